Context: an optimization exercise on an open-source flow, tuned for small area and few clock cycles. The choices shown serve that exercise and are no tape-out recipe.
Only simulation tests tie the RTL to the original design; equivalence was not proved.
The runs stand in the order in which they began. Some may have run side by side, so a run need not build on the results above it, and the first need not be the original design.
Not every run is shown, and edits may drop behaviour that the tests do not exercise.
No activity file was given, so power comes from the tool's default toggle rates.

[design/flow/design.v]
module FIFO2(CLK,
             RST_N,
             D_IN,
             ENQ,
             FULL_N,
             D_OUT,
             DEQ,
             EMPTY_N,
             CLR);
   parameter width = 1;
   parameter guarded = 1;
   input     CLK ;
   input     RST_N ;
   input [width - 1 : 0] D_IN;
   input                 ENQ;
   input                 DEQ;
   input                 CLR ;
   output                FULL_N;
   output                EMPTY_N;
   output [width - 1 : 0] D_OUT;
   reg                    full_reg;
   reg                    empty_reg;
   reg [width - 1 : 0]    data0_reg;
   reg [width - 1 : 0]    data1_reg;
   assign                 FULL_N = full_reg ;
   assign                 EMPTY_N = empty_reg ;
   assign                 D_OUT = data0_reg ;
   wire                   d0di = (ENQ && ! empty_reg ) || ( ENQ && DEQ && full_reg ) ;
   wire                   d0d1 = DEQ && ! full_reg ;
   wire                   d0h = ((! DEQ) && (! ENQ )) || (!DEQ && empty_reg ) || ( ! ENQ &&full_reg) ;
   wire                   d1di = ENQ & empty_reg ;
   always@(posedge CLK  )
     begin
        if (!RST_N)
          begin
             empty_reg <=  1'b0;
             full_reg  <=  1'b1;
          end  
        else
          begin
             if (CLR)
               begin
                  empty_reg <=  1'b0;
                  full_reg  <=  1'b1;
               end  
             else if ( ENQ && ! DEQ )  
               begin
                  empty_reg <=  1'b1;
                  full_reg <=  ! empty_reg ;
               end
             else if ( DEQ && ! ENQ )
               begin
                  full_reg  <=  1'b1;
                  empty_reg <=  ! full_reg;
               end  
          end  
     end  
   always@(posedge CLK   )
     begin
          begin
             data0_reg  <= 
                           {width{d0di}} & D_IN | {width{d0d1}} & data1_reg | {width{d0h}} & data0_reg ;
             data1_reg <= 
                          d1di ? D_IN : data1_reg ;
          end  
     end  
   always@(posedge CLK)
     begin: error_checks
        reg deqerror, enqerror ;
        deqerror =  0;
        enqerror = 0;
        if ( RST_N )
          begin
             if ( ! empty_reg && DEQ )
               begin
                  deqerror =  1;
                  $display( "Warning: FIFO2: %m -- Dequeuing from empty fifo" ) ;
               end
             if ( ! full_reg && ENQ && (!DEQ || guarded) )
               begin
                  enqerror = 1;
                  $display( "Warning: FIFO2: %m -- Enqueuing to a full fifo" ) ;
               end
          end
     end  
endmodule
module mkBluetreeMux2(CLK,
		      RST_N,
		      EN_client_request_get,
		      client_request_get,
		      RDY_client_request_get,
		      client_response_put,
		      EN_client_response_put,
		      RDY_client_response_put,
		      server0_request_put,
		      EN_server0_request_put,
		      RDY_server0_request_put,
		      EN_server0_response_get,
		      server0_response_get,
		      RDY_server0_response_get,
		      server1_request_put,
		      EN_server1_request_put,
		      RDY_server1_request_put,
		      EN_server1_response_get,
		      server1_response_get,
		      RDY_server1_response_get);
  input  CLK;
  input  RST_N;
  input  EN_client_request_get;
  output [197 : 0] client_request_get;
  output RDY_client_request_get;
  input  [174 : 0] client_response_put;
  input  EN_client_response_put;
  output RDY_client_response_put;
  input  [197 : 0] server0_request_put;
  input  EN_server0_request_put;
  output RDY_server0_request_put;
  input  EN_server0_response_get;
  output [174 : 0] server0_response_get;
  output RDY_server0_response_get;
  input  [197 : 0] server1_request_put;
  input  EN_server1_request_put;
  output RDY_server1_request_put;
  input  EN_server1_response_get;
  output [174 : 0] server1_response_get;
  output RDY_server1_response_get;
  wire [197 : 0] client_request_get;
  wire [174 : 0] server0_response_get, server1_response_get;
  wire RDY_client_request_get,
       RDY_client_response_put,
       RDY_server0_request_put,
       RDY_server0_response_get,
       RDY_server1_request_put,
       RDY_server1_response_get;
  wire down_valid_0_1__whas, down_valid_1_1__whas;
  reg [174 : 0] down;
  wire [174 : 0] down__D_IN;
  wire down__EN;
  reg down_valid_0;
  wire down_valid_0__D_IN, down_valid_0__EN;
  reg down_valid_1;
  wire down_valid_1__D_IN, down_valid_1__EN;
  reg [31 : 0] ticks;
  wire [31 : 0] ticks__D_IN;
  wire ticks__EN;
  wire [197 : 0] in0__D_IN, in0__D_OUT;
  wire in0__CLR, in0__DEQ, in0__EMPTY_N, in0__ENQ, in0__FULL_N;
  wire [197 : 0] in1__D_IN, in1__D_OUT;
  wire in1__CLR, in1__DEQ, in1__EMPTY_N, in1__ENQ, in1__FULL_N;
  wire [197 : 0] up__D_IN, up__D_OUT;
  wire up__CLR, up__DEQ, up__EMPTY_N, up__ENQ, up__FULL_N;
  wire CAN_FIRE_RL_relay_up_1, WILL_FIRE_RL_relay_up_0;
  wire [197 : 0] MUX_up__enq_1__VAL_1, MUX_up__enq_1__VAL_2;
  wire MUX_up__enq_1__SEL_2;
  wire [7 : 0] x__h1007, x__h1149, x__h1627, y_avValue_cpu_id__h1526;
  assign client_request_get = up__D_OUT ;
  assign RDY_client_request_get = up__EMPTY_N ;
  assign RDY_client_response_put = 1'd1 ;
  assign RDY_server0_request_put = in0__FULL_N ;
  assign server0_response_get = down ;
  assign RDY_server0_response_get = down_valid_0 ;
  assign RDY_server1_request_put = in1__FULL_N ;
  assign server1_response_get = down ;
  assign RDY_server1_response_get = down_valid_1 ;
  FIFO2 #(.width(32'd198), .guarded(32'd1)) in0(.RST_N(RST_N),
						.CLK(CLK),
						.D_IN(in0__D_IN),
						.ENQ(in0__ENQ),
						.DEQ(in0__DEQ),
						.CLR(in0__CLR),
						.D_OUT(in0__D_OUT),
						.FULL_N(in0__FULL_N),
						.EMPTY_N(in0__EMPTY_N));
  FIFO2 #(.width(32'd198), .guarded(32'd1)) in1(.RST_N(RST_N),
						.CLK(CLK),
						.D_IN(in1__D_IN),
						.ENQ(in1__ENQ),
						.DEQ(in1__DEQ),
						.CLR(in1__CLR),
						.D_OUT(in1__D_OUT),
						.FULL_N(in1__FULL_N),
						.EMPTY_N(in1__EMPTY_N));
  FIFO2 #(.width(32'd198), .guarded(32'd1)) up(.RST_N(RST_N),
					       .CLK(CLK),
					       .D_IN(up__D_IN),
					       .ENQ(up__ENQ),
					       .DEQ(up__DEQ),
					       .CLR(up__CLR),
					       .D_OUT(up__D_OUT),
					       .FULL_N(up__FULL_N),
					       .EMPTY_N(up__EMPTY_N));
  assign WILL_FIRE_RL_relay_up_0 = in0__EMPTY_N && up__FULL_N ;
  assign CAN_FIRE_RL_relay_up_1 = up__FULL_N && in1__EMPTY_N ;
  assign MUX_up__enq_1__SEL_2 =
	     CAN_FIRE_RL_relay_up_1 && !WILL_FIRE_RL_relay_up_0 ;
  assign MUX_up__enq_1__VAL_1 =
	     { in0__D_OUT[197:16], x__h1007, in0__D_OUT[7:0] } ;
  assign MUX_up__enq_1__VAL_2 =
	     { in1__D_OUT[197:16], x__h1149, in1__D_OUT[7:0] } ;
  assign down_valid_0_1__whas =
	     EN_client_response_put &&
	     (client_response_put[7:0] == 8'd255 || !client_response_put[0]) ;
  assign down_valid_1_1__whas =
	     EN_client_response_put && client_response_put[0] ;
  assign down__D_IN = { client_response_put[174:8], x__h1627 } ;
  assign down__EN = EN_client_response_put ;
  assign down_valid_0__D_IN = down_valid_0_1__whas ;
  assign down_valid_0__EN = 1'd1 ;
  assign down_valid_1__D_IN = down_valid_1_1__whas ;
  assign down_valid_1__EN = 1'd1 ;
  assign ticks__D_IN = ticks + 32'd1 ;
  assign ticks__EN = 1'd1 ;
  assign in0__D_IN = server0_request_put ;
  assign in0__ENQ = EN_server0_request_put ;
  assign in0__DEQ = WILL_FIRE_RL_relay_up_0 ;
  assign in0__CLR = 1'b0 ;
  assign in1__D_IN = server1_request_put ;
  assign in1__ENQ = EN_server1_request_put ;
  assign in1__DEQ = MUX_up__enq_1__SEL_2 ;
  assign in1__CLR = 1'b0 ;
  assign up__D_IN =
	     WILL_FIRE_RL_relay_up_0 ?
	       MUX_up__enq_1__VAL_1 :
	       MUX_up__enq_1__VAL_2 ;
  assign up__ENQ =
	     WILL_FIRE_RL_relay_up_0 ||
	     CAN_FIRE_RL_relay_up_1 && !WILL_FIRE_RL_relay_up_0 ;
  assign up__DEQ = EN_client_request_get ;
  assign up__CLR = 1'b0 ;
  assign x__h1007 =
	     (in0__D_OUT[15:8] == 8'd255) ?
	       in0__D_OUT[15:8] :
	       { in0__D_OUT[14:8], 1'd0 } ;
  assign x__h1149 =
	     (in1__D_OUT[15:8] == 8'd255) ?
	       in1__D_OUT[15:8] :
	       { in1__D_OUT[14:8], 1'd1 } ;
  assign x__h1627 =
	     (client_response_put[7:0] == 8'd255) ?
	       client_response_put[7:0] :
	       y_avValue_cpu_id__h1526 ;
  assign y_avValue_cpu_id__h1526 = { 1'd0, client_response_put[7:1] } ;
  always@(posedge CLK)
  begin
    if (!RST_N)
      begin
        down <=  175'd0;
	down_valid_0 <=  1'd0;
	down_valid_1 <=  1'd0;
	ticks <=  32'd0;
      end
    else
      begin
        if (down__EN) down <=  down__D_IN;
	if (down_valid_0__EN)
	  down_valid_0 <=  down_valid_0__D_IN;
	if (down_valid_1__EN)
	  down_valid_1 <=  down_valid_1__D_IN;
	if (ticks__EN) ticks <=  ticks__D_IN;
      end
  end
endmodule   
module bluetree4(
  input          CLK,
  input          RST_N,
  input  [197:0] p0_req,
  input          p0_req_en,
  output         p0_req_rdy,
  output [174:0] p0_resp,
  output         p0_resp_valid,
  input  [197:0] p1_req,
  input          p1_req_en,
  output         p1_req_rdy,
  output [174:0] p1_resp,
  output         p1_resp_valid,
  input  [197:0] p2_req,
  input          p2_req_en,
  output         p2_req_rdy,
  output [174:0] p2_resp,
  output         p2_resp_valid,
  input  [197:0] p3_req,
  input          p3_req_en,
  output         p3_req_rdy,
  output [174:0] p3_resp,
  output         p3_resp_valid,
  output [197:0] mem_req,
  output         mem_req_valid,
  input          mem_req_deq,
  input  [174:0] mem_resp,
  input          mem_resp_en
);
  wire [197:0] l_up, r_up;
  wire         l_up_rdy, r_up_rdy;
  wire         root_s0_rdy, root_s1_rdy;
  wire [174:0] root_s0_resp, root_s1_resp;
  wire         root_s0_valid, root_s1_valid;
  wire         l_resp_rdy, r_resp_rdy, root_resp_rdy;
  wire         l_s0_rdy, l_s1_rdy, r_s0_rdy, r_s1_rdy;
  wire l_move = l_up_rdy && root_s0_rdy;
  wire r_move = r_up_rdy && root_s1_rdy;
  mkBluetreeMux2 root(
    .CLK(CLK), .RST_N(RST_N),
    .EN_client_request_get(mem_req_deq),
    .client_request_get(mem_req),
    .RDY_client_request_get(mem_req_valid),
    .client_response_put(mem_resp),
    .EN_client_response_put(mem_resp_en),
    .RDY_client_response_put(root_resp_rdy),
    .server0_request_put(l_up),
    .EN_server0_request_put(l_move),
    .RDY_server0_request_put(root_s0_rdy),
    .EN_server0_response_get(root_s0_valid),
    .server0_response_get(root_s0_resp),
    .RDY_server0_response_get(root_s0_valid),
    .server1_request_put(r_up),
    .EN_server1_request_put(r_move),
    .RDY_server1_request_put(root_s1_rdy),
    .EN_server1_response_get(root_s1_valid),
    .server1_response_get(root_s1_resp),
    .RDY_server1_response_get(root_s1_valid));
  mkBluetreeMux2 left(
    .CLK(CLK), .RST_N(RST_N),
    .EN_client_request_get(l_move),
    .client_request_get(l_up),
    .RDY_client_request_get(l_up_rdy),
    .client_response_put(root_s0_resp),
    .EN_client_response_put(root_s0_valid),
    .RDY_client_response_put(l_resp_rdy),
    .server0_request_put(p0_req),
    .EN_server0_request_put(p0_req_en),
    .RDY_server0_request_put(p0_req_rdy),
    .EN_server0_response_get(p0_resp_valid),
    .server0_response_get(p0_resp),
    .RDY_server0_response_get(p0_resp_valid),
    .server1_request_put(p1_req),
    .EN_server1_request_put(p1_req_en),
    .RDY_server1_request_put(p1_req_rdy),
    .EN_server1_response_get(p1_resp_valid),
    .server1_response_get(p1_resp),
    .RDY_server1_response_get(p1_resp_valid));
  mkBluetreeMux2 right(
    .CLK(CLK), .RST_N(RST_N),
    .EN_client_request_get(r_move),
    .client_request_get(r_up),
    .RDY_client_request_get(r_up_rdy),
    .client_response_put(root_s1_resp),
    .EN_client_response_put(root_s1_valid),
    .RDY_client_response_put(r_resp_rdy),
    .server0_request_put(p2_req),
    .EN_server0_request_put(p2_req_en),
    .RDY_server0_request_put(p2_req_rdy),
    .EN_server0_response_get(p2_resp_valid),
    .server0_response_get(p2_resp),
    .RDY_server0_response_get(p2_resp_valid),
    .server1_request_put(p3_req),
    .EN_server1_request_put(p3_req_en),
    .RDY_server1_request_put(p3_req_rdy),
    .EN_server1_response_get(p3_resp_valid),
    .server1_response_get(p3_resp),
    .RDY_server1_response_get(p3_resp_valid));
endmodule
[design/flow/run.sh]
#!/bin/bash
# synth_recipe.tcl (not shown) runs the flow's synth.tcl, then flattens the netlist and writes it again
# the make line also repeats each setting of config.mk as NAME=value (left out here)
make -C /OpenROAD-flow-scripts/flow DESIGN_CONFIG=/design/flow/config.mk WORK_HOME=/design/flow/orfs CLKGATE_MAP_FILE= SYNTH_SCRIPT=/design/flow/synth_recipe.tcl finish
[design/flow/config.mk]
export PLATFORM = sky130hd
export DESIGN_NAME = bluetree4
export DESIGN_NICKNAME = bluetree4
export VERILOG_FILES = /design/flow/design.v
export SDC_FILE = /design/flow/constraint.sdc
export NUM_CORES = 4
export LEC_CHECK = 0
export CAP_MARGIN = 20
export CORE_AREA = 10 10 630 630
export DIE_AREA = 0 0 640 640
export SLEW_MARGIN = 20
[design/flow/constraint.sdc]
create_clock -name core_clock -period 5.0 [get_ports {CLK}]
set_input_delay 1.0000 -clock core_clock [delete_from_list [all_inputs] [get_ports {CLK}]]
set_output_delay 1.0000 -clock core_clock [all_outputs]
set_load 0.01 [all_outputs]
==> qor.yml, run 1 <==
syn_to_final_growth_pct: 23.7
post-dp-hpwl_um: 436000
grt_pass1_wl_um: 839000
grtUsageMet3_pct: 8.43
timing.slew.headroom_pct: 8.79
postCtsSetupRepairBufs: 0
nets: 13000
synthCells: 10700
grt_max_degree: 238
numCtsBuffers: 435
cts_tree: "yes"
synth_compound_area_share_pct: 13.9
regArea_um2: 99900
crit_arrival_ps: 2770
vdd_drop_max_mv: 0.432
power_leakage_nw: 66.9
min-delay-start: "right.up.data0_reg[72]$_DFF_P_"
final_cells: 17500
yosysWarnings: 2
fillers: 32600
clock_skew_ps: 61.4
crit_chain: "clkdlybuf4s50_1"
synth.area.mux_share_pct: 7.83
die_h_um: 640
grt.total_usage_pct: 28.8
antenna_found_initial: 165
critPathCaptureType: "primary output"
cpMaxStageDelayCell: "clkdlybuf4s50_1"
drtAntennaViolNets: 0
pwr_density_cell_nw_per_um2: 583
first_global_vias: 98400
synth_top_family_by_area: "compound AO/OA/AOI/OAI gates"
final_cell_mix: "dfxtp_1, clkdlybuf4s50_1, a221o_1, edfxtp_1, and2_1"
met1_usage_pct: 33.0
synth_cell_types: 40
crit_family: "buffers and inverters"
maxCapViolations: 0
synth_xor_area_share_pct: 0
rows: 227
synth.avg_cell_area_um2: 14.3
synth_nets: 11700
placed_cells: 16600
worst_hold_slack_ps: 438
vias: 99800
finalHoldViolCount: 0
synth-simple-area-share_pct: 8.16
clock_latency_ps: 980
drtIter0Drc: 9543
start_util_pct: 39.7
dpl_cell_area_um2: 173000
finalCritPeriodShare_pct: 75.4
core_area_um2: 383000
period_minus_slack_ps: 3770
cts-root-buf: "clkbuf_16"
htreeDepth: 5
clk_path_buf_depth: 4
fmax_ghz: 0.265
fp.dieW_um: 640
total_power_mw: 110
fin_tns_setup_ps: 0
multi_input_area_um2: 46000
dr.pass1.iters: 6
preCtsSetupSlack_ps: 1410
die_area_um2: 410000
io_pins: 1882
final_common_cell: "dfxtp_1"
top_usage_layer: "met2"
cts.reportedPaths.clkPinSlew_ps: 70
drv_slew: 0
status: "complete, no violations"
via_per_inst: 5.71
slowest_delay_ps: 1160
setup_viol: 0
ys_ff_latch: 4103
hold_path.class: "reg -> reg"
cts.sinks: 4103
syn_area_um2: 152000
portBuffers: 1878
drt_wl_total_um: 621000
place.gp.congestion: 0.953
synthAdderAreaFrac_pct: 0.173
met2_usage_pct: 45.6
synth_flop_cell: "dfxtp_1"
grt-ovfl-total: 0
postLayoutCoreUtil_pct: 49.2
ys_seq_area_share_pct: 65.7
crit_path_start: "right.down[39]$_SDFFE_PN0P_"
async_reset_ff_share_pct: 0
cts_resized: 0
max_slew.worst_pin.slew_ps: 1370
synth_edf_count: 1777
drive_gt1_share_pct: 11.0
hold_buffers: 0
detail_route.wl_per_cell_um: 35.5
crit_buf_inv: 1
final_area_um2: 188000
setup_slack_ps: 1230
drc_errors: 0
critPathLaunchType: "register"
crit_fanout: 3
worstPathRequired_ps: 4000
worst-setup-path-type: "reg -> out"
rsz0062_at_grt: "false"
reg2reg_from: "right.in0.empty_reg$_SDFFE_PN0P_"
## worst register-to-register path, stage by stage (launching register included)
cell and delay, ps:
dfxtp_1 650, nand2_4 490, inv_2 380, ha_1 210
a22o_4 860, buf_4 570, a221o_1 290
## Yosys cell counts (22+ instances only)
cell / instances / area [µm²]
buf_1: 51 / 191
buf_2: 183 / 916
o21ai_0: 22 / 110
o21a_1: 402 / 3020
nor2b_1: 530 / 3320
mux2i_1: 522 / 5230
dfxtp_1: 2326 / 46600
buf_6: 47 / 529
and2_0: 373 / 2330
mux2_1: 106 / 1190
buf_4: 356 / 2670
edfxtp_1: 1777 / 53400
and2_1: 1018 / 6370
inv_1: 30 / 113
a221o_1: 1780 / 17800
mux2_2: 485 / 5460
clkbuf_1: 539 / 2020
## power breakdown
part / switching [mW] / internal [mW]
Sequential: 5.14 / 44.5
Clock: 13.8 / 18.8
Combinational: 14.9 / 12.6
Total: 33.8 / 75.8
## final cells by class
type / instances / area share [%]
diodes: 103 / 0.137
repair buffers: 2042 / 11.2
multi-input cells: 5343 / 24.4
flip-flops and latches: 4103 / 53.1
inverters: 33 / 0.0739
clock buffers: 642 / 6.61
clock inverters: 173 / 1.03
well taps: 5038 / 3.35
## cells by family (layout without fill, tap and decap cells)
logic type      after synthesis  count (layout)
fa+ha+maj                    21              21
compound gates             2226            2226
mux                        1115            1115
flops                      4103            4103
buf+inv                    1209            2890
simple gates               1981            1981
other cells                   0             103
## routing by layer
metal  vias up  wire length (µm)  part of all wire (%)
li1      43100                 -                     -
met1     51200            228000                    37
met2      4305            285000                    46
met3      1150             53100                   8.6
met4        48             54900                   8.8
met5         -               285                 0.046
## final timing paths
| path | end | slack, ps | cells after the start |
|---|---|---|---|
| worst min register to register | root.in1.data1_reg[72]$_DFFE_PP_ | 440 | 0 |
| worst max register to register | right.in0.data0_reg[107]$_DFF_P_ | 1500 | 6 |
| worst max-delay path | p3_resp[39] | 1230 | 1 |
| worst min-delay path | root.in1.data1_reg[72]$_DFFE_PP_ | 440 | 0 |
Testbench counts, summed over its fixed seeds: cycles 6,120.
==> run 2: changes to the inputs <==
==> design/flow/design.v (replaced) <==
module bluetree4(
  input          CLK,
  input          RST_N,
  input  [197:0] p0_req,
  input          p0_req_en,
  output         p0_req_rdy,
  output [174:0] p0_resp,
  output         p0_resp_valid,
  input  [197:0] p1_req,
  input          p1_req_en,
  output         p1_req_rdy,
  output [174:0] p1_resp,
  output         p1_resp_valid,
  input  [197:0] p2_req,
  input          p2_req_en,
  output         p2_req_rdy,
  output [174:0] p2_resp,
  output         p2_resp_valid,
  input  [197:0] p3_req,
  input          p3_req_en,
  output         p3_req_rdy,
  output [174:0] p3_resp,
  output         p3_resp_valid,
  output [197:0] mem_req,
  output         mem_req_valid,
  input          mem_req_deq,
  input  [174:0] mem_resp,
  input          mem_resp_en
);
  reg [197:0] slot0, slot1, slot2, slot3;
  reg [3:0]   full;       
  reg [3:0]   sel;        
  reg         out_v;      
  reg [3:0]   last;       
  wire [3:0] en = {p3_req_en, p2_req_en, p1_req_en, p0_req_en};
  always @(posedge CLK) begin
    if (!full[0]) slot0 <= p0_req;
    if (!full[1]) slot1 <= p1_req;
    if (!full[2]) slot2 <= p2_req;
    if (!full[3]) slot3 <= p3_req;
  end
  wire       taken  = out_v & mem_req_deq;
  wire [3:0] full_n = (full & ~(sel & {4{taken}})) | en;
  wire       hold   = out_v & ~mem_req_deq;
  wire [7:0] dbl  = {full_n, full_n};
  reg  [3:0] pick;
  always @(*) begin
    pick = 4'b0000;
    case (1'b1)
      last[0]: pick = dbl[1] ? 4'b0010 : dbl[2] ? 4'b0100 : dbl[3] ? 4'b1000 : dbl[4] ? 4'b0001 : 4'b0000;
      last[1]: pick = dbl[2] ? 4'b0100 : dbl[3] ? 4'b1000 : dbl[4] ? 4'b0001 : dbl[5] ? 4'b0010 : 4'b0000;
      last[2]: pick = dbl[3] ? 4'b1000 : dbl[4] ? 4'b0001 : dbl[5] ? 4'b0010 : dbl[6] ? 4'b0100 : 4'b0000;
      default: pick = dbl[4] ? 4'b0001 : dbl[5] ? 4'b0010 : dbl[6] ? 4'b0100 : dbl[7] ? 4'b1000 : 4'b0000;
    endcase
  end
  always @(posedge CLK) begin
    if (!RST_N) begin
      full  <= 4'b0000;
      out_v <= 1'b0;
      sel   <= 4'b0000;
      last  <= 4'b0001;
    end else begin
      full <= full_n;
      if (!hold) begin
        sel   <= pick;
        out_v <= |full_n;
        if (|full_n) last <= pick;
      end
    end
  end
  assign p0_req_rdy = ~full[0];
  assign p1_req_rdy = ~full[1];
  assign p2_req_rdy = ~full[2];
  assign p3_req_rdy = ~full[3];
  wire [197:0] m = ({198{sel[0]}} & slot0) | ({198{sel[1]}} & slot1) |
                   ({198{sel[2]}} & slot2) | ({198{sel[3]}} & slot3);
  wire       pb0 = sel[1] | sel[3];
  wire       pb1 = sel[2] | sel[3];
  wire [7:0] id  = m[15:8];
  wire       bc  = (&id[6:0]) & (id[7] | pb0);
  assign mem_req       = {m[197:16], bc ? 8'hFF : {id[5:0], pb0, pb1}, m[7:0]};
  assign mem_req_valid = out_v;
  reg [174:0] rsp;
  reg [3:0]   rv;
  wire [7:0] rid  = mem_resp[7:0];
  wire       rbc  = &rid;
  wire [1:0] rdst = {rid[0], rid[1]};    
  always @(posedge CLK) begin
    rsp <= {mem_resp[174:8], rbc ? 8'hFF : {2'b00, rid[7:2]}};
    if (!RST_N) rv <= 4'b0000;
    else if (!mem_resp_en) rv <= 4'b0000;
    else if (rbc) rv <= 4'b1111;
    else rv <= 4'b0001 << rdst;
  end
  assign p0_resp = rsp;
  assign p1_resp = rsp;
  assign p2_resp = rsp;
  assign p3_resp = rsp;
  assign {p3_resp_valid, p2_resp_valid, p1_resp_valid, p0_resp_valid} = rv;
endmodule
==> qor.yml, run 2 <==
status: "complete, no violations"
postCtsSetupRepairBufs: 0  # unchanged
period_minus_slack_ps: 4670  # +900 ps
synthCells: 2273  # -79%
hold_buffers: 0  # unchanged
rrSetupSlack_ps: 2500  # +1000 ps
drive_gt1_share_pct: 7.11  # -3.9 points
drv_slew: 0  # unchanged
final_area_um2: 61800  # -67%
synth.area.top_cells: "edfxtp_1, buf_4, dfxtp_1"
drtIter0Drc: 3241  # -66%
timing.slew.headroom_pct: 14.6  # +5.8 points
fmax_ghz: 0.214  # -19%
placed_cells: 8626  # -48%
drt_wl_total_um: 292000  # -53%
async_reset_ff_share_pct: 0  # unchanged
detail_route.wl_per_cell_um: 32.7  # -7.8%
portBuffers: 1879  # +0.053%
clock_latency_ps: 920  # -60 ps
rsz0062_at_grt: "false"
reg2reg_from: "full[3]$_SDFF_PN0_"
grt.total_usage_pct: 13.3  # -15 points
crit_buf_inv: 2  # +1
synth_edf_count: 790  # -56%
setup_viol: 0  # unchanged
worst_hold_slack_ps: 517  # +78.9 ps
place.gp.congestion: 0.926  # -2.8%
cts_resized: 0  # unchanged
syn_area_um2: 36000  # -76%
setup_slack_ps: 332  # -900 ps
synth_top_area_share_pct: 65.9  # +31 points
yosysWarnings: 1  # -1
synth.most_common_cell: "edfxtp_1"
antenna_found_initial: 168  # +1.8%
grt_pass1_wl_um: 349000  # -58%
start_util_pct: 9.41  # -30 points
reg_top3: "slot0 x198, slot2 x198"
holdPathStages: 2  # +2
cts.sinks: 980  # -76%
critPathLaunchType: "register"
postLayoutCoreUtil_pct: 16.1  # -33 points
dpl_cell_area_um2: 57500  # -67%
hold_path.class: "reg -> reg"
holdPathEnd: "last[2]$_SDFFE_PN0P_"
die_h_um: 640  # unchanged
syn_to_final_growth_pct: 71.5
io_pins: 1882  # unchanged
pwr_density_cell_nw_per_um2: 367  # -37%
crit_family: "compound AO/OA/AOI/OAI gates"
final_cells: 8926  # -49%
worstPathRequired_ps: 4000  # about the same
r2r-end: "slot3[58]$_DFFE_PN_"
grt_max_degree: 97  # -59%
cts.reportedPaths.clkPinSlew_ps: 60  # about the same
drtAntennaViolNets: 0  # unchanged
power_leakage_nw: 21.0  # -69%
numCtsBuffers: 123  # -72%
via_per_inst: 3.12  # -45%
synth_nets: 3248  # -72%
clk_path_buf_depth: 4  # unchanged
ys_seq_area_share_pct: 76.5  # +11 points
rows: 227  # unchanged
vias: 27800  # -72%
vdd_drop_max_mv: 0.330  # -24%
cpMaxStageDelayCell: "a22oi_1"
preCtsSetupSlack_ps: 1220  # -193 ps
synth_flop_cell: "edfxtp_1"
ys_ff_latch: 980  # -76%
synth_cell_types: 35  # -13%
slowest_delay_ps: 1040  # -120 ps
fp.dieW_um: 640  # unchanged
clock_skew_ps: 124  # +62.9 ps
min-delay-start: "last[2]$_SDFFE_PN0P_"
htreeDepth: 3  # -2
cts-root-buf: "clkbuf_16"
critPathCaptureType: "primary output"
maxCapViolations: 0  # unchanged
finalCritPeriodShare_pct: 93.4  # +18 points
fillers: 41900  # +29%
die_area_um2: 410000  # unchanged
synth.avg_cell_area_um2: 15.8  # +11%
max_slew.worst_pin.slew_ps: 1280  # -87.7 ps
crit_chain: "buf_12 -> a22oi_1 -> nand2_1 -> clkdlybuf4s50_1"
worst-setup-path-type: "reg -> out"
first_global_vias: 27500  # -72%
grt-ovfl-total: 0  # unchanged
synth_area_leader_cell: "edfxtp_1"
drc_errors: 0  # unchanged
fin_tns_setup_ps: 0  # unchanged
post-dp-hpwl_um: 247000  # -43%
core_area_um2: 383000  # unchanged
crit_fanout: 28  # +25
nets: 4688  # -64%
final_common_cell: "clkdlybuf4s50_1"
final_cell_mix: "clkdlybuf4s50_1, edfxtp_1, a22oi_1, nand2_1, dfxtp_1"
total_power_mw: 22.7  # -79%
cts_tree: "yes"
r2r_cells: 3  # -3
netlist_top_cells_count: "edfxtp_1, buf_4, a22oi_1, nand2_1, dfxtp_1"
finalHoldViolCount: 0  # unchanged
dr.pass1.iters: 5  # -1
crit_arrival_ps: 3670  # +900 ps
[run 2: worst max path at each step]
stage	start	end	cells past startpoint
CTS	sel[0]$_SDFFE_PN0N_	mem_req[40]	3
global route	sel[2]$_SDFFE_PN0N_	mem_req[161]	4
floorplan	full[2]$_SDFF_PN0_	slot2[0]$_DFFE_PN_	1
finish	sel[2]$_SDFFE_PN0N_	mem_req[27]	4
detailed placement	sel[0]$_SDFFE_PN0N_	mem_req[40]	3
global placement	sel[0]$_SDFFE_PN0N_	mem_req[40]	3
[run 2: report_power, final]
group,total (mW),internal (mW),switching (mW)
registers,10.1,9.47,0.641
logic,3.25,1.70,1.55
clock network,9.31,5.40,3.90
total,22.7,16.6,6.10
[run 2: final cells by class]
cell class / instances / area, µm² / area share, %
Sequential cell: 980 / 27500 / 44.6
Timing Repair Buffer: 1937 / 19400 / 31.5
Tap cell: 5038 / 6300 / 10.2
Multi-Input combinational cell: 663 / 4140 / 6.70
Clock buffer: 154 / 3340 / 5.40
Clock inverter: 68 / 772 / 1.25
Antenna cell: 78 / 195 / 0.316
Inverter: 8 / 45.0 / 0.0729
[run 2: worst min-delay path, cell delays in order (launching register included)]
cell     delay [ps]
dfxtp_1         330
nand2_1          70
o22ai_1          70
[run 2: cell families after synthesis]
group,share of synthesized area (%)
AO/OA/AOI/OAI,8.71
AND/OR/NAND/NOR,2.76
buffers and inverters,12.1
flip-flops,76.5
[run 2: routing by layer]
layer / GRT usage, % / wire, µm
met3: 5.29 / 30800
met4: 6.29 / 16100
met5: 0 / 478
met2: 23.3 / 145000
met1: 14.0 / 100000
Testbench counts for the RTL of run 2, summed over its fixed seeds: cycles 5,489.
==> run 3: changes to the inputs <==
--- a/design/flow/design.v
+++ b/design/flow/design.v
@@ -31,7 +31,6 @@
   reg [3:0]   full;       
   reg [3:0]   sel;        
   reg         out_v;      
-  reg [3:0]   last;       
   wire [3:0] en = {p3_req_en, p2_req_en, p1_req_en, p0_req_en};
   always @(posedge CLK) begin
     if (!full[0]) slot0 <= p0_req;
@@ -42,30 +41,42 @@
   wire       taken  = out_v & mem_req_deq;
   wire [3:0] full_n = (full & ~(sel & {4{taken}})) | en;
   wire       hold   = out_v & ~mem_req_deq;
-  wire [7:0] dbl  = {full_n, full_n};
+  reg [2:0] d0, d1, d2, d3;
+  wire [2:0] dd [0:3];
+  assign dd[0] = d0; assign dd[1] = d1; assign dd[2] = d2; assign dd[3] = d3;
   reg  [3:0] pick;
+  integer i, j;
   always @(*) begin
-    pick = 4'b0000;
-    case (1'b1)
-      last[0]: pick = dbl[1] ? 4'b0010 : dbl[2] ? 4'b0100 : dbl[3] ? 4'b1000 : dbl[4] ? 4'b0001 : 4'b0000;
-      last[1]: pick = dbl[2] ? 4'b0100 : dbl[3] ? 4'b1000 : dbl[4] ? 4'b0001 : dbl[5] ? 4'b0010 : 4'b0000;
-      last[2]: pick = dbl[3] ? 4'b1000 : dbl[4] ? 4'b0001 : dbl[5] ? 4'b0010 : dbl[6] ? 4'b0100 : 4'b0000;
-      default: pick = dbl[4] ? 4'b0001 : dbl[5] ? 4'b0010 : dbl[6] ? 4'b0100 : dbl[7] ? 4'b1000 : 4'b0000;
-    endcase
+    for (i = 0; i < 4; i = i + 1) begin
+      pick[i] = full_n[i];
+      for (j = 0; j < 4; j = j + 1)
+        if (j < i && full_n[j] && !(dd[i] <  dd[j])) pick[i] = 1'b0;
+        else if (j > i && full_n[j] && !(dd[i] <= dd[j])) pick[i] = 1'b0;
+    end
   end
+  wire [3:0] served = sel & {4{taken}};
+  wire       at_max = |(served & {d3 == 3'd7, d2 == 3'd7, d1 == 3'd7, d0 == 3'd7});
+  wire [2:0] u0 = served[0] ? (at_max ? d0 : d0 + 3'd1) : (at_max && d0 != 3'd0) ? d0 - 3'd1 : d0;
+  wire [2:0] u1 = served[1] ? (at_max ? d1 : d1 + 3'd1) : (at_max && d1 != 3'd0) ? d1 - 3'd1 : d1;
+  wire [2:0] u2 = served[2] ? (at_max ? d2 : d2 + 3'd1) : (at_max && d2 != 3'd0) ? d2 - 3'd1 : d2;
+  wire [2:0] u3 = served[3] ? (at_max ? d3 : d3 + 3'd1) : (at_max && d3 != 3'd0) ? d3 - 3'd1 : d3;
+  wire       all_nz = (u0 != 3'd0) && (u1 != 3'd0) && (u2 != 3'd0) && (u3 != 3'd0);
   always @(posedge CLK) begin
     if (!RST_N) begin
       full  <= 4'b0000;
       out_v <= 1'b0;
       sel   <= 4'b0000;
-      last  <= 4'b0001;
+      d0 <= 3'd0; d1 <= 3'd0; d2 <= 3'd0; d3 <= 3'd0;
     end else begin
       full <= full_n;
       if (!hold) begin
         sel   <= pick;
         out_v <= |full_n;
-        if (|full_n) last <= pick;
       end
+      d0 <= all_nz ? u0 - 3'd1 : u0;
+      d1 <= all_nz ? u1 - 3'd1 : u1;
+      d2 <= all_nz ? u2 - 3'd1 : u2;
+      d3 <= all_nz ? u3 - 3'd1 : u3;
     end
   end
   assign p0_req_rdy = ~full[0];
==> design/flow/flow/run.sh (new file) <==
#!/bin/bash
# The standard layout, with the port buffers that global placement inserts
# made the smallest buffer (buf_1) instead of the one buffer_ports picks.
set -euo pipefail
export BUFFER_PORTS_ARGS="-buffer_cell sky130_fd_sc_hd__buf_1"
bash standard.sh finish > standard_flow.log 2>&1
==> design/flow/standard.sh (new file) <==
#!/bin/bash
# synth_recipe.tcl (not shown) runs the flow's synth.tcl, then flattens the netlist and writes it again
# the make line also repeats each setting of config.mk as NAME=value (left out here)
make -C /OpenROAD-flow-scripts/flow DESIGN_CONFIG=/design/flow/config.mk WORK_HOME=/design/flow/orfs CLKGATE_MAP_FILE= SYNTH_SCRIPT=/design/flow/synth_recipe.tcl "${@:-finish}"
removed: design/flow/run.sh
==> qor.yml, run 3 <==
post-dp-hpwl_um: 279000  # +13%
drive_gt1_share_pct: 7.38  # +0.27 points
synth_area_leader_cell: "edfxtp_1"
crit_path_start: "sel[0]$_SDFFE_PN0N_"
worstPathRequired_ps: 4000  # about the same
synth_edf_count: 790  # unchanged
drv_slew: 0  # unchanged
pwr_density_cell_nw_per_um2: 412  # +12%
grt_max_degree: 109  # +12%
dpl_cell_area_um2: 47400  # -18%
synth_compound_area_share_pct: 9.37  # +0.66 points
postLayoutCoreUtil_pct: 13.5  # -2.7 points
worst-setup-path-type: "reg -> out"
period_minus_slack_ps: 4570  # -102 ps
netlist_top_cells_count: "edfxtp_1, buf_4, a22oi_1, nand2_1, dfxtp_1"
final_cells: 9156  # +2.6%
dr.pass1.iters: 6  # +1
synth.avg_cell_area_um2: 15.2  # -3.8%
fin_tns_setup_ps: 0  # unchanged
ys_seq_area_share_pct: 73.4  # -3.1 points
clock_latency_ps: 940  # +20 ps
crit_buf_inv: 3  # +1
die_h_um: 640  # unchanged
synth_top_area_share_pct: 62.8  # -3.1 points
cpMaxStageDelayCell: "buf_4"
min-delay-start: "mem_resp[164]"
hold_path.class: "in -> reg"
synth_xor_area_share_pct: 0.331  # +0.33 points
die_area_um2: 410000  # unchanged
setup_viol: 0  # unchanged
rows: 227  # unchanged
start_util_pct: 9.87  # +0.46 points
synth-simple-area-share_pct: 3.45  # +0.69 points
hold_buffers: 0  # unchanged
placed_cells: 8824  # +2.3%
via_per_inst: 3.21  # +2.9%
synth.area.mux_share_pct: 0.205  # +0.21 points
clk_path_buf_depth: 4  # unchanged
drtAntennaViolNets: 0  # unchanged
reg_top3: "slot0 x198, slot2 x198"
grt.total_usage_pct: 14.8  # +1.5 points
crit_chain: "buf_12 -> buf_4 -> a22oi_1 -> nand2_1 -> buf_1"
synthCells: 2479  # +9.1%
synth_cell_types: 57  # +63%
synthAdderAreaFrac_pct: 1.39  # +1.4 points
vdd_drop_max_mv: 0.421  # +28%
final_common_cell: "buf_1"
antenna_found_initial: 278  # +65%
fp.dieW_um: 640  # unchanged
synth_nets: 3496  # +7.6%
core_area_um2: 383000  # unchanged
crit_family: "buffers and inverters"
drtIter0Drc: 3335  # +2.9%
maxCapViolations: 0  # unchanged
numCtsBuffers: 122  # -0.81%
finalCritPeriodShare_pct: 91.3  # -2.0 points
total_power_mw: 21.3  # -6.1%
synth_flop_cell: "edfxtp_1"
nets: 4928  # +5.1%
ys_ff_latch: 989  # +0.92%
syn_area_um2: 37800  # +4.9%
crit_arrival_ps: 3570  # -100 ps
reg2reg_from: "sel[2]$_SDFFE_PN0N_"
crit_fanout: 64  # +130%
drt_wl_total_um: 324000  # +11%
grt_pass1_wl_um: 377000  # +8.3%
synth.most_common_cell: "edfxtp_1"
cts-root-buf: "clkbuf_16"
synth.area.top_cells: "edfxtp_1, dfxtp_1, buf_4"
cts_resized: 0  # unchanged
vias: 29400  # +5.5%
place.gp.congestion: 0.957  # +3.3%
async_reset_ff_share_pct: 0  # unchanged
detail_route.wl_per_cell_um: 35.3  # +7.9%
fmax_ghz: 0.219  # +2.2%
finalHoldViolCount: 0  # unchanged
cts_tree: "yes"
first_global_vias: 27700  # +0.77%
cts.sinks: 989  # +0.92%
syn_to_final_growth_pct: 36.7
portBuffers: 1879  # unchanged
power_leakage_nw: 16.6  # -21%
timing.slew.headroom_pct: 13.5  # -1.1 points
final_cell_mix: "buf_1, edfxtp_1, a22oi_1, nand2_1, dfxtp_1"
yosysWarnings: 1  # unchanged
clock_skew_ps: 121  # -3.17 ps
cts.reportedPaths.clkPinSlew_ps: 60  # about the same
final_area_um2: 51600  # -16%
synth_top_family_by_area: "buffers and inverters"
status: "complete, no violations"
critPathCaptureType: "primary output"
drc_errors: 0  # unchanged
slowest_delay_ps: 620  # -420 ps
critPathLaunchType: "register"
max_slew.worst_pin.slew_ps: 1300  # +22.3 ps
io_pins: 1882  # unchanged
htreeDepth: 3  # unchanged
grt-ovfl-total: 0  # unchanged
rsz0062_at_grt: "false"
-- run 3: cell types whose count changed after synthesis, sizes merged, moves of 5 or more --
cell    change
a211oi      +7
a21o        +5
a21oi      +18
clkbuf      +9
dfxtp       +9
ha         +42
inv        +16
nand2      +15
nand3       +6
nor2        +9
nor2b       +5
nor3        +9
o21ai       +9
-- run 3: per-layer routing --
| layer | GRT usage (%) | vias up | share of wire (%) |
|---|---|---|---|
| met5 | 0.162 | - | 0.36 |
| met1 | 14.6 | 14200 | 32 |
| met2 | 25.7 | 2519 | 49 |
| met3 | 7.94 | 706 | 14 |
| li1 | - | 11800 | - |
| met4 | 6.15 | 164 | 5.3 |
-- run 3: worst paths after layout --
check             depth (start not counted)                  to  slack (ps)
setup / recovery                          5         mem_req[82]         430
hold / removal                            1    rsp[164]$_DFF_P_         220
setup reg to reg                         10    d1[1]$_SDFF_PN0_        1370
hold reg to reg                           2  full[1]$_SDFF_PN0_         650
-- run 3: area by class of cell --
cell class              instances  area [µm²]
fillers                     43100      331000
flip-flops and latches        989       27700
repair buffers               1941        7650
well taps                    5038        6300
multi-input cells             833        5570
clock buffers                 146        3180
clock inverters                78         796
diodes                        107         268
inverters                      24         105
-- run 3: timing repair --
item                                    4_1_cts  5_1_grt
endpoints found under the setup margin        1        0
hold endpoints to repair                      0        0
buffers inserted                              1        0
-- run 3: stage by stage --
stage                     worst slack, ps  hold slack, ps
after floorplan                      1220             566
after global placement                931             624
after detailed placement              935             637
after CTS                             289             122
after global routing                  247             153
final                                 434             225
-- run 3: kinds of logic (layout without fill, tap and decap cells) --
group,Yosys count,in the layout
simple gates,304,304
fa+ha+maj,42,42
flops,989,989
buf+inv,657,2189
mux,5,5
compound gates,474,474
other cells,0,107
xor+xnor,8,8
-- run 3: power by group --
part / internal, mW / switching, mW
combinational: 0.578 / 1.53
clock: 5.09 / 3.98
sequential: 9.54 / 0.578
total: 15.2 / 6.08
-- run 3: worst reg2reg max path, cell delays in order (launching register included) --
cell	delay, ps
dfxtp_4	660
buf_4	400
a22oi_4	160
nand2_1	350
nor3_1	110
a311oi_1	340
nand2_1	100
ha_1	210
ha_1	210
or4_1	720
a41o_1	310
Testbench counts for the RTL of run 3, summed over its fixed seeds: cycles 5,279.
==> run 4: changes to the inputs <==
--- a/design/flow/config.mk
+++ b/design/flow/config.mk
@@ -7,5 +7,6 @@
 export LEC_CHECK = 0
 export CAP_MARGIN = 20
 export CORE_AREA = 10 10 630 630
+export CTS_BUF_LIST = sky130_fd_sc_hd__clkbuf_4 sky130_fd_sc_hd__clkbuf_8
 export DIE_AREA = 0 0 640 640
 export SLEW_MARGIN = 20
==> qor.yml, run 4 <==
status: "complete, no violations"
synth-simple-area-share_pct: 3.45  # unchanged
final_cell_mix: "buf_1, edfxtp_1, a22oi_1, dlygate4sd3_1, nand2_1"
synth_xor_area_share_pct: 0.331  # unchanged
drive_gt1_share_pct: 9.40  # +2.0 points
maxCapViolations: 0  # unchanged
synth_top_area_share_pct: 62.8  # unchanged
pwr-share-seq_pct: 47.8  # +0.3 points
placed_cells: 8824  # unchanged
cpMaxStageDelayCell: "dfxtp_4"
critPathLaunchType: "register"
die_area_um2: 410000  # unchanged
numCtsBuffers: 186  # +52%
worst-setup-path-type: "reg -> out"
syn_area_um2: 37800  # unchanged
syn_to_final_growth_pct: 42.8
vias: 30900  # +5.4%
synth.avg_cell_area_um2: 15.2  # unchanged
grt-ovfl-total: 0  # unchanged
crit_buf_inv: 3  # unchanged
dpl_cell_area_um2: 47400  # unchanged
setup_viol: 0  # unchanged
via_per_inst: 3.26  # +1.7%
crit_top_cell: "buf_4"
synthCells: 2479  # unchanged
drv_slew: 0  # unchanged
synth_top_family_by_area: "buffers and inverters"
synth_compound_area_share_pct: 9.37  # unchanged
worstPathRequired_ps: 4000  # about the same
yosysWarnings: 1  # unchanged
synthAdderAreaFrac_pct: 1.39  # unchanged
combPwrFrac_pct: 10.9  # +1.0 points
async_reset_ff_share_pct: 0  # unchanged
grt.total_usage_pct: 14.9  # +0.14 points
vdd_drop_max_mv: 0.275  # -35%
critPathCaptureType: "primary output"
fillers: 42800  # -0.49%
cts_tree: "yes"
p_sw_mw: 6.12  # +0.59%
place.gp.congestion: 0.957  # unchanged
slowest_delay_ps: 680  # +60 ps
reg_top3: "slot0 x198, slot2 x198"
cts-root-buf: "clkbuf_8"
first_global_vias: 29500  # +6.7%
period_minus_slack_ps: 4560  # -0.812 ps
multi_input_area_um2: 5570  # unchanged
synth_flop_cell: "edfxtp_1"
total_power_mw: 21.2  # -0.37%
drt_wl_total_um: 327000  # +0.91%
crit_fanout: 51  # -20%
drtAntennaViolNets: 0  # unchanged
core_area_um2: 383000  # unchanged
fp.dieW_um: 640  # unchanged
synth_edf_count: 790  # unchanged
netlist_top_cells_count: "edfxtp_1, buf_4, a22oi_1, nand2_1, dfxtp_1"
clock_latency_ps: 1040  # +100 ps
htreeDepth: 4  # +1
p_clk_share_pct: 41.4  # -1.2 points
detail_route.wl_per_cell_um: 34.4  # -2.6%
die_h_um: 640  # unchanged
synth_area_leader_cell: "edfxtp_1"
crit_chain: "buf_4 -> buf_4 -> a22oi_1 -> nand2_1 -> buf_1"
setup_slack_ps: 435  # +0.812 ps
power_leakage_nw: 17.7  # +7.0%
post-dp-hpwl_um: 279000  # unchanged
finalHoldViolCount: 0  # unchanged
cts.sinks: 989  # unchanged
crit_family: "buffers and inverters"
clock_skew_ps: 115  # -6.19 ps
final_common_cell: "buf_1"
preCtsSetupSlack_ps: 935  # unchanged
power_switching_share_pct: 28.9  # +0.28 points
grt_max_degree: 109  # unchanged
rows: 227  # unchanged
rsz0062_at_grt: "false"
p_int_mw: 15.1  # -0.76%
hold_path.class: "in -> reg"
fmax_ghz: 0.219  # about the same
postLayoutCoreUtil_pct: 14.1  # +0.61 points
fin_tns_setup_ps: 0  # unchanged
synth_cell_types: 57  # unchanged
pwr_density_cell_nw_per_um2: 393  # -4.7%
max_slew.worst_pin.slew_ps: 1330  # +28.6 ps
synth.most_common_cell: "edfxtp_1"
final_area_um2: 53900  # +4.5%
io_pins: 1882  # unchanged
ys_seq_area_share_pct: 73.4  # unchanged
dr.pass1.iters: 6  # unchanged
regArea_um2: 27700  # unchanged
portBuffers: 1879  # unchanged
start_util_pct: 9.87  # unchanged
final_cells: 9484  # +3.6%
synth.area.mux_share_pct: 0.205  # unchanged
synth.area.top_cells: "edfxtp_1, dfxtp_1, buf_4"
antenna_found_initial: 283  # +1.8%
grt_pass1_wl_um: 384000  # +1.7%
nets: 5233  # +6.2%
ys_ff_latch: 989  # unchanged
drc_errors: 0  # unchanged
cts.reportedPaths.clkPinSlew_ps: 70  # about the same
drtIter0Drc: 3636  # +9.0%
finalCritPeriodShare_pct: 91.3  # about the same
timing.slew.headroom_pct: 11.6  # -1.9 points
worst_hold_slack_ps: 158  # -66.6 ps
crit_arrival_ps: 3560  # about the same
synth_nets: 3496  # unchanged
clk_path_buf_depth: 4  # unchanged
==> run 4: cell type report <==
type / count / area share [%]
inverters: 24 / 0.195
clock inverters: 92 / 1.74
diodes: 86 / 0.399
flip-flops and latches: 989 / 51.4
multi-input cells: 833 / 10.3
well taps: 5038 / 11.7
clock buffers: 240 / 5.58
repair buffers: 2182 / 18.7
==> run 4: worst paths after layout <==
path	end	slack [ps]	from	cells past startpoint
worst max register to register	d1[1]$_SDFF_PN0_	1310	sel[2]$_SDFFE_PN0N_	10
worst min register to register	full[1]$_SDFF_PN0_	640	full[1]$_SDFF_PN0_	2
worst min-delay path	rsp[111]$_DFF_P_	160	mem_resp[111]	1
worst max-delay path	mem_req[142]	440	sel[1]$_SDFFE_PN0N_	5
==> run 4: power groups by stage <==
stage	clock network, mW	registers (mW)	logic [mW]
6_report	8.77	10.1	2.31
5_1_grt	9.40	10.2	2.46
4_1_cts	9.10	10.1	2.37
3_5_place_dp	0	10.3	2.16
3_3_place_gp	0	10.3	2.16
2_1_floorplan	0	9.94	1.04
==> run 4: repair_timing <==
action                     CTS  global route
hold endpoints to repair   241             0
hold buffers               241             0
buffers inserted             1             0
setup endpoints to repair    2             0
gates resized for setup      0             0
==> run 4: layer usage <==
metal  wire length [µm]  up-vias  track usage (%)
met1             105000    14900             14.9
met4              18500      170             6.55
li1                   -    12400                -
met3              43100      776             7.58
met2             159000     2674             26.0
met5               1260        -            0.162
==> run 4: cell families (layout without fill, tap and decap cells) <==
group,Yosys count,count (layout)
adder cells (fa/ha/maj),42,42
other,0,86
XOR/XNOR,8,8
multiplexers,5,5
AND/OR/NAND/NOR,304,304
flip-flops,989,989
AO/OA/AOI/OAI,474,474
buffers and inverters,657,2538
==> run 5: changes to the inputs <==
==> design/flow/config.mk (replaced) <==
export PLATFORM = sky130hd
export DESIGN_NAME = bluetree4
export DESIGN_NICKNAME = bluetree4
export VERILOG_FILES = /design/flow/design.v
export SDC_FILE = /design/flow/constraint.sdc
export NUM_CORES = 4
export LEC_CHECK = 0
export CAP_MARGIN = 20
export CORE_AREA = 10 10 530 530
export CTS_CLUSTER_DIAMETER = 100
export CTS_CLUSTER_SIZE = 20
export DIE_AREA = 0 0 540 540
export SLEW_MARGIN = 20
==> qor.yml, run 5 <==
syn_area_um2: 37800  # unchanged
vias: 29600  # -4.3%
rrSetupSlack_ps: 1350  # +40 ps
postCtsSetupRepairBufs: 0  # -1
worstPathRequired_ps: 4000  # about the same
synth_flop_cell: "edfxtp_1"
drtAntennaViolNets: 0  # unchanged
detail_route.wl_per_cell_um: 42.3  # +23%
async_reset_ff_share_pct: 0  # unchanged
first_global_vias: 28500  # -3.6%
numCtsBuffers: 77  # -59%
cts.sinks: 989  # unchanged
place.gp.congestion: 1.13  # +18%
drtIter0Drc: 4065  # +12%
die_area_um2: 292000  # -29%
min-delay-start: "mem_resp[25]"
worst_hold_slack_ps: 335  # +177 ps
cts.reportedPaths.clkPinSlew_ps: 100  # +30 ps
drt_wl_total_um: 320000  # -2.0%
fin_tns_setup_ps: 0  # unchanged
synth_cell_types: 57  # unchanged
setup_viol: 0  # unchanged
htreeDepth: 3  # -1
r2r_cells: 10  # unchanged
pwr_density_cell_nw_per_um2: 399  # +1.5%
grt_pass1_wl_um: 379000  # -1.2%
start_util_pct: 14.1  # +4.2 points
finalCritPeriodShare_pct: 85.3  # -5.9 points
core_area_um2: 269000  # -30%
preCtsSetupSlack_ps: 1320  # +386 ps
synth.avg_cell_area_um2: 15.2  # unchanged
final_cell_mix: "buf_1, edfxtp_1, a22oi_1, nand2_1, dfxtp_1"
timing.slew.headroom_pct: 2.16  # -9.4 points
rsz0062_at_grt: "false"
crit_path_start: "sel[0]$_SDFFE_PN0N_"
final_common_cell: "buf_1"
power_leakage_nw: 16.0  # -9.8%
hold_path.class: "in -> reg"
yosysWarnings: 1  # unchanged
nets: 4885  # -6.7%
synth_area_leader_cell: "edfxtp_1"
post-dp-hpwl_um: 275000  # -1.5%
clk_path_buf_depth: 3  # -1
cts_tree: "yes"
fmax_ghz: 0.234  # +7.0%
synth_top_area_share_pct: 62.8  # unchanged
max_slew.worst_pin.slew_ps: 1470  # +142 ps
io_pins: 1882  # unchanged
postLayoutCoreUtil_pct: 18.0  # +4.0 points
die_h_um: 540  # -16%
holdPathStages: 1  # unchanged
via_per_inst: 3.91  # +20%
synth.most_common_cell: "edfxtp_1"
portBuffers: 1879  # unchanged
r2r-end: "d1[2]$_SDFF_PN0_"
synth_nets: 3496  # unchanged
fp.dieW_um: 540  # -16%
ys_seq_area_share_pct: 73.4  # unchanged
cts_resized: 0  # unchanged
crit_fanout: 41  # -20%
vdd_drop_max_mv: 0.344  # +25%
synthCells: 2479  # unchanged
worst-setup-path-type: "reg -> out"
grt-ovfl-total: 0  # unchanged
total_power_mw: 19.3  # -8.8%
grt_max_degree: 116  # +6.4%
dr.pass1.iters: 7  # +1
hold_buffers: 0  # -100%
ys_ff_latch: 989  # unchanged
status: "complete, no violations"
finalHoldViolCount: 0  # unchanged
grt.total_usage_pct: 20.7  # +5.8 points
clock_skew_ps: 38.2  # -76.8 ps
synth.area.top_cells: "edfxtp_1, dfxtp_1, buf_4"
clock_latency_ps: 750  # -290 ps
maxCapViolations: 0  # unchanged
antenna_found_initial: 163  # -42%
netlist_top_cells_count: "edfxtp_1, buf_4, a22oi_1, nand2_1, dfxtp_1"
drc_errors: 0  # unchanged
syn_to_final_growth_pct: 28.4
synth_edf_count: 790  # unchanged
rows: 190  # -16%
critPathCaptureType: "primary output"
drv_slew: 0  # unchanged
critPathLaunchType: "register"
drive_gt1_share_pct: 5.82  # -3.6 points
reg2reg_from: "d0[0]$_SDFF_PN0_"
holdPathEnd: "rsp[25]$_DFF_P_"
reg_top3: "slot0 x198, slot2 x198"
crit_arrival_ps: 3270  # -290 ps
period_minus_slack_ps: 4270  # -297 ps
setup_slack_ps: 733  # +297 ps
cts-root-buf: "clkbuf_16"
[run 5: cell counts after synthesis]
Identical to the previous run, type by type.
[run 5: final cells by class]
cell class	count	area (µm²)
fill	29700	220000
antenna	103	258
inverter	24	105
clock buffer	92	2010
sequential	989	27700
clock inverter	35	599
multi-input combinational	833	5570
timing repair buffer	1943	7770
tap	3552	4440
[run 5: metal layers]
layer,track usage [%],part of all wire [%]
met1,22.2,35
met5,3.25,0.57
met4,11.3,6.7
met3,11.3,13
met2,32.2,44
[run 5: cells by family after synthesis]
logic type | synth area share (%)
compound gates | 9.37
xor+xnor | 0.331
fa+ha+maj | 1.39
buf+inv | 11.9
flops | 73.4
mux | 0.205
simple gates | 3.45
[run 5: stage by stage]
step	std cells	area (µm²)
after floorplan	2479	37800
after global placement	7340	45600
after detailed placement	7340	45600
after CTS	7467	48200
after global routing	7541	48400
final	7571	48500
[run 5: power breakdown]
group          internal, mW  leakage, nW  switching (mW)
combinational         0.586         5.10            1.82
clock                  3.15         1.26            3.68
sequential             9.53         9.62           0.581
total                  13.3         16.0            6.08
[run 5: worst max path at each step]
stage | endpoint | slack, ps | cells past startpoint
after floorplan | slot0[0]$_DFFE_PN_ | 1220 | 1
after global placement | d1[1]$_SDFF_PN0_ | 1300 | 9
after detailed placement | d1[2]$_SDFF_PN0_ | 1320 | 9
after CTS | mem_req[164] | 630 | 5
after global routing | mem_req[164] | 590 | 5
final | mem_req[164] | 730 | 5
[run 5: critical path: stages, from the launching register on]
cell and delay, ps:
dfxtp_4 630, buf_4 550, buf_4 610, a22oi_1 310, nand2_1 140, buf_1 170
==> run 6: changes to the inputs <==
--- a/design/flow/config.mk
+++ b/design/flow/config.mk
@@ -7,7 +7,7 @@
 export LEC_CHECK = 0
 export CAP_MARGIN = 20
 export CORE_AREA = 10 10 530 530
-export CTS_CLUSTER_DIAMETER = 100
-export CTS_CLUSTER_SIZE = 20
+export CTS_CLUSTER_DIAMETER = 70
+export CTS_CLUSTER_SIZE = 26
 export DIE_AREA = 0 0 540 540
 export SLEW_MARGIN = 20
==> qor.yml, run 6 <==
first_global_vias: 28500  # +0.018%
vias: 30000  # +1.4%
postCtsSetupRepairBufs: 0  # unchanged
drc_errors: 0  # unchanged
async_reset_ff_share_pct: 0  # unchanged
synth_area_leader_cell: "edfxtp_1"
drtAntennaViolNets: 0  # unchanged
synth-simple-area-share_pct: 3.45  # unchanged
postLayoutCoreUtil_pct: 18.5  # +0.43 points
antenna_found_initial: 168  # +3.1%
final_common_cell: "buf_1"
synthCells: 2479  # unchanged
synth.avg_cell_area_um2: 15.2  # unchanged
rows: 190  # unchanged
cts_resized: 0  # unchanged
synth_cell_types: 57  # unchanged
synth.most_common_cell: "edfxtp_1"
io_pins: 1882  # unchanged
syn_area_um2: 37800  # unchanged
grt-ovfl-total: 0  # unchanged
synth_top_area_share_pct: 62.8  # unchanged
setup_viol: 0  # unchanged
drt_wl_total_um: 321000  # +0.12%
fmax_ghz: 0.229  # -2.5%
portBuffers: 1879  # unchanged
drive_gt1_share_pct: 7.21  # +1.4 points
worst_hold_slack_ps: 249  # -86.0 ps
cts.reportedPaths.clkPinSlew_ps: 80  # -20 ps
cts-root-buf: "clkbuf_16"
htreeDepth: 3  # unchanged
hold_buffers: 0  # unchanged
preCtsSetupSlack_ps: 1320  # unchanged
grt_pass1_wl_um: 380000  # about the same
core_area_um2: 269000  # unchanged
post-dp-hpwl_um: 275000  # unchanged
drtIter0Drc: 4235  # +4.2%
netlist_top_cells_count: "edfxtp_1, buf_4, a22oi_1, nand2_1, dfxtp_1"
synthAdderAreaFrac_pct: 1.39  # unchanged
cts.sinks: 989  # unchanged
dr.pass1.iters: 9  # +2
power_leakage_nw: 16.5  # +3.4%
synth_xor_area_share_pct: 0.331  # unchanged
synth_nets: 3496  # unchanged
synth_top_family_by_area: "buffers and inverters"
maxCapViolations: 0  # unchanged
synth.area.top_cells: "edfxtp_1, dfxtp_1, buf_4"
via_per_inst: 3.94  # +0.72%
die_h_um: 540  # unchanged
hold_path.class: "in -> reg"
ys_ff_latch: 989  # unchanged
crit_chain: "buf_4 -> buf_4 -> a22oi_1 -> nand2_1 -> buf_1"
final_cell_mix: "buf_1, edfxtp_1, a22oi_1, nand2_1, dfxtp_1"
grt_max_degree: 116  # unchanged
critPathLaunchType: "register"
synth_flop_cell: "edfxtp_1"
pwr_density_cell_nw_per_um2: 429  # +7.4%
rsz0062_at_grt: "false"
fp.dieW_um: 540  # unchanged
detail_route.wl_per_cell_um: 42.1  # -0.53%
finalHoldViolCount: 0  # unchanged
numCtsBuffers: 98  # +27%
timing.slew.headroom_pct: 2.50  # +0.34 points
synth.area.mux_share_pct: 0.205  # unchanged
drv_slew: 0  # unchanged
finalCritPeriodShare_pct: 87.5  # +2.2 points
nets: 4906  # +0.43%
synth_compound_area_share_pct: 9.37  # unchanged
place.gp.congestion: 1.13  # unchanged
clock_latency_ps: 890  # +140 ps
worst-setup-path-type: "reg -> out"
fin_tns_setup_ps: 0  # unchanged
start_util_pct: 14.1  # unchanged
status: "complete, no violations"
slowest_delay_ps: 640  # about the same
grt.total_usage_pct: 20.7  # about the same
clock_skew_ps: 73.7  # +35.6 ps
worstPathRequired_ps: 4000  # about the same
period_minus_slack_ps: 4380  # +109 ps
total_power_mw: 21.3  # +10%
ys_seq_area_share_pct: 73.4  # unchanged
yosysWarnings: 1  # unchanged
setup_slack_ps: 624  # -109 ps
crit_arrival_ps: 3380  # +110 ps
synth_edf_count: 790  # unchanged
cpMaxStageDelayCell: "dfxtp_4"
crit_top_cell: "buf_4"
critPathCaptureType: "primary output"
vdd_drop_max_mv: 0.362  # +5.3%
cts_tree: "yes"
max_slew.worst_pin.slew_ps: 1470  # -5.15 ps
crit_fanout: 41  # unchanged
die_area_um2: 292000  # unchanged
reg_top3: "slot0 x198, slot2 x198"
syn_to_final_growth_pct: 31.5
clk_path_buf_depth: 4  # +1
-- run 6: cell counts after synthesis --
Identical to the previous run, type by type.
-- run 6: metal layers --
layer | GRT usage [%] | vias to the layer above | wire (µm) | share of wire (%)
met5 | 2.27 | - | 1380 | 0.43
met1 | 22.2 | 15000 | 113000 | 35
met3 | 11.3 | 576 | 42000 | 13
met2 | 32.1 | 2647 | 144000 | 45
met4 | 11.6 | 68 | 20500 | 6.4
li1 | - | 11700 | - | -
-- run 6: cell type report --
cell class              instances  area (µm²)
fillers                     29600      219000
flip-flops and latches        989       27700
repair buffers               1943        7760
multi-input cells             833        5570
well taps                    3552        4440
clock buffers                 103        2490
clock inverters                75        1310
diodes                        101         253
inverters                      24         105
-- run 6: path summary, 6_finish.rpt --
kind	endpoint	depth (start not counted)	slack, ps	start
hold / removal	rsp[63]$_DFF_P_	1	250	mem_resp[63]
setup / recovery	mem_req[164]	5	620	sel[0]$_SDFFE_PN0N_
hold reg to reg	full[1]$_SDFF_PN0_	2	670	full[1]$_SDFF_PN0_
setup reg to reg	d1[2]$_SDFF_PN0_	10	1340	d0[0]$_SDFF_PN0_
-- run 6: power by group --
part / switching, mW / leakage (nW) / internal, mW
logic: 1.83 / 5.09 / 0.585
registers: 0.588 / 9.62 / 9.53
clock network: 4.17 / 1.81 / 4.58
total: 6.58 / 16.5 / 14.7
-- run 6: stage by stage --
step | cell area (µm²) | std cells
6_report | 49600 | 7620
5_1_grt | 49600 | 7583
4_1_cts | 49400 | 7518
3_5_place_dp | 45600 | 7340
3_3_place_gp | 45600 | 7340
2_1_floorplan | 37800 | 2479
-- run 6: critical path: cells and delay by family, from the launching register on --
family	cells	cell delay (ps)
compound gates	1	300
simple gates	1	150
flops	1	640
buf+inv	3	1340
-- run 6: kinds of logic after synthesis --
group,count (synthesis)
AO/OA/AOI/OAI,474
XOR/XNOR,8
multiplexers,5
buffers and inverters,657
AND/OR/NAND/NOR,304
flip-flops,989
adder cells (fa/ha/maj),42
==> run 7: changes to the inputs <==
--- a/design/flow/design.v
+++ b/design/flow/design.v
@@ -41,26 +41,25 @@
   wire       taken  = out_v & mem_req_deq;
   wire [3:0] full_n = (full & ~(sel & {4{taken}})) | en;
   wire       hold   = out_v & ~mem_req_deq;
-  reg [2:0] d0, d1, d2, d3;
-  wire [2:0] dd [0:3];
-  assign dd[0] = d0; assign dd[1] = d1; assign dd[2] = d2; assign dd[3] = d3;
+  reg  [2:0] d0, d1, d2, d3;
+  wire [2:0] d [0:3];
+  assign d[0] = d0; assign d[1] = d1; assign d[2] = d2; assign d[3] = d3;
   reg  [3:0] pick;
   integer i, j;
   always @(*) begin
     for (i = 0; i < 4; i = i + 1) begin
       pick[i] = full_n[i];
       for (j = 0; j < 4; j = j + 1)
-        if (j < i && full_n[j] && !(dd[i] <  dd[j])) pick[i] = 1'b0;
-        else if (j > i && full_n[j] && !(dd[i] <= dd[j])) pick[i] = 1'b0;
+        if (j < i && full_n[j] && !(d[i] <  d[j])) pick[i] = 1'b0;
+        else if (j > i && full_n[j] && !(d[i] <= d[j])) pick[i] = 1'b0;
     end
   end
   wire [3:0] served = sel & {4{taken}};
-  wire       at_max = |(served & {d3 == 3'd7, d2 == 3'd7, d1 == 3'd7, d0 == 3'd7});
-  wire [2:0] u0 = served[0] ? (at_max ? d0 : d0 + 3'd1) : (at_max && d0 != 3'd0) ? d0 - 3'd1 : d0;
-  wire [2:0] u1 = served[1] ? (at_max ? d1 : d1 + 3'd1) : (at_max && d1 != 3'd0) ? d1 - 3'd1 : d1;
-  wire [2:0] u2 = served[2] ? (at_max ? d2 : d2 + 3'd1) : (at_max && d2 != 3'd0) ? d2 - 3'd1 : d2;
-  wire [2:0] u3 = served[3] ? (at_max ? d3 : d3 + 3'd1) : (at_max && d3 != 3'd0) ? d3 - 3'd1 : d3;
-  wire       all_nz = (u0 != 3'd0) && (u1 != 3'd0) && (u2 != 3'd0) && (u3 != 3'd0);
+  wire [3:0] zero   = {d3 == 3'd0, d2 == 3'd0, d1 == 3'd0, d0 == 3'd0};
+  wire [3:0] top    = {d3 == 3'd7, d2 == 3'd7, d1 == 3'd7, d0 == 3'd7};
+  wire       dec    = |(served & zero) && ((zero & ~served) == 4'b0000);
+  wire [3:0] up     = served & ~top & {4{~dec}};
+  wire [3:0] down   = ~served & {4{dec}};
   always @(posedge CLK) begin
     if (!RST_N) begin
       full  <= 4'b0000;
@@ -73,10 +72,10 @@
         sel   <= pick;
         out_v <= |full_n;
       end
-      d0 <= all_nz ? u0 - 3'd1 : u0;
-      d1 <= all_nz ? u1 - 3'd1 : u1;
-      d2 <= all_nz ? u2 - 3'd1 : u2;
-      d3 <= all_nz ? u3 - 3'd1 : u3;
+      if (up[0]) d0 <= d0 + 3'd1; else if (down[0]) d0 <= d0 - 3'd1;
+      if (up[1]) d1 <= d1 + 3'd1; else if (down[1]) d1 <= d1 - 3'd1;
+      if (up[2]) d2 <= d2 + 3'd1; else if (down[2]) d2 <= d2 - 3'd1;
+      if (up[3]) d3 <= d3 + 3'd1; else if (down[3]) d3 <= d3 - 3'd1;
     end
   end
   assign p0_req_rdy = ~full[0];
--- a/design/flow/config.mk
+++ b/design/flow/config.mk
@@ -7,7 +7,7 @@
 export LEC_CHECK = 0
 export CAP_MARGIN = 20
 export CORE_AREA = 10 10 530 530
-export CTS_CLUSTER_DIAMETER = 70
-export CTS_CLUSTER_SIZE = 26
+export CTS_CLUSTER_DIAMETER = 110
+export CTS_CLUSTER_SIZE = 22
 export DIE_AREA = 0 0 540 540
 export SLEW_MARGIN = 20
==> qor.yml, run 7 <==
drt_wl_total_um: 297000  # -7.3%
maxCapViolations: 0  # unchanged
start_util_pct: 13.8  # -0.29 points
period_minus_slack_ps: 4300  # -74.5 ps
synth_nets: 3386  # -3.1%
pwr_density_cell_nw_per_um2: 381  # -11%
fp.dieW_um: 540  # unchanged
p_sw_mw: 5.54  # -16%
synthCells: 2389  # -3.6%
ys_ff_latch: 989  # unchanged
post-dp-hpwl_um: 256000  # -7.1%
synth_area_leader_cell: "edfxtp_1"
vdd_drop_max_mv: 0.370  # +2.3%
power_leakage_nw: 15.2  # -8.2%
nets: 4770  # -2.8%
crit_fanout: 83  # +100%
die_h_um: 540  # unchanged
critPathCaptureType: "primary output"
io_pins: 1882  # unchanged
core_area_um2: 269000  # unchanged
max_slew.worst_pin.slew_ps: 1420  # -47.4 ps
grt.total_usage_pct: 19.1  # -1.6 points
final_cell_mix: "buf_1, edfxtp_1, a22oi_1, nand2_1, dfxtp_1"
slowest_delay_ps: 1030  # +390 ps
crit_chain: "buf_12 -> a22oi_1 -> nand2_1 -> buf_1"
final_area_um2: 46900  # -5.6%
postCtsSetupRepairBufs: 0  # unchanged
drtAntennaViolNets: 0  # unchanged
total_power_mw: 17.9  # -16%
status: "complete, no violations"
setup_viol: 0  # unchanged
cts-root-buf: "clkbuf_16"
dr.pass1.iters: 8  # -1
worstPathRequired_ps: 4000  # about the same
power_switching_share_pct: 31.0  # +0.065 points
final_common_cell: "buf_1"
dpl_cell_area_um2: 44900  # -1.5%
clock_latency_ps: 770  # -120 ps
worst-setup-path-type: "reg -> out"
drv_slew: 0  # unchanged
synth_cell_types: 41  # -28%
detail_route.wl_per_cell_um: 40.0  # -5.0%
synth_top_area_share_pct: 64.1  # +1.3 points
critPathLaunchType: "register"
grt-ovfl-total: 0  # unchanged
grt_pass1_wl_um: 354000  # -6.7%
yosysWarnings: 1  # unchanged
synth.most_common_cell: "edfxtp_1"
rsz0062_at_grt: "false"
fin_tns_setup_ps: 0  # unchanged
combPwrFrac_pct: 14.4  # +3.1 points
drc_errors: 0  # unchanged
synth.avg_cell_area_um2: 15.5  # +1.6%
cts_resized: 0  # unchanged
htreeDepth: 2  # -1
netlist_top_cells_count: "edfxtp_1, buf_4, a22oi_1, nand2_1, dfxtp_1"
antenna_found_initial: 156  # -7.1%
preCtsSetupSlack_ps: 1470  # +145 ps
cts.sinks: 989  # unchanged
portBuffers: 1879  # unchanged
cts.reportedPaths.clkPinSlew_ps: 100  # +20 ps
clk_path_buf_depth: 3  # -1
drtIter0Drc: 4714  # +11%
synth_flop_cell: "edfxtp_1"
finalHoldViolCount: 0  # unchanged
finalCritPeriodShare_pct: 86.0  # -1.5 points
synth_edf_count: 790  # unchanged
vias: 29600  # -1.4%
setup_slack_ps: 698  # +74.5 ps
p_clk_share_pct: 29.4  # -12 points
clock_skew_ps: 43.3  # -30.4 ps
reg_top3: "slot0 x198, slot2 x198"
place.gp.congestion: 1.35  # +19%
hold_path.class: "in -> reg"
syn_to_final_growth_pct: 26.7
die_area_um2: 292000  # unchanged
cts_tree: "yes"
grt_max_degree: 100  # -14%
async_reset_ff_share_pct: 0  # unchanged
first_global_vias: 28100  # -1.2%
fmax_ghz: 0.232  # +1.7%
p_int_mw: 12.3  # -16%
pwr-share-seq_pct: 56.1  # +8.6 points
rows: 190  # unchanged
cpMaxStageDelayCell: "a22oi_1"
drive_gt1_share_pct: 4.47  # -2.7 points
synth.area.top_cells: "edfxtp_1, dfxtp_1, buf_4"
syn_area_um2: 37000  # -2.1%
timing.slew.headroom_pct: 5.65  # +3.1 points
via_per_inst: 3.98  # +1.1%
hold_buffers: 0  # unchanged
ys_seq_area_share_pct: 74.9  # +1.5 points
crit_arrival_ps: 3300  # -80 ps
numCtsBuffers: 57  # -42%
[run 7: cell count changes after synthesis, sizes merged, moves of 8 or more]
cell	change
ha	-24
buf	-10
a21oi	-17
nor2	-16
nand2	-8
and2	+9
[run 7: path summary, 6_finish.rpt]
path	cells after the start	start	slack (ps)	to
min	1	mem_resp[38]	310	rsp[38]$_DFF_P_
max reg2reg	10	sel[2]$_SDFFE_PN0N_	1590	d3[2]$_SDFFE_PN0P_
min reg2reg	2	d0[1]$_SDFFE_PN0P_	570	d0[1]$_SDFFE_PN0P_
max	4	sel[2]$_SDFFE_PN0N_	700	mem_req[53]
[run 7: power by group through the flow]
stage	logic, mW	clock network (mW)	registers [mW]
global route	2.62	5.64	10.1
CTS	2.47	5.40	10.0
finish	2.58	5.26	10.0
floorplan	1.10	0	9.95
global placement	2.45	0	10.2
detailed placement	2.46	0	10.2
[run 7: cell families after synthesis]
| kind of cell | synth area share [%] |
|---|---|
| multiplexers | 0.216 |
| buffers and inverters | 11.9 |
| XOR/XNOR | 0.189 |
| flip-flops | 74.9 |
| adder cells (fa/ha/maj) | 0.825 |
| AND/OR/NAND/NOR | 3.15 |
| AO/OA/AOI/OAI | 8.82 |
[run 7: metrics by stage]
| stage | std cells | utilization (%) | hold slack (ps) |
|---|---|---|---|
| after detailed placement | 7264 | 16.7 | 562 |
| after CTS | 7349 | 17.4 | 224 |
| after global routing | 7392 | 17.4 | 261 |
| after global placement | 7264 | 16.7 | 550 |
| final | 7434 | 17.4 | 312 |
| after floorplan | 2389 | - | 508 |
[run 7: final cells by class]
class                           count  area [µm²]
Timing Repair Buffer             1950        7790
Sequential cell                   989       27700
Multi-Input combinational cell    755        4880
Inverter                           20        90.1
Antenna cell                       83         208
Tap cell                         3552        4440
Fill cell                       29700      222000
Clock buffer                       66        1460
Clock inverter                     19         275
[run 7: routing by layer]
layer | track usage, % | vias up | wire [µm]
met5 | 3.52 | - | 2340
met4 | 6.07 | 104 | 11800
met3 | 16.5 | 625 | 58200
met2 | 27.2 | 2917 | 122000
met1 | 20.3 | 14700 | 103000
li1 | - | 11200 | -
[run 7: worst max-delay path: cells and delay by family, from the launching register on]
family / cells / cell delay [ps]
AOI/OAI and AO/OA: 1 / 1030
buffers and inverters: 2 / 560
DFF: 1 / 580
and+or+nand+nor: 1 / 180
Testbench counts for the RTL of run 7, summed over its fixed seeds: cycles 5,279.
==> run 8: changes to the inputs <==
==> design/flow/config.mk (replaced) <==
export PLATFORM = sky130hd
export DESIGN_NAME = bluetree4
export DESIGN_NICKNAME = bluetree4
export VERILOG_FILES = /design/flow/design.v
export SDC_FILE = /design/flow/constraint.sdc
export NUM_CORES = 4
export LEC_CHECK = 0
export CAP_MARGIN = 20
export CORE_AREA = 10 10 490 490
export CTS_CLUSTER_DIAMETER = 120
export CTS_CLUSTER_SIZE = 26
export DIE_AREA = 0 0 500 500
export SLEW_MARGIN = 20
==> qor.yml, run 8 <==
start_util_pct: 16.1  # +2.3 points
synth_flop_cell: "edfxtp_1"
synth_cell_types: 41  # unchanged
ys_ff_latch: 989  # unchanged
die_h_um: 500  # -7.4%
fp.dieW_um: 500  # -7.4%
error: "[ERROR PPL-0024] Number of IO pins (1882) exceeds maximum number of available positions (1812). Increase the die perimeter from 2000.00um to 2559.52um."
ys_seq_area_share_pct: 74.9  # unchanged
rows: 176  # -7.4%
synth_edf_count: 790  # unchanged
synthCells: 2389  # unchanged
lastStage: "3_2_place_iop"
synth.area.top_cells: "edfxtp_1, dfxtp_1, buf_4"
synth_top_area_share_pct: 64.1  # unchanged
yosysWarnings: 1  # unchanged
netlist_top_cells_count: "edfxtp_1, buf_4, a22oi_1, nand2_1, dfxtp_1"
synth_nets: 3386  # unchanged
synth.most_common_cell: "edfxtp_1"
syn_area_um2: 37000  # unchanged
status: "aborted with a tool error"
synth_area_leader_cell: "edfxtp_1"
synth.avg_cell_area_um2: 15.5  # unchanged
async_reset_ff_share_pct: 0  # unchanged
==> run 8: kinds of logic after synthesis <==
kind of cell | count (synthesis) | share of synthesized area, %
xor gates and xnor gates | 8 | 0.189
buffers and inverters | 645 | 11.9
DFF | 989 | 74.9
adders and majority gates | 22 | 0.825
muxes | 8 | 0.216
and+or+nand+nor | 275 | 3.15
AOI/OAI and AO/OA | 442 | 8.82
==> run 9: changes to the inputs <==
--- a/design/flow/config.mk
+++ b/design/flow/config.mk
@@ -6,8 +6,8 @@
 export NUM_CORES = 4
 export LEC_CHECK = 0
 export CAP_MARGIN = 20
-export CORE_AREA = 10 10 490 490
+export CORE_AREA = 10 10 530 530
 export CTS_CLUSTER_DIAMETER = 120
 export CTS_CLUSTER_SIZE = 26
-export DIE_AREA = 0 0 500 500
+export DIE_AREA = 0 0 540 540
 export SLEW_MARGIN = 20
==> qor.yml, run 9 <==
crit_arrival_ps: 3320
pwr_density_cell_nw_per_um2: 375
first_global_vias: 28100
setup_slack_ps: 683
dr.pass1.iters: 8
synth_nets: 3386  # unchanged
vdd_drop_max_mv: 0.288
netlist_top_cells_count: "edfxtp_1, buf_4, a22oi_1, nand2_1, dfxtp_1"
portBuffers: 1879
synth-simple-area-share_pct: 3.15  # unchanged
critPathCaptureType: "primary output"
clock_skew_ps: 44.1
crit_family: "compound AO/OA/AOI/OAI gates"
cts.reportedPaths.clkPinSlew_ps: 110
postCtsSetupRepairBufs: 0
cpMaxStageDelayCell: "a22oi_1"
io_pins: 1882
async_reset_ff_share_pct: 0  # unchanged
drive_gt1_share_pct: 4.07
synth.avg_cell_area_um2: 15.5  # unchanged
clk_path_buf_depth: 3
clock_latency_ps: 780
worst-setup-path-type: "reg -> out"
max_slew.worst_pin.slew_ps: 1420
grt.total_usage_pct: 19.1
total_power_mw: 17.5
place.gp.congestion: 1.35
nets: 4760
timing.slew.headroom_pct: 5.67
hold_path.class: "in -> reg"
start_util_pct: 13.8  # -2.3 points
synth.most_common_cell: "edfxtp_1"
syn_area_um2: 37000  # unchanged
synth_edf_count: 790  # unchanged
drtAntennaViolNets: 0
vias: 29600
status: "complete, no violations"
fp.dieW_um: 540  # +8.0%
final_cell_mix: "buf_1, edfxtp_1, a22oi_1, nand2_1, dfxtp_1"
via_per_inst: 3.99
hold_buffers: 0
synthAdderAreaFrac_pct: 0.825  # unchanged
ys_ff_latch: 989  # unchanged
reg_top3: "slot0 x198, slot2 x198"
drc_errors: 0
rsz0062_at_grt: "false"
cts-root-buf: "clkbuf_16"
synth_top_area_share_pct: 64.1  # unchanged
grt_pass1_wl_um: 354000
synthCells: 2389  # unchanged
fmax_ghz: 0.232
synth_compound_area_share_pct: 8.82  # unchanged
critPathLaunchType: "register"
worstPathRequired_ps: 4000
ys_seq_area_share_pct: 74.9  # unchanged
numCtsBuffers: 48
grt_max_degree: 100
setup_viol: 0
finalHoldViolCount: 0
synth_top_family_by_area: "buffers and inverters"
syn_to_final_growth_pct: 26.0
grt-ovfl-total: 0
rows: 190  # +8.0%
drv_slew: 0
maxCapViolations: 0
antenna_found_initial: 157
yosysWarnings: 1  # unchanged
drt_wl_total_um: 297000
synth_flop_cell: "edfxtp_1"
drtIter0Drc: 4593
crit_buf_inv: 2
synth.area.top_cells: "edfxtp_1, dfxtp_1, buf_4"
fin_tns_setup_ps: 0
detail_route.wl_per_cell_um: 40.1
htreeDepth: 2
final_common_cell: "buf_1"
cts_tree: "yes"
post-dp-hpwl_um: 256000
cts.sinks: 989
finalCritPeriodShare_pct: 86.3
die_area_um2: 292000
preCtsSetupSlack_ps: 1470
synth_cell_types: 41  # unchanged
synth.area.mux_share_pct: 0.216  # unchanged
core_area_um2: 269000
cts_resized: 0
synth_xor_area_share_pct: 0.189  # unchanged
synth_area_leader_cell: "edfxtp_1"
die_h_um: 540  # +8.0%
period_minus_slack_ps: 4320
crit_chain: "buf_12 -> a22oi_1 -> nand2_1 -> buf_1"
postLayoutCoreUtil_pct: 17.3
crit_fanout: 83
power_leakage_nw: 15.0
slowest_delay_ps: 1050
[run 9: final timing paths]
| path | from | to | slack, ps | cells after the start |
|---|---|---|---|---|
| max | sel[2]$_SDFFE_PN0N_ | mem_req[53] | 680 | 4 |
| max reg2reg | sel[2]$_SDFFE_PN0N_ | d3[2]$_SDFFE_PN0P_ | 1620 | 10 |
| min | mem_resp[38] | rsp[38]$_DFF_P_ | 340 | 1 |
| min reg2reg | d0[1]$_SDFFE_PN0P_ | d0[1]$_SDFFE_PN0P_ | 570 | 2 |
[run 9: worst register-to-register path, stage by stage, from the launching register on]
cell and delay [ps]:
dfxtp_4 880, nand3_1 450, a22o_1 320, nor3_2 500, buf_4 270, nand2b_1 140, fa_1 210, nand2b_1 120
mux2i_1 100, xor2_1 150, and2_1 160
[run 9: cell type report]
type | count | area, µm²
clock inverters | 15 | 258
repair buffers | 1949 | 7780
fillers | 29700 | 222000
inverters | 20 | 90.1
flip-flops and latches | 989 | 27700
clock buffers | 57 | 1230
diodes | 77 | 193
well taps | 3552 | 4440
multi-input cells | 755 | 4880
[run 9: per-layer routing]
metal  global-route usage (%)  vias up  wire (µm)
met1                     20.1    14800     103000
li1                         -    11200          -
met5                     4.97        -       2740
met2                     27.4     2938     123000
met3                     16.6      643      57700
met4                     5.78      110      11100
[run 9: logic make-up (layout without fill, tap and decap cells)]
kind of cell | after synthesis | in the layout
simple gates | 275 | 275
fa+ha+maj | 22 | 22
mux | 8 | 8
buf+inv | 645 | 2041
flops | 989 | 989
xor+xnor | 8 | 8
other cells | 0 | 77
compound gates | 442 | 442
[run 9: power by group]
group	total (mW)	switching (mW)	internal (mW)
Clock	4.87	2.97	1.90
Combinational	2.57	1.95	0.624
Sequential	10.0	0.512	9.53
[run 9: metrics by stage]
step / hold WS [ps] / cells / instance area (µm²)
floorplan: 508 / 2389 / 37000
global placement: 550 / 7264 / 44900
detailed placement: 562 / 7264 / 44900
CTS: 254 / 7336 / 46400
global route: 291 / 7370 / 46500
finish: 342 / 7414 / 46600
==> run 10: changes to the inputs <==
==> design/flow/flow/run.sh (replaced) <==
#!/bin/bash
# The standard layout, with two changes: the port buffers that global
# placement inserts are the smallest buffer (buf_1) instead of the one
# buffer_ports picks, and clock tree synthesis inserts no dummy loads.
set -euo pipefail
export BUFFER_PORTS_ARGS="-buffer_cell sky130_fd_sc_hd__buf_1"
export CTS_ARGS="-sink_clustering_enable -repair_clock_nets -sink_clustering_size 26 -sink_clustering_max_diameter 120 -dont_use_dummy_load"
bash standard.sh finish > standard_flow.log 2>&1
==> qor.yml, run 10 <==
status: "complete, no violations"
finalCritPeriodShare_pct: 85.8  # -0.57 points
final_area_um2: 46300  # -0.59%
regArea_um2: 27700  # unchanged
grt_pass1_wl_um: 354000  # about the same
pwr_density_cell_nw_per_um2: 368  # -1.8%
synth.area.mux_share_pct: 0.216  # unchanged
crit_family: "compound AO/OA/AOI/OAI gates"
grt.total_usage_pct: 19.1  # about the same
drtAntennaViolNets: 0  # unchanged
grt-ovfl-total: 0  # unchanged
maxCapViolations: 0  # unchanged
cts_resized: 0  # unchanged
drive_gt1_share_pct: 3.77  # -0.29 points
dr.pass1.iters: 7  # -1
reg2reg_from: "sel[2]$_SDFFE_PN0N_"
preCtsSetupSlack_ps: 1470  # unchanged
min-delay-start: "p0_req[110]"
dpl_cell_area_um2: 44900  # unchanged
drv_slew: 0  # unchanged
setup_slack_ps: 712  # +28.6 ps
core_area_um2: 269000  # unchanged
cpMaxStageDelayCell: "a22oi_1"
final_common_cell: "buf_1"
netlist_top_cells_count: "edfxtp_1, buf_4, a22oi_1, nand2_1, dfxtp_1"
yosysWarnings: 1  # unchanged
crit_chain: "buf_12 -> a22oi_1 -> nand2_1 -> buf_1"
crit_arrival_ps: 3290  # -30 ps
detail_route.wl_per_cell_um: 40.2  # +0.31%
numCtsBuffers: 48  # unchanged
start_util_pct: 13.8  # unchanged
hold_path.class: "in -> reg"
met2_usage_pct: 27.4  # about the same
clock_skew_ps: 91.4  # +47.3 ps
postCtsSetupRepairBufs: 0  # unchanged
synth-simple-area-share_pct: 3.15  # unchanged
fin_tns_setup_ps: 0  # unchanged
period_minus_slack_ps: 4290  # -28.6 ps
worst-setup-path-type: "reg -> out"
async_reset_ff_share_pct: 0  # unchanged
postLayoutCoreUtil_pct: 17.2  # -0.10 points
max_slew.worst_pin.slew_ps: 1430  # +12.4 ps
rsz0062_at_grt: "false"
synth_area_leader_cell: "edfxtp_1"
synthAdderAreaFrac_pct: 0.825  # unchanged
worstPathRequired_ps: 4000  # about the same
synth.most_common_cell: "edfxtp_1"
post-dp-hpwl_um: 256000  # unchanged
synth_edf_count: 790  # unchanged
top_usage_layer: "met2"
die_h_um: 540  # unchanged
syn_area_um2: 37000  # unchanged
power_leakage_nw: 14.9  # -0.76%
r2r_cells: 10  # unchanged
nets: 4761  # +0.021%
r2r-end: "d3[2]$_SDFFE_PN0P_"
crit_fanout: 83  # unchanged
setup_viol: 0  # unchanged
ys_ff_latch: 989  # unchanged
first_global_vias: 28000  # -0.30%
die_area_um2: 292000  # unchanged
critPathLaunchType: "register"
fp.dieW_um: 540  # unchanged
path_depth: 4  # unchanged
portBuffers: 1879  # unchanged
placed_cells: 7264  # unchanged
setup.worst_path.end: "mem_req[7]"
fillers: 29700  # +0.017%
final_cells: 7393  # -0.28%
multi_input_area_um2: 4880  # unchanged
final_cell_mix: "buf_1, edfxtp_1, a22oi_1, nand2_1, dfxtp_1"
grt_max_degree: 100  # unchanged
synth_compound_area_share_pct: 8.82  # unchanged
synth_cell_types: 41  # unchanged
rrSetupSlack_ps: 1610  # about the same
drc_errors: 0  # unchanged
synth.area.top_cells: "edfxtp_1, dfxtp_1, buf_4"
met1_usage_pct: 20.3  # +0.19 points
place.gp.congestion: 1.35  # unchanged
synth_xor_area_share_pct: 0.189  # unchanged
grtUsageMet3_pct: 16.3  # -0.33 points
synth_top_area_share_pct: 64.1  # unchanged
cts.reportedPaths.clkPinSlew_ps: 120  # about the same
total_power_mw: 17.1  # -2.4%
timing.slew.headroom_pct: 4.85  # -0.82 points
synth.avg_cell_area_um2: 15.5  # unchanged
vias: 29400  # -0.57%
drtIter0Drc: 4630  # +0.81%
hold_buffers: 0  # unchanged
vdd_drop_max_mv: 0.286  # -0.61%
htreeDepth: 2  # unchanged
worst_hold_slack_ps: 365  # +22.9 ps
synth_nets: 3386  # unchanged
reg_top3: "slot0 x198, slot2 x198"
finalHoldViolCount: 0  # unchanged
cts-root-buf: "clkbuf_16"
crit_path_start: "sel[2]$_SDFFE_PN0N_"
rows: 190  # unchanged
critPathCaptureType: "primary output"
drt_wl_total_um: 297000  # about the same
synthCells: 2389  # unchanged
via_per_inst: 3.98  # -0.29%
fmax_ghz: 0.233  # +0.67%
synth_flop_cell: "edfxtp_1"
slowest_delay_ps: 1170  # +120 ps
cts.sinks: 989  # unchanged
clock_latency_ps: 790  # about the same
cts_tree: "yes"
antenna_found_initial: 158  # +0.64%
clk_path_buf_depth: 3  # unchanged
io_pins: 1882  # unchanged
ys_seq_area_share_pct: 74.9  # unchanged
syn_to_final_growth_pct: 25.2
crit_buf_inv: 2  # unchanged
synth_top_family_by_area: "buffers and inverters"
run 10: cell counts after synthesis:
No cell type changed its count.
run 10: final cells by class:
cell class / instances / area share [%]
Antenna cell: 79 / 0.427
Tap cell: 3552 / 9.59
Sequential cell: 989 / 59.8
Timing Repair Buffer: 1950 / 16.8
Inverter: 20 / 0.194
Clock buffer: 48 / 2.59
Multi-Input combinational cell: 755 / 10.5
run 10: how the worst min path moves through the flow:
stage,to,depth (start not counted)
global placement,d0[1]$_SDFFE_PN0P_,2
CTS,slot0[110]$_DFFE_PN_,1
detailed placement,d0[1]$_SDFFE_PN0P_,2
finish,slot0[110]$_DFFE_PN_,1
global route,rsp[38]$_DFF_P_,1
floorplan,d0[1]$_SDFFE_PN0P_,2
run 10: kinds of logic (layout without fill, tap and decap cells):
family                     count (synthesis)  after routing
DFF                                      989            989
and+or+nand+nor                          275            275
adders and majority gates                 22             22
xor gates and xnor gates                   8              8
muxes                                      8              8
AOI/OAI and AO/OA                        442            442
other                                      0             79
buffers and inverters                    645           2018
run 10: layer usage:
layer  vias to the layer above  wire length (µm)
met5                         -              2740
met4                        98             11000
met3                       642             55800
met2                      2930            123000
met1                     14600            105000
li1                      11100                 -
run 10: where the power goes:
group | internal, mW | switching [mW] | total [mW]
clock | 1.71 | 2.74 | 4.45
sequential | 9.53 | 0.510 | 10.0
combinational | 0.624 | 1.94 | 2.57
==> run 11: changes to the inputs <==
==> design/flow/flow/run.sh (replaced) <==
#!/bin/bash
# The standard layout, with two changes: the port buffers that global
# placement inserts are the smallest buffer (buf_1) instead of the one
# buffer_ports picks, and clock tree synthesis inserts no dummy loads.
set -euo pipefail
export BUFFER_PORTS_ARGS="-buffer_cell sky130_fd_sc_hd__buf_1"
export CTS_ARGS="-sink_clustering_enable -repair_clock_nets -sink_clustering_size 24 -sink_clustering_max_diameter 115 -dont_use_dummy_load"
bash standard.sh finish > standard_flow.log 2>&1
--- a/design/flow/config.mk
+++ b/design/flow/config.mk
@@ -7,7 +7,7 @@
 export LEC_CHECK = 0
 export CAP_MARGIN = 20
 export CORE_AREA = 10 10 530 530
-export CTS_CLUSTER_DIAMETER = 120
-export CTS_CLUSTER_SIZE = 26
+export CTS_CLUSTER_DIAMETER = 115
+export CTS_CLUSTER_SIZE = 24
 export DIE_AREA = 0 0 540 540
 export SLEW_MARGIN = 20
==> qor.yml, run 11 <==
critPathLaunchType: "register"
grt_max_degree: 100  # unchanged
drc_errors: 0  # unchanged
grt.total_usage_pct: 19.1  # about the same
postLayoutCoreUtil_pct: 17.3  # +0.047 points
detail_route.wl_per_cell_um: 40.1  # -0.21%
status: "complete, no violations"
setup_viol: 0  # unchanged
vdd_drop_max_mv: 0.355  # +24%
synth_edf_count: 790  # unchanged
vias: 29700  # +0.87%
drive_gt1_share_pct: 3.82  # +0.050 points
synthCells: 2389  # unchanged
maxCapViolations: 0  # unchanged
core_area_um2: 269000  # unchanged
clk_path_buf_depth: 3  # unchanged
io_pins: 1882  # unchanged
reg2reg_from: "sel[2]$_SDFFE_PN0N_"
via_per_inst: 4.01  # +0.63%
place.gp.congestion: 1.35  # unchanged
syn_to_final_growth_pct: 25.6
synth_top_area_share_pct: 64.1  # unchanged
ys_ff_latch: 989  # unchanged
antenna_found_initial: 161  # +1.9%
fillers: 29700  # -0.024%
numCtsBuffers: 52  # +8.3%
preCtsSetupSlack_ps: 1470  # unchanged
cts-root-buf: "clkbuf_16"
synth_nets: 3386  # unchanged
synth_area_leader_cell: "edfxtp_1"
final_cell_mix: "buf_1, edfxtp_1, a22oi_1, nand2_1, dfxtp_1"
syn_area_um2: 37000  # unchanged
critPathCaptureType: "primary output"
rsz0062_at_grt: "false"
async_reset_ff_share_pct: 0  # unchanged
fp.dieW_um: 540  # unchanged
synth.area.top_cells: "edfxtp_1, dfxtp_1, buf_4"
fin_tns_setup_ps: 0  # unchanged
placed_cells: 7264  # unchanged
r2r-end: "d3[2]$_SDFFE_PN0P_"
cts_tree: "yes"
finalCritPeriodShare_pct: 85.8  # about the same
synth_flop_cell: "edfxtp_1"
die_area_um2: 292000  # unchanged
netlist_top_cells_count: "edfxtp_1, buf_4, a22oi_1, nand2_1, dfxtp_1"
synth_cell_types: 41  # unchanged
r2r_cells: 10  # unchanged
finalHoldViolCount: 0  # unchanged
crit_fanout: 93  # +12%
portBuffers: 1879  # unchanged
power_leakage_nw: 15.0  # +0.28%
drv_slew: 0  # unchanged
worstPathRequired_ps: 4000  # about the same
rows: 190  # unchanged
rrSetupSlack_ps: 1590  # -20 ps
ys_seq_area_share_pct: 74.9  # unchanged
reg_top3: "slot0 x198, slot2 x198"
crit_arrival_ps: 3290  # about the same
regArea_um2: 27700  # unchanged
hold_path.class: "in -> reg"
drtIter0Drc: 4464  # -3.6%
cts.reportedPaths.clkPinSlew_ps: 110  # about the same
yosysWarnings: 1  # unchanged
multi_input_area_um2: 4880  # unchanged
postCtsSetupRepairBufs: 0  # unchanged
grt-ovfl-total: 0  # unchanged
drtAntennaViolNets: 0  # unchanged
dr.pass1.iters: 8  # +1
first_global_vias: 28100  # +0.20%
nets: 4764  # +0.063%
pwr_density_cell_nw_per_um2: 371  # +0.79%
crit_path_start: "sel[3]$_SDFFE_PN0N_"
synth.avg_cell_area_um2: 15.5  # unchanged
worst-setup-path-type: "reg -> out"
cts.sinks: 989  # unchanged
setup_slack_ps: 709  # -2.47 ps
clock_skew_ps: 75.2  # -16.2 ps
max_slew.worst_pin.slew_ps: 1470  # +32.9 ps
hold_buffers: 0  # unchanged
cts_resized: 0  # unchanged
setup.worst_path.end: "mem_req[6]"
start_util_pct: 13.8  # unchanged
grt_pass1_wl_um: 354000  # +0.12%
post-dp-hpwl_um: 256000  # unchanged
period_minus_slack_ps: 4290  # +2.47 ps
htreeDepth: 2  # unchanged
synth.most_common_cell: "edfxtp_1"
final_cells: 7410  # +0.23%
timing.slew.headroom_pct: 2.66  # -2.2 points
die_h_um: 540  # unchanged
final_common_cell: "buf_1"
fmax_ghz: 0.233  # about the same
clock_latency_ps: 780  # about the same
drt_wl_total_um: 297000  # about the same
-- run 11: cell type report --
cell class | instances | area share (%)
inverter | 20 | 0.194
clock buffer | 52 | 2.80
timing repair buffer | 1949 | 16.8
tap | 3552 | 9.57
sequential | 989 | 59.7
antenna | 93 | 0.501
multi-input combinational | 755 | 10.5
-- run 11: routing by layer --
metal	track usage (%)	wire [µm]	share of wire, %
met2	27.4	122000	41
met3	15.9	56500	19
met5	5.47	2730	0.92
met4	6.04	11800	4.0
met1	20.5	104000	35
-- run 11: through the flow --
stage / power (mW) / hold slack [ps] / cell area [µm²]
6_report: 17.2 / 373 / 46500
5_1_grt: 17.7 / 331 / 46300
4_1_cts: 17.3 / 287 / 46200
3_5_place_dp: 12.7 / 562 / 44900
3_3_place_gp: 12.6 / 550 / 44900
2_1_floorplan: 11.0 / 508 / 37000
-- run 11: worst min path at each step --
| stage | end | cells past startpoint | start |
|---|---|---|---|
| floorplan | d0[1]$_SDFFE_PN0P_ | 2 | d0[1]$_SDFFE_PN0P_ |
| finish | rsp[38]$_DFF_P_ | 1 | mem_resp[38] |
| detailed placement | d0[1]$_SDFFE_PN0P_ | 2 | d0[1]$_SDFFE_PN0P_ |
| global route | rsp[38]$_DFF_P_ | 1 | mem_resp[38] |
| CTS | rsp[70]$_DFF_P_ | 1 | mem_resp[70] |
| global placement | d0[1]$_SDFFE_PN0P_ | 2 | d0[1]$_SDFFE_PN0P_ |
-- run 11: where the power goes --
part	total, mW	switching [mW]	internal [mW]	leakage [nW]
Combinational	2.57	1.95	0.624	4.70
Clock	4.63	2.78	1.84	0.641
Sequential	10.0	0.513	9.53	9.62
Total	17.2	5.25	12.0	15.0
-- run 11: critical path, stage by stage, from the launching register on --
cell     delay [ps]
dfxtp_4         500
buf_12          290
a22oi_1        1140
nand2_1         140
buf_1           180
-- run 11: cells by family (layout without fill, tap and decap cells) --
logic type	Yosys count	in the layout	share of synthesized area (%)
AOI/OAI and AO/OA	442	442	8.82
xor gates and xnor gates	8	8	0.189
adders and majority gates	22	22	0.825
buffers and inverters	645	2021	11.9
DFF	989	989	74.9
muxes	8	8	0.216
other	0	93	0
and+or+nand+nor	275	275	3.15

==> afterwards: timing with drivers on the ports <==
How much do the figures lean on ideal ports? The routed layouts below were timed once more, with nothing changed but the port constraints. Step 1, drivers: a clkbuf_16 drives CLK and a buf_2 each remaining input, both assumed. Step 2 also shifts input and output timing later by t, the mid clock arrival at the registers, as if the neighbouring blocks saw the same clock. Slacks: ideal ports / drivers / drivers and shift; pairs: ideal ports / drivers.
| run | t, ns | setup WS [ns] | worst setup path at the end |
|---|---|---|---|
| run 1 | 1.049 | 1.232 / 1.125 / 1.183 | input to register |
| run 2 | 0.944 | 0.332 / 0.246 / 1.191 | register to output |
| run 3 | 0.950 | 0.434 / 0.349 / 1.127 | input to register |
| run 4 | 1.040 | 0.435 / 0.351 / 1.113 | input to register |
| run 5 | 0.829 | 0.733 / 0.630 / 1.259 | input to register |
| run 6 | 0.915 | 0.624 / 0.524 / 1.276 | input to register |
| run 7 | 0.858 | 0.698 / 0.597 / 1.446 | input to register |
| run 9 | 0.846 | 0.683 / 0.582 / 1.428 | register to output |
| run 10 | 0.819 | 0.712 / 0.611 / 1.429 | register to output |
| run 11 | 0.814 | 0.709 / 0.609 / 1.422 | register to output |
After both steps every run listed still meets setup and hold. The setup slack of run 1, which loses most, moves by -0.107 ns with the drivers and by -0.049 ns with both steps.
